Background: an optimization exercise with open tools, aiming at small area, a short achievable clock period and few clock cycles. Do not read the settings as production practice. The RTL was checked by simulation tests, not by an equivalence proof against the original design. Order is by start time. A run may have started before the one above it ended, and the first run may already hold edits. The series may have gaps, and a smaller design here may also do less where the tests do not look.

==> flow/config.mk <==
export PLATFORM = sky130hd
export DESIGN_NAME = SP
export DESIGN_NICKNAME = SP
export VERILOG_FILES = /design/flow/design.v
export SDC_FILE = /design/flow/constraint.sdc
export NUM_CORES = 8
export LEC_CHECK = 0
export ABC_AREA = 1
export CAP_MARGIN = 20
export CORE_MARGIN = 2
export CORE_UTILIZATION = 40
export SLEW_MARGIN = 20
==> flow/constraint.sdc <==
create_clock -name core_clock -period 115.0 [get_ports {clk}]
set_input_delay 23.0000 -clock core_clock [delete_from_list [all_inputs] [get_ports {clk}]]
set_output_delay 23.0000 -clock core_clock [all_outputs]
set_load 0.01 [all_outputs]
==> flow/design.v <==
`timescale 1ns / 1ps
module SP(
input clk,
input rstn,
input in_valid,
input [15:0] in_data,
input [2:0] in_mode,
output reg out_valid,
output reg [15:0] out_data
    );
    parameter IDLE       = 3'b000 ;
    parameter READ_IN    = 3'b001 ;
    parameter MMI        = 3'b010 ;
    parameter MM         = 3'b011 ; 
    parameter SORTING    = 3'b100 ;
    parameter SUM        = 3'b101 ;
    parameter READ_OUT   = 3'b110 ;
    reg [2:0] cs, ns ;
    reg [2:0] mode[0:2] ;
    reg [15:0] A[0:5] ;
    reg [15:0] B[0:5] ;
    reg [15:0] C[0:5] ;
    reg [15:0] D[0:5] ;
    reg [15:0] E[0:5] ;
    reg [3:0] cnt_read_in ;
    reg [6:0] cnt_mmi ;
    reg [3:0] cnt_sorting ;
    reg [3:0] cnt_read_out ;
    always@(posedge clk)begin
        if(!rstn) cs <= IDLE ;
        else cs <= ns ;
    end
    always@(*)begin
        case(cs)
            IDLE:begin
                if(in_valid) ns = READ_IN ;  
                else ns = IDLE ;
            end
            READ_IN:begin
                if(in_valid == 1 && cnt_read_in == (9-1)) ns = MMI ;  
                else ns = READ_IN ;
            end
            MMI:begin
                if(cnt_mmi == 95) ns = MM ; 
                else ns = MMI ;
            end
            MM:begin
                ns = SORTING ;
            end
            SORTING:begin
                if(cnt_sorting == 5) ns = SUM ;
                else ns = SORTING ;
            end
            SUM:begin
                ns = READ_OUT ;
            end
            READ_OUT:begin
                if(cnt_read_out == 5) ns = IDLE ;
                else ns = READ_OUT ;
            end
            default: ns = IDLE ;
        endcase
    end
    always@(posedge clk)begin
        if(!rstn) cnt_read_in <= 0 ;
        else begin
            if((cs == IDLE || cs == READ_IN) && in_valid == 1) cnt_read_in <= cnt_read_in + 1 ;
            else cnt_read_in <= 0 ;
        end
    end
    always@(posedge clk)begin
        if(!rstn) cnt_mmi <= 0 ;
        else begin
            if(cs == MMI) cnt_mmi <= cnt_mmi + 1 ;
            else cnt_mmi <= 0 ;
        end
    end
    always@(posedge clk)begin
        if(!rstn) cnt_sorting <= 0 ;
        else begin
            if(cs == SORTING) cnt_sorting <= cnt_sorting + 1 ;
            else cnt_sorting <= 0 ;
        end
    end
    always@(posedge clk)begin
        if(!rstn) cnt_read_out <= 0 ;
        else begin
            if(cs == READ_OUT) cnt_read_out <= cnt_read_out + 1 ;
            else cnt_read_out <= 0 ;
        end
    end
    integer i ;
    always@(posedge clk)begin
        if(!rstn) begin
            for(i=0; i<3; i=i+1)begin
                mode[i] <= 0 ;
            end
        end
        else begin
            if(in_valid == 1 && cnt_read_in<3) mode[cnt_read_in] <= in_mode ;
        end
    end
    always@(posedge clk)begin
        if(!rstn)begin
            for(i=0; i<6; i=i+1)begin
                A[i] <= 0 ;
            end
        end
        else begin
            case(cs)
                IDLE, READ_IN:begin
                    if(in_valid == 1 && cnt_read_in>2) A[cnt_read_in-3] <= in_data ;
                end
                default:begin
                    A[0] <= A[0] ;
                    A[1] <= A[1] ;
                    A[2] <= A[2] ;
                    A[3] <= A[3] ;
                    A[4] <= A[4] ;
                    A[5] <= A[5] ;
                end   
            endcase
        end
    end
    reg signed[15:0] T1[0:15] ;
    reg signed[15:0] T2[0:15] ;
    reg signed[15:0] A0[0:15] ;
    reg signed[15:0] B0[0:15] ;
    reg signed[15:0] R [0:15] ;
    reg signed[15:0] Q [0:15] ;
    always@(posedge clk)begin
        if(!rstn)begin
            for(i=0; i<6; i=i+1)begin
                B[i] <= 0 ;
            end
        end
        else begin
            case(cs)
                MMI:begin
                    if(mode[0] == 0)begin
                        B[0] <= A[0] ;
                        B[1] <= A[1] ;
                        B[2] <= A[2] ;
                        B[3] <= A[3] ;
                        B[4] <= A[4] ;
                        B[5] <= A[5] ;
                    end
                    else begin
                        if(cnt_mmi[3:0] == 0)begin
                            T1[cnt_mmi[3:0]] = 0 ;
                            T2[cnt_mmi[3:0]] = 1 ;
                            A0[cnt_mmi[3:0]] = 509 ;
                            B0[cnt_mmi[3:0]] = A[cnt_mmi[6:4]] ;
                            R [cnt_mmi[3:0]] = A0[cnt_mmi[3:0]]%B0[cnt_mmi[3:0]] ;
                            Q [cnt_mmi[3:0]] = A0[cnt_mmi[3:0]]/B0[cnt_mmi[3:0]] ;
                        end
                        else begin
                            if(R[cnt_mmi[3:0] - 1] != 0)begin
                                T1[cnt_mmi[3:0]] = T2[cnt_mmi[3:0] - 1] ;
                                T2[cnt_mmi[3:0]] = T1[cnt_mmi[3:0] - 1] - Q[cnt_mmi[3:0] - 1]*T2[cnt_mmi[3:0] - 1] ;
                                A0[cnt_mmi[3:0]] = B0[cnt_mmi[3:0] - 1] ;
                                B0[cnt_mmi[3:0]] = R [cnt_mmi[3:0] - 1] ;
                                R [cnt_mmi[3:0]] = A0[cnt_mmi[3:0]]%B0[cnt_mmi[3:0]] ;
                                Q [cnt_mmi[3:0]] = A0[cnt_mmi[3:0]]/B0[cnt_mmi[3:0]] ;
                            end
                            else begin
                                T1[cnt_mmi[3:0]] = T1[cnt_mmi[3:0] - 1] ;
                                T2[cnt_mmi[3:0]] = T2[cnt_mmi[3:0] - 1] ;
                                A0[cnt_mmi[3:0]] = A0[cnt_mmi[3:0] - 1] ;
                                B0[cnt_mmi[3:0]] = B0[cnt_mmi[3:0] - 1] ;
                                R [cnt_mmi[3:0]] = R [cnt_mmi[3:0] - 1] ;
                                Q [cnt_mmi[3:0]] = Q [cnt_mmi[3:0] - 1] ;
                                if(T2[cnt_mmi[3:0] - 1] <  0) B[cnt_mmi[6:4]] <= T2[cnt_mmi[3:0] - 1] + 509 ;
                                else B[cnt_mmi[6:4]] <= T2[cnt_mmi[3:0] - 1] ;
                            end
                        end
                    end
                end
                default:begin
                    B[0] <= B[0] ;
                    B[1] <= B[1] ;
                    B[2] <= B[2] ;
                    B[3] <= B[3] ;
                    B[4] <= B[4] ;
                    B[5] <= B[5] ;
                end
            endcase
        end
    end
    reg [31:0]mm[0:5] ;
    always@(posedge clk)begin
        if(!rstn)begin
            for(i=0; i<6; i=i+1)begin
                C[i] <= 0 ;
            end
        end
        else begin
            case(cs)
                MM:begin
                    if(mode[1] == 0)begin
                        C[0] <= B[0] ;
                        C[1] <= B[1] ;
                        C[2] <= B[2] ;
                        C[3] <= B[3] ;
                        C[4] <= B[4] ;
                        C[5] <= B[5] ;
                    end
                    else begin
                        mm[0] = (((((((B[1]*B[2])%509)*B[3])%509)*B[4])%509)*B[5])%509 ;
                        mm[1] = (((((((B[0]*B[2])%509)*B[3])%509)*B[4])%509)*B[5])%509 ;
                        mm[2] = (((((((B[0]*B[1])%509)*B[3])%509)*B[4])%509)*B[5])%509 ;
                        mm[3] = (((((((B[0]*B[1])%509)*B[2])%509)*B[4])%509)*B[5])%509 ;
                        mm[4] = (((((((B[0]*B[1])%509)*B[2])%509)*B[3])%509)*B[5])%509 ;
                        mm[5] = (((((((B[0]*B[1])%509)*B[2])%509)*B[3])%509)*B[4])%509 ;
                        C[0] <= mm[0][15:0] ;
                        C[1] <= mm[1][15:0] ;
                        C[2] <= mm[2][15:0] ;
                        C[3] <= mm[3][15:0] ;
                        C[4] <= mm[4][15:0] ;
                        C[5] <= mm[5][15:0] ;                        
                    end
                end
                default:begin
                    C[0] <= C[0] ;
                    C[1] <= C[1] ;
                    C[2] <= C[2] ;
                    C[3] <= C[3] ;
                    C[4] <= C[4] ;
                    C[5] <= C[5] ;
                end
            endcase
        end
    end
    wire [15:0] S [0:5] ;
    sort6 sort15(.in0(C[0]), .in1(C[1]), .in2(C[2]), .in3(C[3]), .in4(C[4]), .in5(C[5]),
                .out0(S[0]), .out1(S[1]), .out2(S[2]), .out3(S[3]), .out4(S[4]), .out5(S[5])) ;
    always@(posedge clk)begin
        if(!rstn)begin
            for(i=0; i<6; i=i+1)begin
                D[i] <= 0 ;
            end
        end
        else begin
            case(cs)
                SORTING:begin
                    if(mode[2] == 0)begin
                        D[0] <= C[0] ;
                        D[1] <= C[1] ;
                        D[2] <= C[2] ;
                        D[3] <= C[3] ;
                        D[4] <= C[4] ;
                        D[5] <= C[5] ;
                    end
                    else begin
                        if(cnt_sorting == 5)begin
                            D[0] <= S[0] ;
                            D[1] <= S[1] ;
                            D[2] <= S[2] ;
                            D[3] <= S[3] ;
                            D[4] <= S[4] ;
                            D[5] <= S[5] ;
                        end
                        else begin
                            D[0] <= D[0] ;
                            D[1] <= D[1] ;
                            D[2] <= D[2] ;
                            D[3] <= D[3] ;
                            D[4] <= D[4] ;
                            D[5] <= D[5] ;
                        end
                    end
                end
                default:begin
                    D[0] <= D[0] ;
                    D[1] <= D[1] ;
                    D[2] <= D[2] ;
                    D[3] <= D[3] ;
                    D[4] <= D[4] ;
                    D[5] <= D[5] ;
                end
            endcase
        end
    end
    reg [20:0] sum [0:5] ;
    always@(posedge clk)begin
        if(!rstn)begin
            for(i=0; i<6; i=i+1)begin
                E[i] <= 0 ;
            end
        end
        else begin
            case(cs)
                SUM:begin
                    sum[0] = (A[0]+B[0]+C[0]+D[0])%509 ;
                    sum[1] = (A[1]+B[1]+C[1]+D[1])%509 ;
                    sum[2] = (A[2]+B[2]+C[2]+D[2])%509 ;
                    sum[3] = (A[3]+B[3]+C[3]+D[3])%509 ;
                    sum[4] = (A[4]+B[4]+C[4]+D[4])%509 ;
                    sum[5] = (A[5]+B[5]+C[5]+D[5])%509 ;
                    E[0] <= sum[0] ;
                    E[1] <= sum[1] ;
                    E[2] <= sum[2] ;
                    E[3] <= sum[3] ;
                    E[4] <= sum[4] ;
                    E[5] <= sum[5] ;
                end
                default:begin
                    E[0] <= E[0] ;
                    E[1] <= E[1] ;
                    E[2] <= E[2] ;
                    E[3] <= E[3] ;
                    E[4] <= E[4] ;
                    E[5] <= E[5] ;
                end
            endcase
        end
    end
    always@(posedge clk)begin
        if(!rstn) out_valid <= 0 ;
        else begin
            if(cs == READ_OUT) out_valid <= 1 ;
            else out_valid <= 0 ;
        end
    end
    always@(posedge clk)begin
        if(!rstn) out_data <= 0 ;
        else begin
            case(cs)
                READ_OUT:begin
                    out_data <= E[cnt_read_out] ;
                end
                default:out_data <= 0 ;
            endcase
        end
    end
endmodule
module sort6
(
    input [15:0] in0, in1, in2, in3, in4, in5,
    output [15:0] out0, out1, out2, out3, out4, out5
) ;
    wire [15:0] s10, s11, s12, s13, s14, s15 ;
    wire [15:0] s20, s21, s22, s23, s24, s25 ;
    wire [15:0] s30, s31, s32, s33, s34, s35 ;
    wire [15:0] s40, s41, s42, s43, s44, s45 ;
    wire [15:0] s50, s51, s52, s53, s54, s55 ;
    assign s20 = s10 ;
    assign s25 = s15 ;
    assign s40 = s30 ;
    assign s45 = s35 ;
    assign out0 = s50 ;
    assign out5 = s55 ;
    sort2 sort0(.in0(in0), .in1(in1), .out0(s10), .out1(s11)) ;
    sort2 sort1(.in0(in2), .in1(in3), .out0(s12), .out1(s13)) ;
    sort2 sort2(.in0(in4), .in1(in5), .out0(s14), .out1(s15)) ;
    sort2 sort3(.in0(s11), .in1(s12), .out0(s21), .out1(s22)) ;
    sort2 sort4(.in0(s13), .in1(s14), .out0(s23), .out1(s24)) ;
    sort2 sort5(.in0(s20), .in1(s21), .out0(s30), .out1(s31)) ;
    sort2 sort6(.in0(s22), .in1(s23), .out0(s32), .out1(s33)) ;
    sort2 sort7(.in0(s24), .in1(s25), .out0(s34), .out1(s35)) ;
    sort2 sort8(.in0(s31), .in1(s32), .out0(s41), .out1(s42)) ;
    sort2 sort9(.in0(s33), .in1(s34), .out0(s43), .out1(s44)) ;
    sort2 sort10(.in0(s40), .in1(s41), .out0(s50), .out1(s51)) ;
    sort2 sort11(.in0(s42), .in1(s43), .out0(s52), .out1(s53)) ;
    sort2 sort12(.in0(s44), .in1(s45), .out0(s54), .out1(s55)) ;
    sort2 sort13(.in0(s51), .in1(s52), .out0(out1), .out1(out2)) ;
    sort2 sort14(.in0(s53), .in1(s54), .out0(out3), .out1(out4)) ;
endmodule
module sort2
(
    input [15:0] in0, in1,
    output reg [15:0] out0, out1
) ;
    always@(*)begin
        if(in0 > in1)begin
            out0 <= in1 ;
            out1 <= in0 ;
        end
        else begin
            out0 <= in0 ;
            out1 <= in1 ;
        end
    end
endmodule
==> flow/run.sh <==
#!/bin/bash
# synth_recipe.tcl (not shown) runs the flow's synth.tcl, then flattens the netlist and writes it again
# the make line also repeats each setting of config.mk as NAME=value (left out here)
make -C /OpenROAD-flow-scripts/flow DESIGN_CONFIG=/design/flow/config.mk WORK_HOME=/design/flow/orfs CLKGATE_MAP_FILE= SYNTH_SCRIPT=/design/flow/synth_recipe.tcl finish
==> impl_metrics.xml, run 1 <==
<?xml version="1.0" encoding="UTF-8"?>
<metrics>
  <group name="logic_synthesis">
    <metric name="synth_enable_flop_cells" unit="">1721</metric>
    <metric name="ys_types" unit="">127</metric>
    <metric name="postSynth.asyncResetShare" unit="">0</metric>
    <metric name="postSynthAreaPerCell" unit="um2">7.18</metric>
    <metric name="ys_seq_elements" unit="">2048</metric>
    <metric name="synth_largest_type_area_fraction" unit="">0.226</metric>
    <metric name="synth.area.top_cells" unit="">sky130_fd_sc_hd__fa_1 (23%), sky130_fd_sc_hd__nand2_1 (12%), sky130_fd_sc_hd__edfxtp_1 (11%), sky130_fd_sc_hd__inv_1 (9.7%), sky130_fd_sc_hd__ha_1 (5.4%)</metric>
    <metric name="synth.yosys.warnings" unit="">24</metric>
    <metric name="post_synth_inst_count" unit="">67100</metric>
    <metric name="post_synth_instance_area" unit="um2">482000</metric>
    <metric name="synth_largest_area_cell" unit="">sky130_fd_sc_hd__fa_1</metric>
    <metric name="synth_ff_type" unit="">sky130_fd_sc_hd__edfxtp_1</metric>
    <metric name="ys_seq_area_frac" unit="">0.121</metric>
  </group>
  <group name="clocking">
    <metric name="clk_path_buf_depth" unit="">4</metric>
    <metric name="cts-resized-gates" unit="">0</metric>
    <metric name="clkSlewWorstSetupHoldPaths" unit="ns">0.07</metric>
    <metric name="cts.sinks" unit="">2048</metric>
    <metric name="insertion_delay" unit="ns">1.01</metric>
    <metric name="clock_tree_from_tritoncts" unit="">yes</metric>
    <metric name="cts_inserted_buffers" unit="">210</metric>
    <metric name="cts-root-buf" unit="">sky130_fd_sc_hd__clkbuf_16</metric>
    <metric name="postCtsSetupBuffers" unit="">0</metric>
    <metric name="cts_hold_buffers" unit="">0</metric>
    <metric name="h_tree_lvl_count" unit="">4</metric>
  </group>
  <group name="setup_path">
    <metric name="rrSetupSlack" unit="ns">12.19</metric>
    <metric name="critical-path-top-delay-family" unit="">simple AND/OR/NAND/NOR gates</metric>
    <metric name="reg2regPathDepth" unit="">651</metric>
    <metric name="reg2reg_to" unit="">C[5][14]</metric>
    <metric name="worstPathRequired" unit="ns">115.78</metric>
    <metric name="critical_path.slowest_cell" unit="">sky130_fd_sc_hd__edfxtp_1</metric>
    <metric name="critical-path-max-stage-delay" unit="ns">1.06</metric>
    <metric name="critical_path.endpoint_type" unit="">flop</metric>
    <metric name="worstPathArrival" unit="ns">103.60</metric>
    <metric name="cp_num_buf_inv" unit="">75</metric>
    <metric name="cpMostUsedCell" unit="">sky130_fd_sc_hd__nand2_2</metric>
    <metric name="worst-path-stages" unit="">651</metric>
    <metric name="crit_path_start_kind" unit="">flop</metric>
    <metric name="worst_setup_endpoint" unit="">C[5][14]</metric>
    <metric name="critPathMaxFanout" unit="">24</metric>
    <metric name="worstReg2RegStart" unit="">B[0][5]</metric>
    <metric name="path_type_of_the_worst_setup_path" unit="">flop to flop</metric>
    <metric name="timing.critical_path.from" unit="">B[0][5]</metric>
  </group>
  <group name="sta">
    <metric name="slew_of_the_pin_with_the_lowest_slew_margin" unit="ns">1.30</metric>
    <metric name="fmax" unit="GHz">0.00973</metric>
    <metric name="post-route-worst-setup-slack" unit="ns">12.19</metric>
    <metric name="timing.clock.skew" unit="ns">0.143</metric>
    <metric name="hold-worst-slack" unit="ns">0.468</metric>
    <metric name="sum_of_negative_setup_slack" unit="ns">0</metric>
    <metric name="max_slew_margin" unit="">0.127</metric>
    <metric name="grt_setup_unrepaired" unit="">no</metric>
    <metric name="finalCritPeriodShare" unit="">0.894</metric>
    <metric name="hold_violations" unit="">0</metric>
    <metric name="setup_violations" unit="">0</metric>
    <metric name="timing_max_transition_violations_final" unit="">0</metric>
    <metric name="finalWorstPathRequiredPeriod" unit="ns">102.81</metric>
  </group>
  <group name="routing">
    <metric name="detail_route.drc_violations" unit="">0</metric>
    <metric name="antenna_violating_nets_post_route" unit="">0</metric>
    <metric name="vias_per_std_cell" unit="">5.26</metric>
    <metric name="routedWlPerCell" unit="um">20.4</metric>
    <metric name="total_vias_in_the_final_route" unit="">433000</metric>
    <metric name="initialDrtViolationCount" unit="">37000</metric>
    <metric name="totalWireLength" unit="mm">1680</metric>
    <metric name="drt_first_pass_iters" unit="">7</metric>
  </group>
  <group name="floorplanning">
    <metric name="initial_util" unit="">0.401</metric>
    <metric name="rows" unit="">403</metric>
    <metric name="die-area" unit="um2">1210000</metric>
    <metric name="floorplan.io_pins" unit="">39</metric>
    <metric name="die_height" unit="mm">1.10</metric>
    <metric name="dieWidth" unit="mm">1.10</metric>
    <metric name="core" unit="um2">1200000</metric>
  </group>
  <group name="placed_design">
    <metric name="placedInstanceArea" unit="um2">498000</metric>
    <metric name="weighted_congestion_reported_at_the_end_of_routability_driven_placement" unit="">0.997</metric>
    <metric name="preCtsSetupSlack" unit="ns">12.00</metric>
    <metric name="hpwl" unit="mm">1320</metric>
    <metric name="portBuffers" unit="">38</metric>
  </group>
  <group name="min_path">
    <metric name="min_delay_worst_endpoint" unit="">E[1][1]</metric>
    <metric name="timing.hold.worst_path_depth" unit="">2</metric>
    <metric name="worstHoldStart" unit="">E[1][1]</metric>
    <metric name="worst_hold_path_type" unit="">flop to flop</metric>
  </group>
  <group name="grt">
    <metric name="globalRouteTotalUtil" unit="">0.271</metric>
    <metric name="globalRoute.totalOverflow" unit="">0</metric>
    <metric name="grt_max_degree" unit="">182</metric>
    <metric name="antenna_found_initial" unit="">77</metric>
    <metric name="grt_pass1_vias" unit="">422000</metric>
    <metric name="grt_pass1_wl" unit="mm">2560</metric>
  </group>
  <group name="cells_and_area">
    <metric name="drive_above_1_share" unit="">0.149</metric>
    <metric name="final_cell_area" unit="um2">506000</metric>
    <metric name="synthToLayoutAreaGrowth" unit="%">4.97</metric>
    <metric name="num-fill-cells" unit="">126000</metric>
    <metric name="num-nets-final" unit="">73600</metric>
  </group>
  <group name="run">
    <metric name="max_cap_viols" unit="">0</metric>
  </group>
  <group name="run_status">
    <metric name="outcome" unit="">complete, no violations</metric>
  </group>
</metrics>
==> flip-flops by register name, summed over array words and instances (netlist names), 7 cells and up <==
signal,flops
A,128
A0,240
B,96
B0,256
C,96
D,96
E,96
Q,256
R,256
T1,240
T2,240
cnt_mmi,7
mode,9
out_data,16
==> synth_stat cells, drive strengths merged, types with 177 or more instances <==
cell,n
nor2,6182
edfxtp,1721
xnor2,438
clkbuf,1790
nand3b,285
clkinv,282
inv,13300
ha,2065
nand4,741
o21bai,390
o22ai,234
o21ai,3791
nand3,4696
a21oi,2206
o211ai,304
nand2,19100
xor2,1374
buf,294
fa,5429
a22o,177
dfxtp,327
nor3,457
==> placed cells by master (no fill, tap or decap), types with 419 or more instances in the layout <==
master	synthesis	layout
sky130_fd_sc_hd__nand2_1	14900	14900
sky130_fd_sc_hd__inv_1	12400	12300
sky130_fd_sc_hd__fa_1	5429	5429
sky130_fd_sc_hd__nor2_1	5080	5035
sky130_fd_sc_hd__nand3_1	3674	3673
sky130_fd_sc_hd__nand2_2	2978	2980
sky130_fd_sc_hd__o21ai_0	2937	2900
sky130_fd_sc_hd__ha_1	2065	2065
sky130_fd_sc_hd__a21oi_1	1999	1965
sky130_fd_sc_hd__edfxtp_1	1721	1721
sky130_fd_sc_hd__xor2_1	1336	1335
sky130_fd_sc_hd__nand2_4	1196	1198
sky130_fd_sc_hd__nand3_2	889	889
sky130_fd_sc_hd__buf_4	13	801
sky130_fd_sc_hd__nor2_2	767	775
sky130_fd_sc_hd__inv_2	721	749
sky130_fd_sc_hd__nand4_1	699	699
sky130_fd_sc_hd__o21ai_1	567	581
sky130_fd_sc_hd__xnor2_1	423	419
==> through the flow <==
| step | cells | util |
|---|---|---|
| 6_report | 82300 | 0.421 |
| 5_1_grt | 82200 | 0.420 |
| 4_1_cts | 82200 | 0.420 |
| 3_5_place_dp | 81900 | 0.414 |
| 3_3_place_gp | 81800 | 0.414 |
| 2_1_floorplan | 67100 | - |
==> logic make-up (layout without fill, tap and decap cells) <==
group | Yosys count | in the layout | synth area share
flip-flops | 2048 | 2048 | 0.121
XOR/XNOR | 1814 | 1814 | 0.0340
adder cells (fa/ha/maj) | 7494 | 7494 | 0.279
multiplexers | 4 | 4 | 0.0000909
AND/OR/NAND/NOR | 31900 | 31900 | 0.331
buffers and inverters | 15700 | 14900 | 0.133
AO/OA/AOI/OAI | 8066 | 8066 | 0.102
other | 0 | 51 | 0
==> layout make-up <==
type	instances	area [um2]	area share
inverter	13600	52900	0.105
multi-input combinational	49300	360000	0.713
clock buffer	258	5550	0.0110
tap	16000	20000	0.0396
antenna	51	128	0.000252
clock inverter	126	1510	0.00298
timing repair buffer	860	6820	0.0135
sequential	2048	58200	0.115
==> per-layer routing <==
layer,global-route usage,vias up,part of all wire
met3,0.0451,3223,0.084
met4,0.113,30,0.051
li1,-,206000,-
met1,0.358,208000,0.41
met5,0,-,0.00012
met2,0.442,16100,0.45
Testbench counts, summed over its fixed seeds: cycles 152,328.
Power of run 1 is not shown: the default activity estimate is doubtful for this run.
==> inputs of run 2 (changes only) <==
==> flow/design.v (replaced) <==
`timescale 1ns / 1ps
module SP(
input clk,
input rstn,
input in_valid,
input [15:0] in_data,
input [2:0] in_mode,
output reg out_valid,
output reg [15:0] out_data
    );
    function [8:0] inv509(input [8:0] a);
        case (a)
            9'd0: inv509 = 9'd0;
            9'd1: inv509 = 9'd1;
            9'd2: inv509 = 9'd255;
            9'd3: inv509 = 9'd170;
            9'd4: inv509 = 9'd382;
            9'd5: inv509 = 9'd102;
            9'd6: inv509 = 9'd85;
            9'd7: inv509 = 9'd291;
            9'd8: inv509 = 9'd191;
            9'd9: inv509 = 9'd396;
            9'd10: inv509 = 9'd51;
            9'd11: inv509 = 9'd324;
            9'd12: inv509 = 9'd297;
            9'd13: inv509 = 9'd235;
            9'd14: inv509 = 9'd400;
            9'd15: inv509 = 9'd34;
            9'd16: inv509 = 9'd350;
            9'd17: inv509 = 9'd30;
            9'd18: inv509 = 9'd198;
            9'd19: inv509 = 9'd134;
            9'd20: inv509 = 9'd280;
            9'd21: inv509 = 9'd97;
            9'd22: inv509 = 9'd162;
            9'd23: inv509 = 9'd332;
            9'd24: inv509 = 9'd403;
            9'd25: inv509 = 9'd224;
            9'd26: inv509 = 9'd372;
            9'd27: inv509 = 9'd132;
            9'd28: inv509 = 9'd200;
            9'd29: inv509 = 9'd158;
            9'd30: inv509 = 9'd17;
            9'd31: inv509 = 9'd312;
            9'd32: inv509 = 9'd175;
            9'd33: inv509 = 9'd108;
            9'd34: inv509 = 9'd15;
            9'd35: inv509 = 9'd160;
            9'd36: inv509 = 9'd99;
            9'd37: inv509 = 9'd454;
            9'd38: inv509 = 9'd67;
            9'd39: inv509 = 9'd248;
            9'd40: inv509 = 9'd140;
            9'd41: inv509 = 9'd149;
            9'd42: inv509 = 9'd303;
            9'd43: inv509 = 9'd438;
            9'd44: inv509 = 9'd81;
            9'd45: inv509 = 9'd181;
            9'd46: inv509 = 9'd166;
            9'd47: inv509 = 9'd65;
            9'd48: inv509 = 9'd456;
            9'd49: inv509 = 9'd187;
            9'd50: inv509 = 9'd112;
            9'd51: inv509 = 9'd10;
            9'd52: inv509 = 9'd186;
            9'd53: inv509 = 9'd461;
            9'd54: inv509 = 9'd66;
            9'd55: inv509 = 9'd472;
            9'd56: inv509 = 9'd100;
            9'd57: inv509 = 9'd384;
            9'd58: inv509 = 9'd79;
            9'd59: inv509 = 9'd440;
            9'd60: inv509 = 9'd263;
            9'd61: inv509 = 9'd242;
            9'd62: inv509 = 9'd156;
            9'd63: inv509 = 9'd202;
            9'd64: inv509 = 9'd342;
            9'd65: inv509 = 9'd47;
            9'd66: inv509 = 9'd54;
            9'd67: inv509 = 9'd38;
            9'd68: inv509 = 9'd262;
            9'd69: inv509 = 9'd450;
            9'd70: inv509 = 9'd80;
            9'd71: inv509 = 9'd466;
            9'd72: inv509 = 9'd304;
            9'd73: inv509 = 9'd258;
            9'd74: inv509 = 9'd227;
            9'd75: inv509 = 9'd414;
            9'd76: inv509 = 9'd288;
            9'd77: inv509 = 9'd119;
            9'd78: inv509 = 9'd124;
            9'd79: inv509 = 9'd58;
            9'd80: inv509 = 9'd70;
            9'd81: inv509 = 9'd44;
            9'd82: inv509 = 9'd329;
            9'd83: inv509 = 9'd92;
            9'd84: inv509 = 9'd406;
            9'd85: inv509 = 9'd6;
            9'd86: inv509 = 9'd219;
            9'd87: inv509 = 9'd392;
            9'd88: inv509 = 9'd295;
            9'd89: inv509 = 9'd326;
            9'd90: inv509 = 9'd345;
            9'd91: inv509 = 9'd179;
            9'd92: inv509 = 9'd83;
            9'd93: inv509 = 9'd104;
            9'd94: inv509 = 9'd287;
            9'd95: inv509 = 9'd434;
            9'd96: inv509 = 9'd228;
            9'd97: inv509 = 9'd21;
            9'd98: inv509 = 9'd348;
            9'd99: inv509 = 9'd36;
            9'd100: inv509 = 9'd56;
            9'd101: inv509 = 9'd126;
            9'd102: inv509 = 9'd5;
            9'd103: inv509 = 9'd425;
            9'd104: inv509 = 9'd93;
            9'd105: inv509 = 9'd223;
            9'd106: inv509 = 9'd485;
            9'd107: inv509 = 9'd333;
            9'd108: inv509 = 9'd33;
            9'd109: inv509 = 9'd495;
            9'd110: inv509 = 9'd236;
            9'd111: inv509 = 9'd321;
            9'd112: inv509 = 9'd50;
            9'd113: inv509 = 9'd500;
            9'd114: inv509 = 9'd192;
            9'd115: inv509 = 9'd270;
            9'd116: inv509 = 9'd294;
            9'd117: inv509 = 9'd422;
            9'd118: inv509 = 9'd220;
            9'd119: inv509 = 9'd77;
            9'd120: inv509 = 9'd386;
            9'd121: inv509 = 9'd122;
            9'd122: inv509 = 9'd121;
            9'd123: inv509 = 9'd389;
            9'd124: inv509 = 9'd78;
            9'd125: inv509 = 9'd452;
            9'd126: inv509 = 9'd101;
            9'd127: inv509 = 9'd505;
            9'd128: inv509 = 9'd171;
            9'd129: inv509 = 9'd146;
            9'd130: inv509 = 9'd278;
            9'd131: inv509 = 9'd136;
            9'd132: inv509 = 9'd27;
            9'd133: inv509 = 9'd310;
            9'd134: inv509 = 9'd19;
            9'd135: inv509 = 9'd230;
            9'd136: inv509 = 9'd131;
            9'd137: inv509 = 9'd483;
            9'd138: inv509 = 9'd225;
            9'd139: inv509 = 9'd260;
            9'd140: inv509 = 9'd40;
            9'd141: inv509 = 9'd361;
            9'd142: inv509 = 9'd233;
            9'd143: inv509 = 9'd299;
            9'd144: inv509 = 9'd152;
            9'd145: inv509 = 9'd337;
            9'd146: inv509 = 9'd129;
            9'd147: inv509 = 9'd232;
            9'd148: inv509 = 9'd368;
            9'd149: inv509 = 9'd41;
            9'd150: inv509 = 9'd207;
            9'd151: inv509 = 9'd209;
            9'd152: inv509 = 9'd144;
            9'd153: inv509 = 9'd173;
            9'd154: inv509 = 9'd314;
            9'd155: inv509 = 9'd266;
            9'd156: inv509 = 9'd62;
            9'd157: inv509 = 9'd308;
            9'd158: inv509 = 9'd29;
            9'd159: inv509 = 9'd493;
            9'd160: inv509 = 9'd35;
            9'd161: inv509 = 9'd411;
            9'd162: inv509 = 9'd22;
            9'd163: inv509 = 9'd178;
            9'd164: inv509 = 9'd419;
            9'd165: inv509 = 9'd327;
            9'd166: inv509 = 9'd46;
            9'd167: inv509 = 9'd445;
            9'd168: inv509 = 9'd203;
            9'd169: inv509 = 9'd253;
            9'd170: inv509 = 9'd3;
            9'd171: inv509 = 9'd128;
            9'd172: inv509 = 9'd364;
            9'd173: inv509 = 9'd153;
            9'd174: inv509 = 9'd196;
            9'd175: inv509 = 9'd32;
            9'd176: inv509 = 9'd402;
            9'd177: inv509 = 9'd486;
            9'd178: inv509 = 9'd163;
            9'd179: inv509 = 9'd91;
            9'd180: inv509 = 9'd427;
            9'd181: inv509 = 9'd45;
            9'd182: inv509 = 9'd344;
            9'd183: inv509 = 9'd420;
            9'd184: inv509 = 9'd296;
            9'd185: inv509 = 9'd498;
            9'd186: inv509 = 9'd52;
            9'd187: inv509 = 9'd49;
            9'd188: inv509 = 9'd398;
            9'd189: inv509 = 9'd237;
            9'd190: inv509 = 9'd217;
            9'd191: inv509 = 9'd8;
            9'd192: inv509 = 9'd114;
            9'd193: inv509 = 9'd240;
            9'd194: inv509 = 9'd265;
            9'd195: inv509 = 9'd355;
            9'd196: inv509 = 9'd174;
            9'd197: inv509 = 9'd478;
            9'd198: inv509 = 9'd18;
            9'd199: inv509 = 9'd376;
            9'd200: inv509 = 9'd28;
            9'd201: inv509 = 9'd352;
            9'd202: inv509 = 9'd63;
            9'd203: inv509 = 9'd168;
            9'd204: inv509 = 9'd257;
            9'd205: inv509 = 9'd437;
            9'd206: inv509 = 9'd467;
            9'd207: inv509 = 9'd150;
            9'd208: inv509 = 9'd301;
            9'd209: inv509 = 9'd151;
            9'd210: inv509 = 9'd366;
            9'd211: inv509 = 9'd234;
            9'd212: inv509 = 9'd497;
            9'd213: inv509 = 9'd325;
            9'd214: inv509 = 9'd421;
            9'd215: inv509 = 9'd393;
            9'd216: inv509 = 9'd271;
            9'd217: inv509 = 9'd190;
            9'd218: inv509 = 9'd502;
            9'd219: inv509 = 9'd86;
            9'd220: inv509 = 9'd118;
            9'd221: inv509 = 9'd433;
            9'd222: inv509 = 9'd415;
            9'd223: inv509 = 9'd105;
            9'd224: inv509 = 9'd25;
            9'd225: inv509 = 9'd138;
            9'd226: inv509 = 9'd250;
            9'd227: inv509 = 9'd74;
            9'd228: inv509 = 9'd96;
            9'd229: inv509 = 9'd489;
            9'd230: inv509 = 9'd135;
            9'd231: inv509 = 9'd379;
            9'd232: inv509 = 9'd147;
            9'd233: inv509 = 9'd142;
            9'd234: inv509 = 9'd211;
            9'd235: inv509 = 9'd13;
            9'd236: inv509 = 9'd110;
            9'd237: inv509 = 9'd189;
            9'd238: inv509 = 9'd293;
            9'd239: inv509 = 9'd394;
            9'd240: inv509 = 9'd193;
            9'd241: inv509 = 9'd245;
            9'd242: inv509 = 9'd61;
            9'd243: inv509 = 9'd354;
            9'd244: inv509 = 9'd315;
            9'd245: inv509 = 9'd241;
            9'd246: inv509 = 9'd449;
            9'd247: inv509 = 9'd441;
            9'd248: inv509 = 9'd39;
            9'd249: inv509 = 9'd370;
            9'd250: inv509 = 9'd226;
            9'd251: inv509 = 9'd436;
            9'd252: inv509 = 9'd305;
            9'd253: inv509 = 9'd169;
            9'd254: inv509 = 9'd507;
            9'd255: inv509 = 9'd2;
            9'd256: inv509 = 9'd340;
            9'd257: inv509 = 9'd204;
            9'd258: inv509 = 9'd73;
            9'd259: inv509 = 9'd283;
            9'd260: inv509 = 9'd139;
            9'd261: inv509 = 9'd470;
            9'd262: inv509 = 9'd68;
            9'd263: inv509 = 9'd60;
            9'd264: inv509 = 9'd268;
            9'd265: inv509 = 9'd194;
            9'd266: inv509 = 9'd155;
            9'd267: inv509 = 9'd448;
            9'd268: inv509 = 9'd264;
            9'd269: inv509 = 9'd316;
            9'd270: inv509 = 9'd115;
            9'd271: inv509 = 9'd216;
            9'd272: inv509 = 9'd320;
            9'd273: inv509 = 9'd399;
            9'd274: inv509 = 9'd496;
            9'd275: inv509 = 9'd298;
            9'd276: inv509 = 9'd367;
            9'd277: inv509 = 9'd362;
            9'd278: inv509 = 9'd130;
            9'd279: inv509 = 9'd374;
            9'd280: inv509 = 9'd20;
            9'd281: inv509 = 9'd413;
            9'd282: inv509 = 9'd435;
            9'd283: inv509 = 9'd259;
            9'd284: inv509 = 9'd371;
            9'd285: inv509 = 9'd484;
            9'd286: inv509 = 9'd404;
            9'd287: inv509 = 9'd94;
            9'd288: inv509 = 9'd76;
            9'd289: inv509 = 9'd391;
            9'd290: inv509 = 9'd423;
            9'd291: inv509 = 9'd7;
            9'd292: inv509 = 9'd319;
            9'd293: inv509 = 9'd238;
            9'd294: inv509 = 9'd116;
            9'd295: inv509 = 9'd88;
            9'd296: inv509 = 9'd184;
            9'd297: inv509 = 9'd12;
            9'd298: inv509 = 9'd275;
            9'd299: inv509 = 9'd143;
            9'd300: inv509 = 9'd358;
            9'd301: inv509 = 9'd208;
            9'd302: inv509 = 9'd359;
            9'd303: inv509 = 9'd42;
            9'd304: inv509 = 9'd72;
            9'd305: inv509 = 9'd252;
            9'd306: inv509 = 9'd341;
            9'd307: inv509 = 9'd446;
            9'd308: inv509 = 9'd157;
            9'd309: inv509 = 9'd481;
            9'd310: inv509 = 9'd133;
            9'd311: inv509 = 9'd491;
            9'd312: inv509 = 9'd31;
            9'd313: inv509 = 9'd335;
            9'd314: inv509 = 9'd154;
            9'd315: inv509 = 9'd244;
            9'd316: inv509 = 9'd269;
            9'd317: inv509 = 9'd395;
            9'd318: inv509 = 9'd501;
            9'd319: inv509 = 9'd292;
            9'd320: inv509 = 9'd272;
            9'd321: inv509 = 9'd111;
            9'd322: inv509 = 9'd460;
            9'd323: inv509 = 9'd457;
            9'd324: inv509 = 9'd11;
            9'd325: inv509 = 9'd213;
            9'd326: inv509 = 9'd89;
            9'd327: inv509 = 9'd165;
            9'd328: inv509 = 9'd464;
            9'd329: inv509 = 9'd82;
            9'd330: inv509 = 9'd418;
            9'd331: inv509 = 9'd346;
            9'd332: inv509 = 9'd23;
            9'd333: inv509 = 9'd107;
            9'd334: inv509 = 9'd477;
            9'd335: inv509 = 9'd313;
            9'd336: inv509 = 9'd356;
            9'd337: inv509 = 9'd145;
            9'd338: inv509 = 9'd381;
            9'd339: inv509 = 9'd506;
            9'd340: inv509 = 9'd256;
            9'd341: inv509 = 9'd306;
            9'd342: inv509 = 9'd64;
            9'd343: inv509 = 9'd463;
            9'd344: inv509 = 9'd182;
            9'd345: inv509 = 9'd90;
            9'd346: inv509 = 9'd331;
            9'd347: inv509 = 9'd487;
            9'd348: inv509 = 9'd98;
            9'd349: inv509 = 9'd474;
            9'd350: inv509 = 9'd16;
            9'd351: inv509 = 9'd480;
            9'd352: inv509 = 9'd201;
            9'd353: inv509 = 9'd447;
            9'd354: inv509 = 9'd243;
            9'd355: inv509 = 9'd195;
            9'd356: inv509 = 9'd336;
            9'd357: inv509 = 9'd365;
            9'd358: inv509 = 9'd300;
            9'd359: inv509 = 9'd302;
            9'd360: inv509 = 9'd468;
            9'd361: inv509 = 9'd141;
            9'd362: inv509 = 9'd277;
            9'd363: inv509 = 9'd380;
            9'd364: inv509 = 9'd172;
            9'd365: inv509 = 9'd357;
            9'd366: inv509 = 9'd210;
            9'd367: inv509 = 9'd276;
            9'd368: inv509 = 9'd148;
            9'd369: inv509 = 9'd469;
            9'd370: inv509 = 9'd249;
            9'd371: inv509 = 9'd284;
            9'd372: inv509 = 9'd26;
            9'd373: inv509 = 9'd378;
            9'd374: inv509 = 9'd279;
            9'd375: inv509 = 9'd490;
            9'd376: inv509 = 9'd199;
            9'd377: inv509 = 9'd482;
            9'd378: inv509 = 9'd373;
            9'd379: inv509 = 9'd231;
            9'd380: inv509 = 9'd363;
            9'd381: inv509 = 9'd338;
            9'd382: inv509 = 9'd4;
            9'd383: inv509 = 9'd408;
            9'd384: inv509 = 9'd57;
            9'd385: inv509 = 9'd431;
            9'd386: inv509 = 9'd120;
            9'd387: inv509 = 9'd388;
            9'd388: inv509 = 9'd387;
            9'd389: inv509 = 9'd123;
            9'd390: inv509 = 9'd432;
            9'd391: inv509 = 9'd289;
            9'd392: inv509 = 9'd87;
            9'd393: inv509 = 9'd215;
            9'd394: inv509 = 9'd239;
            9'd395: inv509 = 9'd317;
            9'd396: inv509 = 9'd9;
            9'd397: inv509 = 9'd459;
            9'd398: inv509 = 9'd188;
            9'd399: inv509 = 9'd273;
            9'd400: inv509 = 9'd14;
            9'd401: inv509 = 9'd476;
            9'd402: inv509 = 9'd176;
            9'd403: inv509 = 9'd24;
            9'd404: inv509 = 9'd286;
            9'd405: inv509 = 9'd416;
            9'd406: inv509 = 9'd84;
            9'd407: inv509 = 9'd504;
            9'd408: inv509 = 9'd383;
            9'd409: inv509 = 9'd453;
            9'd410: inv509 = 9'd473;
            9'd411: inv509 = 9'd161;
            9'd412: inv509 = 9'd488;
            9'd413: inv509 = 9'd281;
            9'd414: inv509 = 9'd75;
            9'd415: inv509 = 9'd222;
            9'd416: inv509 = 9'd405;
            9'd417: inv509 = 9'd426;
            9'd418: inv509 = 9'd330;
            9'd419: inv509 = 9'd164;
            9'd420: inv509 = 9'd183;
            9'd421: inv509 = 9'd214;
            9'd422: inv509 = 9'd117;
            9'd423: inv509 = 9'd290;
            9'd424: inv509 = 9'd503;
            9'd425: inv509 = 9'd103;
            9'd426: inv509 = 9'd417;
            9'd427: inv509 = 9'd180;
            9'd428: inv509 = 9'd465;
            9'd429: inv509 = 9'd439;
            9'd430: inv509 = 9'd451;
            9'd431: inv509 = 9'd385;
            9'd432: inv509 = 9'd390;
            9'd433: inv509 = 9'd221;
            9'd434: inv509 = 9'd95;
            9'd435: inv509 = 9'd282;
            9'd436: inv509 = 9'd251;
            9'd437: inv509 = 9'd205;
            9'd438: inv509 = 9'd43;
            9'd439: inv509 = 9'd429;
            9'd440: inv509 = 9'd59;
            9'd441: inv509 = 9'd247;
            9'd442: inv509 = 9'd471;
            9'd443: inv509 = 9'd455;
            9'd444: inv509 = 9'd462;
            9'd445: inv509 = 9'd167;
            9'd446: inv509 = 9'd307;
            9'd447: inv509 = 9'd353;
            9'd448: inv509 = 9'd267;
            9'd449: inv509 = 9'd246;
            9'd450: inv509 = 9'd69;
            9'd451: inv509 = 9'd430;
            9'd452: inv509 = 9'd125;
            9'd453: inv509 = 9'd409;
            9'd454: inv509 = 9'd37;
            9'd455: inv509 = 9'd443;
            9'd456: inv509 = 9'd48;
            9'd457: inv509 = 9'd323;
            9'd458: inv509 = 9'd499;
            9'd459: inv509 = 9'd397;
            9'd460: inv509 = 9'd322;
            9'd461: inv509 = 9'd53;
            9'd462: inv509 = 9'd444;
            9'd463: inv509 = 9'd343;
            9'd464: inv509 = 9'd328;
            9'd465: inv509 = 9'd428;
            9'd466: inv509 = 9'd71;
            9'd467: inv509 = 9'd206;
            9'd468: inv509 = 9'd360;
            9'd469: inv509 = 9'd369;
            9'd470: inv509 = 9'd261;
            9'd471: inv509 = 9'd442;
            9'd472: inv509 = 9'd55;
            9'd473: inv509 = 9'd410;
            9'd474: inv509 = 9'd349;
            9'd475: inv509 = 9'd494;
            9'd476: inv509 = 9'd401;
            9'd477: inv509 = 9'd334;
            9'd478: inv509 = 9'd197;
            9'd479: inv509 = 9'd492;
            9'd480: inv509 = 9'd351;
            9'd481: inv509 = 9'd309;
            9'd482: inv509 = 9'd377;
            9'd483: inv509 = 9'd137;
            9'd484: inv509 = 9'd285;
            9'd485: inv509 = 9'd106;
            9'd486: inv509 = 9'd177;
            9'd487: inv509 = 9'd347;
            9'd488: inv509 = 9'd412;
            9'd489: inv509 = 9'd229;
            9'd490: inv509 = 9'd375;
            9'd491: inv509 = 9'd311;
            9'd492: inv509 = 9'd479;
            9'd493: inv509 = 9'd159;
            9'd494: inv509 = 9'd475;
            9'd495: inv509 = 9'd109;
            9'd496: inv509 = 9'd274;
            9'd497: inv509 = 9'd212;
            9'd498: inv509 = 9'd185;
            9'd499: inv509 = 9'd458;
            9'd500: inv509 = 9'd113;
            9'd501: inv509 = 9'd318;
            9'd502: inv509 = 9'd218;
            9'd503: inv509 = 9'd424;
            9'd504: inv509 = 9'd407;
            9'd505: inv509 = 9'd127;
            9'd506: inv509 = 9'd339;
            9'd507: inv509 = 9'd254;
            9'd508: inv509 = 9'd508;
            9'd509: inv509 = 9'd0;
            9'd510: inv509 = 9'd0;
            9'd511: inv509 = 9'd0;
            default: inv509 = 9'd0;
        endcase
    endfunction
    function [8:0] red16(input [15:0] x);
        reg [9:0] t;
        begin
            t = x[8:0] + {x[15:9], 1'b0} + x[15:9];
            red16 = (t >= 10'd509) ? t - 10'd509 : t[8:0];
        end
    endfunction
    function [8:0] red11(input [10:0] x);
        reg [9:0] t;
        begin
            t = x[8:0] + {x[10:9], 1'b0} + x[10:9];
            red11 = (t >= 10'd509) ? t - 10'd509 : t[8:0];
        end
    endfunction
    function [8:0] mulmod(input [8:0] x, input [8:0] y);
        reg [17:0] p;
        reg [10:0] t;
        begin
            p = x * y;
            t = p[8:0] + {p[17:9], 1'b0} + p[17:9];
            mulmod = red11(t);
        end
    endfunction
    reg [4:0] ph;
    reg m0, m1, m2;
    reg [8:0] P;
    reg [1:0] z;
    reg [15:0] k0, k1, k2, k3, k4, k5;
    reg [8:0]  s0, s1, s2, s3, s4, s5;
    reg [2:0]  r0, r1, r2, r3, r4, r5;
    wire arr     = (ph >= 5'd3) && (ph <= 5'd8);
    wire proc_a  = (ph >= 5'd4) && (ph <= 5'd9);
    wire first   = (ph == 5'd4);
    wire is_t5   = (ph == 5'd9);
    wire proc_c  = m1 && (ph >= 5'd10) && (ph <= 5'd14);
    wire proc    = proc_a || proc_c;
    wire [8:0] a  = red16(k0);
    wire [8:0] h  = inv509(a);
    wire [8:0] b  = m0 ? h : a;
    wire [8:0] g  = m0 ? a : h;
    wire       bz = (b == 9'd0);
    wire       gz = (k0[8:0] == 9'd0);
    wire [8:0] yc = (z == 2'd0) ? k0[8:0] : ((z == 2'd1) && gz) ? 9'd1 : 9'd0;
    wire [8:0] mx = first ? 9'd1 : P;
    wire [8:0] my = proc_c ? yc : (bz ? 9'd1 : b);
    wire [8:0] mp = mulmod(mx, my);
    wire [8:0] c5 = (z == 2'd0) ? P : 9'd0;
    wire [9:0] ab   = m0 ? (a + h) : {a, 1'b0};
    wire [8:0] cadd = m1 ? (is_t5 ? c5 : 9'd0) : b;
    wire [10:0] sa_sum = ab + cadd;
    wire [10:0] sc_sum = s0 + mp;
    wire [8:0] s_a  = red11(sa_sum);
    wire [8:0] s_c  = red11(sc_sum);
    wire [8:0] ns   = proc_c ? s_c : s_a;
    wire [15:0] nk  = proc_c ? {7'd0, mp} :
                      m1 ? {7'd0, (is_t5 ? c5 : g)} :
                      m0 ? {7'd0, h} : k0;
    wire ins = m2 && (m1 ? ((ph >= 5'd9) && (ph <= 5'd14)) : proc_a);
    wire [2:0] n = m1 ? (ph[2:0] - 3'd1) : (ph[2:0] - 3'd4);    
    wire v1 = (n >= 3'd1), v2 = (n >= 3'd2), v3 = (n >= 3'd3), v4 = (n >= 3'd4), v5 = (n >= 3'd5);
    wire l1 = nk < k1, l2 = nk < k2, l3 = nk < k3, l4 = nk < k4, l5 = nk < k5;
    wire i1 = ins & v1 & l1, i2 = ins & v2 & l2, i3 = ins & v3 & l3, i4 = ins & v4 & l4, i5 = ins & v5 & l5;
    wire [2:0] nr = (v1 & ~l1) + (v2 & ~l2) + (v3 & ~l3) + (v4 & ~l4) + (v5 & ~l5);
    wire [2:0] q0 = ins ? nr : r0;
    wire [15:0] kq0 = ins ? nk : k0;
    wire [2:0] q1 = r1 + i1, q2 = r2 + i2, q3 = r3 + i3, q4 = r4 + i4, q5 = r5 + i5;
    wire win_a = !m1 && (ph >= 5'd9) && (ph <= 5'd14);
    wire win_b = m1 && !m2 && (ph >= 5'd10) && (ph <= 5'd15);
    wire win_c = m1 && m2 && (ph >= 5'd14) && (ph <= 5'd19);
    wire win   = win_a || win_b || win_c;
    wire [2:0] idx = ph[2:0] - (win_a ? 3'd1 : win_b ? 3'd2 : 3'd6);   
    wire [15:0] ksel = ({16{q0 == idx}} & kq0) | ({16{q1 == idx}} & k1) | ({16{q2 == idx}} & k2) |
                       ({16{q3 == idx}} & k3) | ({16{q4 == idx}} & k4) | ({16{q5 == idx}} & k5);
    wire [8:0] dsel = red16(m2 ? ksel : k5);
    wire [8:0] dv   = (m1 && !m2) ? (proc_c ? mp : k0[8:0]) : dsel;
    wire [8:0] sv   = m1 ? (m2 ? s4 : (proc_c ? s_c : s0)) : s5;
    wire [10:0] e_sum = sv + dv;
    wire [8:0] e    = red11(e_sum);
    wire [4:0] last = !m1 ? 5'd14 : !m2 ? 5'd15 : 5'd19;
    always @(posedge clk) begin
        if (!rstn) begin
            ph <= 5'd0;
            out_valid <= 1'b0;
            out_data <= 16'd0;
        end else begin
            if (ph == 5'd0) ph <= in_valid ? 5'd1 : 5'd0;
            else if (ph == last) ph <= 5'd0;
            else ph <= ph + 5'd1;
            out_valid <= win;
            out_data <= win ? {7'd0, e} : 16'd0;
        end
    end
    always @(posedge clk) begin
        if (ph == 5'd0) m0 <= |in_mode;
        if (ph == 5'd1) m1 <= |in_mode;
        if (ph == 5'd2) m2 <= |in_mode;
        if (proc_a) begin
            P <= mp;
            z <= (first ? 2'd0 : z) + ((bz && !(z[1] && !first)) ? 2'd1 : 2'd0);
        end
        k0 <= arr ? in_data : k5;
        k1 <= proc ? nk : k0;
        k2 <= k1; k3 <= k2; k4 <= k3; k5 <= k4;
        s0 <= s5;
        s1 <= proc ? ns : s0;
        s2 <= s1; s3 <= s2; s4 <= s3; s5 <= s4;
        r0 <= q5;
        r1 <= proc ? nr : r0;
        r2 <= q1; r3 <= q2; r4 <= q3; r5 <= q4;
    end
endmodule
==> run 2 against run 1 <==
Against the previous run: the run now fails in synthesis (1_2_yosys).
==> impl_metrics.xml, run 2 <==
<?xml version="1.0" encoding="UTF-8"?>
<metrics>
  <group name="logic_synthesis">
    <metric name="synth.yosys.warnings" unit="">1</metric>
  </group>
  <group name="run_status">
    <metric name="outcome" unit="">aborted with a tool error</metric>
    <metric name="error" unit="">ERROR: TCL interpreter returned an error: Source files actually used in the design:</metric>
    <metric name="last_flow_stage_reached" unit="">synthesis (1_2_yosys)</metric>
  </group>
</metrics>
Testbench counts for the RTL of run 2, summed over its fixed seeds: cycles 21,177.
==> inputs of run 3 (changes only) <==
==> flow/design.v (replaced) <==
`timescale 1ns / 1ps
module SP(
input clk,
input rstn,
input in_valid,
input [15:0] in_data,
input [2:0] in_mode,
output reg out_valid,
output reg [15:0] out_data
    );
    function [8:0] inv_odd(input [7:0] k);
        case (k)
            8'd0: inv_odd = 9'd1;
            8'd1: inv_odd = 9'd170;
            8'd2: inv_odd = 9'd102;
            8'd3: inv_odd = 9'd291;
            8'd4: inv_odd = 9'd396;
            8'd5: inv_odd = 9'd324;
            8'd6: inv_odd = 9'd235;
            8'd7: inv_odd = 9'd34;
            8'd8: inv_odd = 9'd30;
            8'd9: inv_odd = 9'd134;
            8'd10: inv_odd = 9'd97;
            8'd11: inv_odd = 9'd332;
            8'd12: inv_odd = 9'd224;
            8'd13: inv_odd = 9'd132;
            8'd14: inv_odd = 9'd158;
            8'd15: inv_odd = 9'd312;
            8'd16: inv_odd = 9'd108;
            8'd17: inv_odd = 9'd160;
            8'd18: inv_odd = 9'd454;
            8'd19: inv_odd = 9'd248;
            8'd20: inv_odd = 9'd149;
            8'd21: inv_odd = 9'd438;
            8'd22: inv_odd = 9'd181;
            8'd23: inv_odd = 9'd65;
            8'd24: inv_odd = 9'd187;
            8'd25: inv_odd = 9'd10;
            8'd26: inv_odd = 9'd461;
            8'd27: inv_odd = 9'd472;
            8'd28: inv_odd = 9'd384;
            8'd29: inv_odd = 9'd440;
            8'd30: inv_odd = 9'd242;
            8'd31: inv_odd = 9'd202;
            8'd32: inv_odd = 9'd47;
            8'd33: inv_odd = 9'd38;
            8'd34: inv_odd = 9'd450;
            8'd35: inv_odd = 9'd466;
            8'd36: inv_odd = 9'd258;
            8'd37: inv_odd = 9'd414;
            8'd38: inv_odd = 9'd119;
            8'd39: inv_odd = 9'd58;
            8'd40: inv_odd = 9'd44;
            8'd41: inv_odd = 9'd92;
            8'd42: inv_odd = 9'd6;
            8'd43: inv_odd = 9'd392;
            8'd44: inv_odd = 9'd326;
            8'd45: inv_odd = 9'd179;
            8'd46: inv_odd = 9'd104;
            8'd47: inv_odd = 9'd434;
            8'd48: inv_odd = 9'd21;
            8'd49: inv_odd = 9'd36;
            8'd50: inv_odd = 9'd126;
            8'd51: inv_odd = 9'd425;
            8'd52: inv_odd = 9'd223;
            8'd53: inv_odd = 9'd333;
            8'd54: inv_odd = 9'd495;
            8'd55: inv_odd = 9'd321;
            8'd56: inv_odd = 9'd500;
            8'd57: inv_odd = 9'd270;
            8'd58: inv_odd = 9'd422;
            8'd59: inv_odd = 9'd77;
            8'd60: inv_odd = 9'd122;
            8'd61: inv_odd = 9'd389;
            8'd62: inv_odd = 9'd452;
            8'd63: inv_odd = 9'd505;
            8'd64: inv_odd = 9'd146;
            8'd65: inv_odd = 9'd136;
            8'd66: inv_odd = 9'd310;
            8'd67: inv_odd = 9'd230;
            8'd68: inv_odd = 9'd483;
            8'd69: inv_odd = 9'd260;
            8'd70: inv_odd = 9'd361;
            8'd71: inv_odd = 9'd299;
            8'd72: inv_odd = 9'd337;
            8'd73: inv_odd = 9'd232;
            8'd74: inv_odd = 9'd41;
            8'd75: inv_odd = 9'd209;
            8'd76: inv_odd = 9'd173;
            8'd77: inv_odd = 9'd266;
            8'd78: inv_odd = 9'd308;
            8'd79: inv_odd = 9'd493;
            8'd80: inv_odd = 9'd411;
            8'd81: inv_odd = 9'd178;
            8'd82: inv_odd = 9'd327;
            8'd83: inv_odd = 9'd445;
            8'd84: inv_odd = 9'd253;
            8'd85: inv_odd = 9'd128;
            8'd86: inv_odd = 9'd153;
            8'd87: inv_odd = 9'd32;
            8'd88: inv_odd = 9'd486;
            8'd89: inv_odd = 9'd91;
            8'd90: inv_odd = 9'd45;
            8'd91: inv_odd = 9'd420;
            8'd92: inv_odd = 9'd498;
            8'd93: inv_odd = 9'd49;
            8'd94: inv_odd = 9'd237;
            8'd95: inv_odd = 9'd8;
            8'd96: inv_odd = 9'd240;
            8'd97: inv_odd = 9'd355;
            8'd98: inv_odd = 9'd478;
            8'd99: inv_odd = 9'd376;
            8'd100: inv_odd = 9'd352;
            8'd101: inv_odd = 9'd168;
            8'd102: inv_odd = 9'd437;
            8'd103: inv_odd = 9'd150;
            8'd104: inv_odd = 9'd151;
            8'd105: inv_odd = 9'd234;
            8'd106: inv_odd = 9'd325;
            8'd107: inv_odd = 9'd393;
            8'd108: inv_odd = 9'd190;
            8'd109: inv_odd = 9'd86;
            8'd110: inv_odd = 9'd433;
            8'd111: inv_odd = 9'd105;
            8'd112: inv_odd = 9'd138;
            8'd113: inv_odd = 9'd74;
            8'd114: inv_odd = 9'd489;
            8'd115: inv_odd = 9'd379;
            8'd116: inv_odd = 9'd142;
            8'd117: inv_odd = 9'd13;
            8'd118: inv_odd = 9'd189;
            8'd119: inv_odd = 9'd394;
            8'd120: inv_odd = 9'd245;
            8'd121: inv_odd = 9'd354;
            8'd122: inv_odd = 9'd241;
            8'd123: inv_odd = 9'd441;
            8'd124: inv_odd = 9'd370;
            8'd125: inv_odd = 9'd436;
            8'd126: inv_odd = 9'd169;
            8'd127: inv_odd = 9'd2;
            8'd128: inv_odd = 9'd204;
            8'd129: inv_odd = 9'd283;
            8'd130: inv_odd = 9'd470;
            8'd131: inv_odd = 9'd60;
            8'd132: inv_odd = 9'd194;
            8'd133: inv_odd = 9'd448;
            8'd134: inv_odd = 9'd316;
            8'd135: inv_odd = 9'd216;
            8'd136: inv_odd = 9'd399;
            8'd137: inv_odd = 9'd298;
            8'd138: inv_odd = 9'd362;
            8'd139: inv_odd = 9'd374;
            8'd140: inv_odd = 9'd413;
            8'd141: inv_odd = 9'd259;
            8'd142: inv_odd = 9'd484;
            8'd143: inv_odd = 9'd94;
            8'd144: inv_odd = 9'd391;
            8'd145: inv_odd = 9'd7;
            8'd146: inv_odd = 9'd238;
            8'd147: inv_odd = 9'd88;
            8'd148: inv_odd = 9'd12;
            8'd149: inv_odd = 9'd143;
            8'd150: inv_odd = 9'd208;
            8'd151: inv_odd = 9'd42;
            8'd152: inv_odd = 9'd252;
            8'd153: inv_odd = 9'd446;
            8'd154: inv_odd = 9'd481;
            8'd155: inv_odd = 9'd491;
            8'd156: inv_odd = 9'd335;
            8'd157: inv_odd = 9'd244;
            8'd158: inv_odd = 9'd395;
            8'd159: inv_odd = 9'd292;
            8'd160: inv_odd = 9'd111;
            8'd161: inv_odd = 9'd457;
            8'd162: inv_odd = 9'd213;
            8'd163: inv_odd = 9'd165;
            8'd164: inv_odd = 9'd82;
            8'd165: inv_odd = 9'd346;
            8'd166: inv_odd = 9'd107;
            8'd167: inv_odd = 9'd313;
            8'd168: inv_odd = 9'd145;
            8'd169: inv_odd = 9'd506;
            8'd170: inv_odd = 9'd306;
            8'd171: inv_odd = 9'd463;
            8'd172: inv_odd = 9'd90;
            8'd173: inv_odd = 9'd487;
            8'd174: inv_odd = 9'd474;
            8'd175: inv_odd = 9'd480;
            8'd176: inv_odd = 9'd447;
            8'd177: inv_odd = 9'd195;
            8'd178: inv_odd = 9'd365;
            8'd179: inv_odd = 9'd302;
            8'd180: inv_odd = 9'd141;
            8'd181: inv_odd = 9'd380;
            8'd182: inv_odd = 9'd357;
            8'd183: inv_odd = 9'd276;
            8'd184: inv_odd = 9'd469;
            8'd185: inv_odd = 9'd284;
            8'd186: inv_odd = 9'd378;
            8'd187: inv_odd = 9'd490;
            8'd188: inv_odd = 9'd482;
            8'd189: inv_odd = 9'd231;
            8'd190: inv_odd = 9'd338;
            8'd191: inv_odd = 9'd408;
            8'd192: inv_odd = 9'd431;
            8'd193: inv_odd = 9'd388;
            8'd194: inv_odd = 9'd123;
            8'd195: inv_odd = 9'd289;
            8'd196: inv_odd = 9'd215;
            8'd197: inv_odd = 9'd317;
            8'd198: inv_odd = 9'd459;
            8'd199: inv_odd = 9'd273;
            8'd200: inv_odd = 9'd476;
            8'd201: inv_odd = 9'd24;
            8'd202: inv_odd = 9'd416;
            8'd203: inv_odd = 9'd504;
            8'd204: inv_odd = 9'd453;
            8'd205: inv_odd = 9'd161;
            8'd206: inv_odd = 9'd281;
            8'd207: inv_odd = 9'd222;
            8'd208: inv_odd = 9'd426;
            8'd209: inv_odd = 9'd164;
            8'd210: inv_odd = 9'd214;
            8'd211: inv_odd = 9'd290;
            8'd212: inv_odd = 9'd103;
            8'd213: inv_odd = 9'd180;
            8'd214: inv_odd = 9'd439;
            8'd215: inv_odd = 9'd385;
            8'd216: inv_odd = 9'd221;
            8'd217: inv_odd = 9'd282;
            8'd218: inv_odd = 9'd205;
            8'd219: inv_odd = 9'd429;
            8'd220: inv_odd = 9'd247;
            8'd221: inv_odd = 9'd455;
            8'd222: inv_odd = 9'd167;
            8'd223: inv_odd = 9'd353;
            8'd224: inv_odd = 9'd246;
            8'd225: inv_odd = 9'd430;
            8'd226: inv_odd = 9'd409;
            8'd227: inv_odd = 9'd443;
            8'd228: inv_odd = 9'd323;
            8'd229: inv_odd = 9'd397;
            8'd230: inv_odd = 9'd53;
            8'd231: inv_odd = 9'd343;
            8'd232: inv_odd = 9'd428;
            8'd233: inv_odd = 9'd206;
            8'd234: inv_odd = 9'd369;
            8'd235: inv_odd = 9'd442;
            8'd236: inv_odd = 9'd410;
            8'd237: inv_odd = 9'd494;
            8'd238: inv_odd = 9'd334;
            8'd239: inv_odd = 9'd492;
            8'd240: inv_odd = 9'd309;
            8'd241: inv_odd = 9'd137;
            8'd242: inv_odd = 9'd106;
            8'd243: inv_odd = 9'd347;
            8'd244: inv_odd = 9'd229;
            8'd245: inv_odd = 9'd311;
            8'd246: inv_odd = 9'd159;
            8'd247: inv_odd = 9'd109;
            8'd248: inv_odd = 9'd212;
            8'd249: inv_odd = 9'd458;
            8'd250: inv_odd = 9'd318;
            8'd251: inv_odd = 9'd424;
            8'd252: inv_odd = 9'd127;
            8'd253: inv_odd = 9'd254;
            default: inv_odd = 9'd0;
        endcase
    endfunction
    function [8:0] inv509(input [8:0] a);
        reg [8:0] x, v;
        begin
            x = a[0] ? a : 9'd509 - a;
            v = inv_odd(x[8:1]);
            inv509 = (!a[0] && a != 9'd0) ? 9'd509 - v : v;
        end
    endfunction
    function [8:0] red16(input [15:0] x);
        reg [9:0] t;
        begin
            t = x[8:0] + {x[15:9], 1'b0} + x[15:9];
            red16 = (t >= 10'd509) ? t - 10'd509 : t[8:0];
        end
    endfunction
    function [8:0] red11(input [10:0] x);
        reg [9:0] t;
        begin
            t = x[8:0] + {x[10:9], 1'b0} + x[10:9];
            red11 = (t >= 10'd509) ? t - 10'd509 : t[8:0];
        end
    endfunction
    function [8:0] mulmod(input [8:0] x, input [8:0] y);
        reg [17:0] p;
        reg [10:0] t;
        begin
            p = x * y;
            t = p[8:0] + {p[17:9], 1'b0} + p[17:9];
            mulmod = red11(t);
        end
    endfunction
    reg [4:0] ph;
    reg m0, m1, m2;
    reg [8:0] P;
    reg [1:0] z;
    reg [15:0] k0, k1, k2, k3, k4, k5;
    reg [8:0]  s0, s1, s2, s3, s4, s5;
    reg [2:0]  r0, r1, r2, r3, r4, r5;
    wire arr     = (ph >= 5'd3) && (ph <= 5'd8);
    wire proc_a  = (ph >= 5'd4) && (ph <= 5'd9);
    wire first   = (ph == 5'd4);
    wire is_t5   = (ph == 5'd9);
    wire proc_c  = m1 && (ph >= 5'd10) && (ph <= 5'd14);
    wire proc    = proc_a || proc_c;
    wire [8:0] a  = red16(k0);
    wire [8:0] h  = inv509(a);
    wire [8:0] b  = m0 ? h : a;
    wire [8:0] g  = m0 ? a : h;
    wire       bz = (b == 9'd0);
    wire       gz = (k0[8:0] == 9'd0);
    wire [8:0] yc = (z == 2'd0) ? k0[8:0] : ((z == 2'd1) && gz) ? 9'd1 : 9'd0;
    wire [8:0] mx = first ? 9'd1 : P;
    wire [8:0] my = proc_c ? yc : (bz ? 9'd1 : b);
    wire [8:0] mp = mulmod(mx, my);
    wire [8:0] c5 = (z == 2'd0) ? P : 9'd0;
    wire [9:0] ab   = m0 ? (a + h) : {a, 1'b0};
    wire [8:0] cadd = m1 ? (is_t5 ? c5 : 9'd0) : b;
    wire [10:0] sa_sum = ab + cadd;
    wire [10:0] sc_sum = s0 + mp;
    wire [8:0] s_a  = red11(sa_sum);
    wire [8:0] s_c  = red11(sc_sum);
    wire [8:0] ns   = proc_c ? s_c : s_a;
    wire [15:0] nk  = proc_c ? {7'd0, mp} :
                      m1 ? {7'd0, (is_t5 ? c5 : g)} :
                      m0 ? {7'd0, h} : k0;
    wire ins = m2 && (m1 ? ((ph >= 5'd9) && (ph <= 5'd14)) : proc_a);
    wire [2:0] n = m1 ? (ph[2:0] - 3'd1) : (ph[2:0] - 3'd4);    
    wire v1 = (n >= 3'd1), v2 = (n >= 3'd2), v3 = (n >= 3'd3), v4 = (n >= 3'd4), v5 = (n >= 3'd5);
    wire l1 = nk < k1, l2 = nk < k2, l3 = nk < k3, l4 = nk < k4, l5 = nk < k5;
    wire i1 = ins & v1 & l1, i2 = ins & v2 & l2, i3 = ins & v3 & l3, i4 = ins & v4 & l4, i5 = ins & v5 & l5;
    wire [2:0] nr = (v1 & ~l1) + (v2 & ~l2) + (v3 & ~l3) + (v4 & ~l4) + (v5 & ~l5);
    wire [2:0] q0 = ins ? nr : r0;
    wire [15:0] kq0 = ins ? nk : k0;
    wire [2:0] q1 = r1 + i1, q2 = r2 + i2, q3 = r3 + i3, q4 = r4 + i4, q5 = r5 + i5;
    wire win_a = !m1 && (ph >= 5'd9) && (ph <= 5'd14);
    wire win_b = m1 && !m2 && (ph >= 5'd10) && (ph <= 5'd15);
    wire win_c = m1 && m2 && (ph >= 5'd14) && (ph <= 5'd19);
    wire win   = win_a || win_b || win_c;
    wire [2:0] idx = ph[2:0] - (win_a ? 3'd1 : win_b ? 3'd2 : 3'd6);   
    wire [15:0] ksel = ({16{q0 == idx}} & kq0) | ({16{q1 == idx}} & k1) | ({16{q2 == idx}} & k2) |
                       ({16{q3 == idx}} & k3) | ({16{q4 == idx}} & k4) | ({16{q5 == idx}} & k5);
    wire [8:0] dsel = red16(m2 ? ksel : k5);
    wire [8:0] dv   = (m1 && !m2) ? (proc_c ? mp : k0[8:0]) : dsel;
    wire [8:0] sv   = m1 ? (m2 ? s4 : (proc_c ? s_c : s0)) : s5;
    wire [10:0] e_sum = sv + dv;
    wire [8:0] e    = red11(e_sum);
    wire [4:0] last = !m1 ? 5'd14 : !m2 ? 5'd15 : 5'd19;
    always @(posedge clk) begin
        if (!rstn) begin
            ph <= 5'd0;
            out_valid <= 1'b0;
            out_data <= 16'd0;
        end else begin
            if (ph == 5'd0) ph <= in_valid ? 5'd1 : 5'd0;
            else if (ph == last) ph <= 5'd0;
            else ph <= ph + 5'd1;
            out_valid <= win;
            out_data <= win ? {7'd0, e} : 16'd0;
        end
    end
    always @(posedge clk) begin
        if (ph == 5'd0) m0 <= |in_mode;
        if (ph == 5'd1) m1 <= |in_mode;
        if (ph == 5'd2) m2 <= |in_mode;
        if (proc_a) begin
            P <= mp;
            z <= (first ? 2'd0 : z) + ((bz && !(z[1] && !first)) ? 2'd1 : 2'd0);
        end
        k0 <= arr ? in_data : k5;
        k1 <= proc ? nk : k0;
        k2 <= k1; k3 <= k2; k4 <= k3; k5 <= k4;
        s0 <= s5;
        s1 <= proc ? ns : s0;
        s2 <= s1; s3 <= s2; s4 <= s3; s5 <= s4;
        r0 <= q5;
        r1 <= proc ? nr : r0;
        r2 <= q1; r3 <= q2; r4 <= q3; r5 <= q4;
    end
endmodule
==> run 3 against run 2 <==
Against the previous run: now clean on timing, DRC and antenna.
==> impl_metrics.xml, run 3 <==
<?xml version="1.0" encoding="UTF-8"?>
<metrics>
  <group name="setup_path">
    <metric name="critical_path.slowest_cell" unit="">sky130_fd_sc_hd__buf_4</metric>
    <metric name="critical_path.endpoint_type" unit="">flop</metric>
    <metric name="critical-path-max-stage-delay" unit="ns">0.60</metric>
    <metric name="crit_path_start_kind" unit="">flop</metric>
    <metric name="worst-path-stages" unit="">156</metric>
    <metric name="reg2regPathDepth" unit="">156</metric>
    <metric name="worstPathArrival" unit="ns">27.91</metric>
    <metric name="critPathMaxFanout" unit="">57</metric>
    <metric name="path_type_of_the_worst_setup_path" unit="">flop to flop</metric>
    <metric name="cpMostUsedCell" unit="">sky130_fd_sc_hd__nand2_1</metric>
    <metric name="cp_num_buf_inv" unit="">25</metric>
    <metric name="worstPathRequired" unit="ns">115.36</metric>
    <metric name="critical-path-top-delay-family" unit="">adder cells</metric>
  </group>
  <group name="routing">
    <metric name="vias_per_std_cell" unit="">5.41</metric>
    <metric name="drt_first_pass_iters" unit="">8</metric>
    <metric name="antenna_violating_nets_post_route" unit="">0</metric>
    <metric name="initialDrtViolationCount" unit="">2529</metric>
    <metric name="detail_route.drc_violations" unit="">0</metric>
    <metric name="total_vias_in_the_final_route" unit="">21100</metric>
    <metric name="totalWireLength" unit="mm">70.0</metric>
    <metric name="routedWlPerCell" unit="um">17.9</metric>
  </group>
  <group name="logic_synthesis">
    <metric name="synth_largest_type_area_fraction" unit="">0.170</metric>
    <metric name="synth_largest_area_cell" unit="">sky130_fd_sc_hd__dfxtp_1</metric>
    <metric name="synth.area.top_cells" unit="">sky130_fd_sc_hd__dfxtp_1 (17%), sky130_fd_sc_hd__ha_1 (14%), sky130_fd_sc_hd__nand2_1 (14%), sky130_fd_sc_hd__nand3_1 (8.9%), sky130_fd_sc_hd__inv_1 (8.6%)</metric>
    <metric name="synth.yosys.warnings" unit="">1</metric>
    <metric name="most_frequent_cells_after_synthesis" unit="">sky130_fd_sc_hd__nand2_1 (786), sky130_fd_sc_hd__inv_1 (495), sky130_fd_sc_hd__nand3_1 (382), sky130_fd_sc_hd__ha_1 (240), sky130_fd_sc_hd__nor2_1 (231)</metric>
    <metric name="ys_types" unit="">65</metric>
    <metric name="post_synth_inst_count" unit="">3235</metric>
    <metric name="synth_most_common_cell" unit="">sky130_fd_sc_hd__nand2_1</metric>
    <metric name="ys_seq_elements" unit="">197</metric>
    <metric name="postSynthAreaPerCell" unit="um2">6.65</metric>
    <metric name="post_synth_instance_area" unit="um2">21500</metric>
    <metric name="postSynth.asyncResetShare" unit="">0</metric>
    <metric name="synth_enable_flop_cells" unit="">14</metric>
    <metric name="synth_ff_type" unit="">sky130_fd_sc_hd__dfxtp_1</metric>
    <metric name="ys_seq_area_frac" unit="">0.190</metric>
  </group>
  <group name="sta">
    <metric name="hold_violations" unit="">0</metric>
    <metric name="slew_of_the_pin_with_the_lowest_slew_margin" unit="ns">0.889</metric>
    <metric name="timing.clock.skew" unit="ns">0.0160</metric>
    <metric name="finalCritPeriodShare" unit="">0.239</metric>
    <metric name="fmax" unit="GHz">0.0363</metric>
    <metric name="setup_violations" unit="">0</metric>
    <metric name="timing_max_transition_violations_final" unit="">0</metric>
    <metric name="max_slew_margin" unit="">0.403</metric>
    <metric name="finalWorstPathRequiredPeriod" unit="ns">27.54</metric>
    <metric name="sum_of_negative_setup_slack" unit="ns">0</metric>
    <metric name="grt_setup_unrepaired" unit="">no</metric>
  </group>
  <group name="cells_and_area">
    <metric name="synthToLayoutAreaGrowth" unit="%">6.39</metric>
    <metric name="antenna_cells" unit="">0</metric>
    <metric name="num-nets-final" unit="">3547</metric>
    <metric name="layout.cells.most_common_list" unit="">sky130_fd_sc_hd__nand2_1 (786), sky130_fd_sc_hd__inv_1 (495), sky130_fd_sc_hd__nand3_1 (382)</metric>
    <metric name="drive_above_1_share" unit="">0.0461</metric>
    <metric name="final_common_cell" unit="">sky130_fd_sc_hd__nand2_1</metric>
  </group>
  <group name="floorplanning">
    <metric name="floorplan.io_pins" unit="">39</metric>
    <metric name="dieWidth" unit="um">236</metric>
    <metric name="die_height" unit="um">236</metric>
    <metric name="die-area" unit="um2">55700</metric>
    <metric name="initial_util" unit="">0.402</metric>
    <metric name="rows" unit="">85</metric>
    <metric name="core" unit="um2">53500</metric>
  </group>
  <group name="clocking">
    <metric name="cts_hold_buffers" unit="">0</metric>
    <metric name="h_tree_lvl_count" unit="">4</metric>
    <metric name="cts_inserted_buffers" unit="">17</metric>
    <metric name="clkSlewWorstSetupHoldPaths" unit="ns">0.08</metric>
    <metric name="insertion_delay" unit="ns">0.48</metric>
    <metric name="clk_path_buf_depth" unit="">2</metric>
    <metric name="cts-root-buf" unit="">sky130_fd_sc_hd__clkbuf_16</metric>
    <metric name="clock_tree_from_tritoncts" unit="">yes</metric>
    <metric name="cts-resized-gates" unit="">0</metric>
    <metric name="cts.sinks" unit="">197</metric>
    <metric name="postCtsSetupBuffers" unit="">0</metric>
  </group>
  <group name="placed_design">
    <metric name="weighted_congestion_reported_at_the_end_of_routability_driven_placement" unit="">1.02</metric>
    <metric name="hpwl" unit="mm">53.9</metric>
    <metric name="portBuffers" unit="">31</metric>
  </group>
  <group name="grt">
    <metric name="globalRouteTotalUtil" unit="">0.252</metric>
    <metric name="grt_pass1_wl" unit="mm">111</metric>
    <metric name="antenna_found_initial" unit="">0</metric>
    <metric name="grt_max_degree" unit="">109</metric>
    <metric name="grt_pass1_vias" unit="">20100</metric>
    <metric name="globalRoute.totalOverflow" unit="">0</metric>
  </group>
  <group name="min_path">
    <metric name="timing.hold.worst_path_depth" unit="">0</metric>
    <metric name="worst_hold_path_type" unit="">flop to flop</metric>
  </group>
  <group name="run_status">
    <metric name="outcome" unit="">complete, no violations</metric>
  </group>
  <group name="run">
    <metric name="max_cap_viols" unit="">0</metric>
  </group>
</metrics>
==> run 3: per-stage QoR <==
step | instance area [um2] | hold WS (ns) | cells | setup slack, ns | utilization
detailed placement | 22300 | 0.312 | 3876 | 87.86 | 0.417
global route | 22900 | 0.331 | 3908 | 84.73 | 0.428
finish | 22900 | 0.323 | 3908 | 87.46 | 0.428
global placement | 22300 | 0.310 | 3876 | 88.18 | 0.416
floorplan | 21500 | 0.310 | 3241 | 91.35 | -
CTS | 22900 | 0.326 | 3908 | 87.68 | 0.428
==> run 3: final cells by class <==
| cell class | count | area, um2 |
|---|---|---|
| Clock buffer | 17 | 425 |
| Timing Repair Buffer | 51 | 460 |
| Multi-Input combinational cell | 2412 | 14900 |
| Sequential cell | 197 | 4080 |
| Tap cell | 696 | 871 |
| Fill cell | 5662 | 30600 |
| Inverter | 520 | 1950 |
| Clock inverter | 15 | 188 |
==> run 3: worst paths after layout <==
| kind | start | end | slack, ns |
|---|---|---|---|
| worst max-delay path | k0[1] | out_data[1] | 87.46 |
| worst min-delay path | s1[3] | s2[3] | 0.32 |
| worst max register to register | k0[1] | out_data[1] | 87.46 |
| worst min register to register | s1[3] | s2[3] | 0.32 |
==> run 3: per-layer routing <==
metal	up-vias	part of all wire	track usage
met5	-	0	0
met4	0	0.050	0.123
met3	204	0.076	0.0341
met2	935	0.45	0.407
met1	9592	0.43	0.331
li1	10400	-	-
==> run 3: cells by family (layout without fill, tap and decap cells) <==
kind of cell,after synthesis,in the layout,synth area share
adders and majority gates,326,326,0.220
muxes,1,1,0.000523
DFF,197,197,0.190
other,1,7,0.000174
AOI/OAI and AO/OA,440,440,0.118
xor gates and xnor gates,98,98,0.0406
and+or+nand+nor,1540,1540,0.312
buffers and inverters,632,603,0.120
Testbench counts for the RTL of run 3, summed over its fixed seeds: cycles 21,177.
Power of run 3 is not shown: default switching activity piles up to over one toggle a cycle in this logic, so the estimate is an artifact.
==> inputs of run 4 (changes only) <==
--- a/flow/design.v
+++ b/flow/design.v
@@ -290,11 +290,13 @@
         end
     endfunction
-    function [8:0] mulmod(input [8:0] x, input [8:0] y);
-        reg [17:0] p;
+    function [8:0] red17(input [8:0] x, input [15:0] d);
+        reg [16:0] v;
         reg [10:0] t;
+        reg [9:0] u;
         begin
-            p = x * y;
-            t = p[8:0] + {p[17:9], 1'b0} + p[17:9];
-            mulmod = red11(t);
+            v = x + d;
+            t = v[8:0] + {v[16:9], 1'b0} + v[16:9];
+            u = t[8:0] + {t[10:9], 1'b0} + t[10:9];
+            red17 = (u >= 10'd509) ? u - 10'd509 : u[8:0];
         end
     endfunction
@@ -320,6 +322,7 @@
     wire [8:0] yc = (z == 2'd0) ? k0[8:0] : ((z == 2'd1) && gz) ? 9'd1 : 9'd0;
     wire [8:0] mx = first ? 9'd1 : P;
-    wire [8:0] my = proc_c ? yc : (bz ? 9'd1 : b);
-    wire [8:0] mp = mulmod(mx, my);
+    wire [8:0] my = proc_c ? yc : {b[8:1], b[0] | bz};
+    wire [8:0] mp;
+    mulmod509 mul(.x(mx), .y(my), .z(mp));
     wire [8:0] c5 = (z == 2'd0) ? P : 9'd0;
     wire [9:0] ab   = m0 ? (a + h) : {a, 1'b0};
@@ -339,6 +342,4 @@
     wire i1 = ins & v1 & l1, i2 = ins & v2 & l2, i3 = ins & v3 & l3, i4 = ins & v4 & l4, i5 = ins & v5 & l5;
     wire [2:0] nr = (v1 & ~l1) + (v2 & ~l2) + (v3 & ~l3) + (v4 & ~l4) + (v5 & ~l5);
-    wire [2:0] q0 = ins ? nr : r0;
-    wire [15:0] kq0 = ins ? nk : k0;
     wire [2:0] q1 = r1 + i1, q2 = r2 + i2, q3 = r3 + i3, q4 = r4 + i4, q5 = r5 + i5;
     wire win_a = !m1 && (ph >= 5'd9) && (ph <= 5'd14);
@@ -347,11 +348,16 @@
     wire win   = win_a || win_b || win_c;
     wire [2:0] idx = ph[2:0] - (win_a ? 3'd1 : win_b ? 3'd2 : 3'd6);   
-    wire [15:0] ksel = ({16{q0 == idx}} & kq0) | ({16{q1 == idx}} & k1) | ({16{q2 == idx}} & k2) |
-                       ({16{q3 == idx}} & k3) | ({16{q4 == idx}} & k4) | ({16{q5 == idx}} & k5);
-    wire [8:0] dsel = red16(m2 ? ksel : k5);
-    wire [8:0] dv   = (m1 && !m2) ? (proc_c ? mp : k0[8:0]) : dsel;
-    wire [8:0] sv   = m1 ? (m2 ? s4 : (proc_c ? s_c : s0)) : s5;
-    wire [10:0] e_sum = sv + dv;
-    wire [8:0] e    = red11(e_sum);
+    wire e0 = !ins && (r0 == idx), e1 = (r1 == idx), e2 = (r2 == idx), e3 = (r3 == idx), e4 = (r4 == idx), e5 = (r5 == idx);
+    wire [15:0] ksel = ({16{e0}} & k0) | ({16{e1}} & k1) | ({16{e2}} & k2) |
+                       ({16{e3}} & k3) | ({16{e4}} & k4) | ({16{e5}} & k5);
+    wire newmin = ins && ((e1 & l1) | (e2 & l2) | (e3 & l3) | (e4 & l4) | (e5 & l5));
+    wire [8:0] nres = proc_c ? mp : m1 ? c5 : b;
+    wire [8:0] dred = red16(m2 ? ksel : k5);
+    wire [8:0] dsrt = newmin ? nres : dred;
+    wire [9:0] dd = (m1 && !m2) ? (proc_c ? {mp, 1'b0} : {1'b0, k0[8:0]}) :
+                    {1'b0, dsrt};
+    wire [8:0] sv  = m1 ? (m2 ? s4 : s0) : s5;
+    wire [10:0] e_sum = sv + dd;
+    wire [8:0] e   = red11(e_sum);
     wire [4:0] last = !m1 ? 5'd14 : !m2 ? 5'd15 : 5'd19;
     always @(posedge clk) begin
@@ -387,2 +393,567 @@
     end
 endmodule
+module mulmod509(input [8:0] x, input [8:0] y, output [8:0] z);
+    wire w1;
+    assign w1 = ~(x[0]&y[0]);
+    wire w2;
+    assign w2 = ~(x[0]&y[1]);
+    wire w3;
+    assign w3 = ~(x[0]&y[2]);
+    wire w4;
+    assign w4 = ~(x[0]&y[3]);
+    wire w5;
+    assign w5 = ~(x[0]&y[4]);
+    wire w6;
+    assign w6 = ~(x[0]&y[5]);
+    wire w7;
+    assign w7 = ~(x[0]&y[6]);
+    wire w8;
+    assign w8 = ~(x[0]&y[7]);
+    wire w9;
+    assign w9 = ~(x[0]&y[8]);
+    wire w10;
+    assign w10 = ~(x[1]&y[0]);
+    wire w11;
+    assign w11 = ~(x[1]&y[1]);
+    wire w12;
+    assign w12 = ~(x[1]&y[2]);
+    wire w13;
+    assign w13 = ~(x[1]&y[3]);
+    wire w14;
+    assign w14 = ~(x[1]&y[4]);
+    wire w15;
+    assign w15 = ~(x[1]&y[5]);
+    wire w16;
+    assign w16 = ~(x[1]&y[6]);
+    wire w17;
+    assign w17 = ~(x[1]&y[7]);
+    wire w18;
+    assign w18 = ~(x[1]&y[8]);
+    wire w19;
+    assign w19 = ~(x[2]&y[0]);
+    wire w20;
+    assign w20 = ~(x[2]&y[1]);
+    wire w21;
+    assign w21 = ~(x[2]&y[2]);
+    wire w22;
+    assign w22 = ~(x[2]&y[3]);
+    wire w23;
+    assign w23 = ~(x[2]&y[4]);
+    wire w24;
+    assign w24 = ~(x[2]&y[5]);
+    wire w25;
+    assign w25 = ~(x[2]&y[6]);
+    wire w26;
+    assign w26 = ~(x[2]&y[7]);
+    wire w27;
+    assign w27 = ~(x[2]&y[8]);
+    wire w28;
+    assign w28 = ~(x[3]&y[0]);
+    wire w29;
+    assign w29 = ~(x[3]&y[1]);
+    wire w30;
+    assign w30 = ~(x[3]&y[2]);
+    wire w31;
+    assign w31 = ~(x[3]&y[3]);
+    wire w32;
+    assign w32 = ~(x[3]&y[4]);
+    wire w33;
+    assign w33 = ~(x[3]&y[5]);
+    wire w34;
+    assign w34 = ~(x[3]&y[6]);
+    wire w35;
+    assign w35 = ~(x[3]&y[7]);
+    wire w36;
+    assign w36 = ~(x[3]&y[8]);
+    wire w37;
+    assign w37 = ~(x[4]&y[0]);
+    wire w38;
+    assign w38 = ~(x[4]&y[1]);
+    wire w39;
+    assign w39 = ~(x[4]&y[2]);
+    wire w40;
+    assign w40 = ~(x[4]&y[3]);
+    wire w41;
+    assign w41 = ~(x[4]&y[4]);
+    wire w42;
+    assign w42 = ~(x[4]&y[5]);
+    wire w43;
+    assign w43 = ~(x[4]&y[6]);
+    wire w44;
+    assign w44 = ~(x[4]&y[7]);
+    wire w45;
+    assign w45 = ~(x[4]&y[8]);
+    wire w46;
+    assign w46 = ~(x[5]&y[0]);
+    wire w47;
+    assign w47 = ~(x[5]&y[1]);
+    wire w48;
+    assign w48 = ~(x[5]&y[2]);
+    wire w49;
+    assign w49 = ~(x[5]&y[3]);
+    wire w50;
+    assign w50 = ~(x[5]&y[4]);
+    wire w51;
+    assign w51 = ~(x[5]&y[5]);
+    wire w52;
+    assign w52 = ~(x[5]&y[6]);
+    wire w53;
+    assign w53 = ~(x[5]&y[7]);
+    wire w54;
+    assign w54 = ~(x[5]&y[8]);
+    wire w55;
+    assign w55 = ~(x[6]&y[0]);
+    wire w56;
+    assign w56 = ~(x[6]&y[1]);
+    wire w57;
+    assign w57 = ~(x[6]&y[2]);
+    wire w58;
+    assign w58 = ~(x[6]&y[3]);
+    wire w59;
+    assign w59 = ~(x[6]&y[4]);
+    wire w60;
+    assign w60 = ~(x[6]&y[5]);
+    wire w61;
+    assign w61 = ~(x[6]&y[6]);
+    wire w62;
+    assign w62 = ~(x[6]&y[7]);
+    wire w63;
+    assign w63 = ~(x[6]&y[8]);
+    wire w64;
+    assign w64 = ~(x[7]&y[0]);
+    wire w65;
+    assign w65 = ~(x[7]&y[1]);
+    wire w66;
+    assign w66 = ~(x[7]&y[2]);
+    wire w67;
+    assign w67 = ~(x[7]&y[3]);
+    wire w68;
+    assign w68 = ~(x[7]&y[4]);
+    wire w69;
+    assign w69 = ~(x[7]&y[5]);
+    wire w70;
+    assign w70 = ~(x[7]&y[6]);
+    wire w71;
+    assign w71 = ~(x[7]&y[7]);
+    wire w72;
+    assign w72 = ~(x[7]&y[8]);
+    wire w73;
+    assign w73 = ~(x[8]&y[0]);
+    wire w74;
+    assign w74 = ~(x[8]&y[1]);
+    wire w75;
+    assign w75 = ~(x[8]&y[2]);
+    wire w76;
+    assign w76 = ~(x[8]&y[3]);
+    wire w77;
+    assign w77 = ~(x[8]&y[4]);
+    wire w78;
+    assign w78 = ~(x[8]&y[5]);
+    wire w79;
+    assign w79 = ~(x[8]&y[6]);
+    wire w80;
+    assign w80 = ~(x[8]&y[7]);
+    wire w81;
+    assign w81 = ~(x[8]&y[8]);
+    wire w82;
+    wire w83;
+    assign w82 = w74^w66^w58;
+    assign w83 = (w74&w66)|(w74&w58)|(w66&w58);
+    wire w84;
+    wire w85;
+    assign w84 = w50^w42^w34;
+    assign w85 = (w50&w42)|(w50&w34)|(w42&w34);
+    wire w86;
+    wire w87;
+    assign w86 = w26^w18^w1;
+    assign w87 = (w26&w18)|(w26&w1)|(w18&w1);
+    wire w88;
+    wire w89;
+    assign w88 = w75^w74^w67;
+    assign w89 = (w75&w74)|(w75&w67)|(w74&w67);
+    wire w90;
+    wire w91;
+    assign w90 = w66^w59^w58;
+    assign w91 = (w66&w59)|(w66&w58)|(w59&w58);
+    wire w92;
+    wire w93;
+    assign w92 = w51^w50^w43;
+    assign w93 = (w51&w50)|(w51&w43)|(w50&w43);
+    wire w94;
+    wire w95;
+    assign w94 = w42^w35^w34;
+    assign w95 = (w42&w35)|(w42&w34)|(w35&w34);
+    wire w96;
+    wire w97;
+    assign w96 = w27^w26^w18;
+    assign w97 = (w27&w26)|(w27&w18)|(w26&w18);
+    wire w98;
+    wire w99;
+    assign w98 = w76^w75^w68;
+    assign w99 = (w76&w75)|(w76&w68)|(w75&w68);
+    wire w100;
+    wire w101;
+    assign w100 = w67^w60^w59;
+    assign w101 = (w67&w60)|(w67&w59)|(w60&w59);
+    wire w102;
+    wire w103;
+    assign w102 = w52^w51^w44;
+    assign w103 = (w52&w51)|(w52&w44)|(w51&w44);
+    wire w104;
+    wire w105;
+    assign w104 = w43^w36^w35;
+    assign w105 = (w43&w36)|(w43&w35)|(w36&w35);
+    wire w106;
+    wire w107;
+    assign w106 = w27^w19^w11;
+    assign w107 = (w27&w19)|(w27&w11)|(w19&w11);
+    wire w108;
+    wire w109;
+    assign w108 = w77^w76^w69;
+    assign w109 = (w77&w76)|(w77&w69)|(w76&w69);
+    wire w110;
+    wire w111;
+    assign w110 = w68^w61^w60;
+    assign w111 = (w68&w61)|(w68&w60)|(w61&w60);
+    wire w112;
+    wire w113;
+    assign w112 = w53^w52^w45;
+    assign w113 = (w53&w52)|(w53&w45)|(w52&w45);
+    wire w114;
+    wire w115;
+    assign w114 = w44^w36^w28;
+    assign w115 = (w44&w36)|(w44&w28)|(w36&w28);
+    wire w116;
+    wire w117;
+    assign w116 = w20^w12^w4;
+    assign w117 = (w20&w12)|(w20&w4)|(w12&w4);
+    wire w118;
+    wire w119;
+    assign w118 = w78^w77^w70;
+    assign w119 = (w78&w77)|(w78&w70)|(w77&w70);
+    wire w120;
+    wire w121;
+    assign w120 = w69^w62^w61;
+    assign w121 = (w69&w62)|(w69&w61)|(w62&w61);
+    wire w122;
+    wire w123;
+    assign w122 = w54^w53^w45;
+    assign w123 = (w54&w53)|(w54&w45)|(w53&w45);
+    wire w124;
+    wire w125;
+    assign w124 = w37^w29^w21;
+    assign w125 = (w37&w29)|(w37&w21)|(w29&w21);
+    wire w126;
+    wire w127;
+    assign w126 = w79^w78^w71;
+    assign w127 = (w79&w78)|(w79&w71)|(w78&w71);
+    wire w128;
+    wire w129;
+    assign w128 = w70^w63^w62;
+    assign w129 = (w70&w63)|(w70&w62)|(w63&w62);
+    wire w130;
+    wire w131;
+    assign w130 = w54^w46^w38;
+    assign w131 = (w54&w46)|(w54&w38)|(w46&w38);
+    wire w132;
+    wire w133;
+    assign w132 = w30^w22^w14;
+    assign w133 = (w30&w22)|(w30&w14)|(w22&w14);
+    wire w134;
+    wire w135;
+    assign w134 = w80^w79^w72;
+    assign w135 = (w80&w79)|(w80&w72)|(w79&w72);
+    wire w136;
+    wire w137;
+    assign w136 = w71^w63^w55;
+    assign w137 = (w71&w63)|(w71&w55)|(w63&w55);
+    wire w138;
+    wire w139;
+    assign w138 = w47^w39^w31;
+    assign w139 = (w47&w39)|(w47&w31)|(w39&w31);
+    wire w140;
+    wire w141;
+    assign w140 = w23^w15^w7;
+    assign w141 = (w23&w15)|(w23&w7)|(w15&w7);
+    wire w142;
+    wire w143;
+    assign w142 = w81^w80^w72;
+    assign w143 = (w81&w80)|(w81&w72)|(w80&w72);
+    wire w144;
+    wire w145;
+    assign w144 = w64^w56^w48;
+    assign w145 = (w64&w56)|(w64&w48)|(w56&w48);
+    wire w146;
+    wire w147;
+    assign w146 = w40^w32^w24;
+    assign w147 = (w40&w32)|(w40&w24)|(w32&w24);
+    wire w148;
+    wire w149;
+    assign w148 = w81^w73^w65;
+    assign w149 = (w81&w73)|(w81&w65)|(w73&w65);
+    wire w150;
+    wire w151;
+    assign w150 = w57^w49^w41;
+    assign w151 = (w57&w49)|(w57&w41)|(w49&w41);
+    wire w152;
+    wire w153;
+    assign w152 = w33^w25^w17;
+    assign w153 = (w33&w25)|(w33&w17)|(w25&w17);
+    wire w154;
+    wire w155;
+    assign w154 = w86^w84^w82;
+    assign w155 = (w86&w84)|(w86&w82)|(w84&w82);
+    wire w156;
+    wire w157;
+    assign w156 = w10^w2^w96;
+    assign w157 = (w10&w2)|(w10&w96)|(w2&w96);
+    wire w158;
+    wire w159;
+    assign w158 = w94^w92^w90;
+    assign w159 = (w94&w92)|(w94&w90)|(w92&w90);
+    wire w160;
+    wire w161;
+    assign w160 = w88^w87^w85;
+    assign w161 = (w88&w87)|(w88&w85)|(w87&w85);
+    wire w162;
+    wire w163;
+    assign w162 = w3^w106^w104;
+    assign w163 = (w3&w106)|(w3&w104)|(w106&w104);
+    wire w164;
+    wire w165;
+    assign w164 = w102^w100^w98;
+    assign w165 = (w102&w100)|(w102&w98)|(w100&w98);
+    wire w166;
+    wire w167;
+    assign w166 = w97^w95^w93;
+    assign w167 = (w97&w95)|(w97&w93)|(w95&w93);
+    wire w168;
+    wire w169;
+    assign w168 = w116^w114^w112;
+    assign w169 = (w116&w114)|(w116&w112)|(w114&w112);
+    wire w170;
+    wire w171;
+    assign w170 = w110^w108^w107;
+    assign w171 = (w110&w108)|(w110&w107)|(w108&w107);
+    wire w172;
+    wire w173;
+    assign w172 = w105^w103^w101;
+    assign w173 = (w105&w103)|(w105&w101)|(w103&w101);
+    wire w174;
+    wire w175;
+    assign w174 = w13^w5^w124;
+    assign w175 = (w13&w5)|(w13&w124)|(w5&w124);
+    wire w176;
+    wire w177;
+    assign w176 = w122^w120^w118;
+    assign w177 = (w122&w120)|(w122&w118)|(w120&w118);
+    wire w178;
+    wire w179;
+    assign w178 = w117^w115^w113;
+    assign w179 = (w117&w115)|(w117&w113)|(w115&w113);
+    wire w180;
+    wire w181;
+    assign w180 = w6^w132^w130;
+    assign w181 = (w6&w132)|(w6&w130)|(w132&w130);
+    wire w182;
+    wire w183;
+    assign w182 = w128^w126^w125;
+    assign w183 = (w128&w126)|(w128&w125)|(w126&w125);
+    wire w184;
+    wire w185;
+    assign w184 = w123^w121^w119;
+    assign w185 = (w123&w121)|(w123&w119)|(w121&w119);
+    wire w186;
+    wire w187;
+    assign w186 = w140^w138^w136;
+    assign w187 = (w140&w138)|(w140&w136)|(w138&w136);
+    wire w188;
+    wire w189;
+    assign w188 = w134^w133^w131;
+    assign w189 = (w134&w133)|(w134&w131)|(w133&w131);
+    wire w190;
+    wire w191;
+    assign w190 = w16^w8^w146;
+    assign w191 = (w16&w8)|(w16&w146)|(w8&w146);
+    wire w192;
+    wire w193;
+    assign w192 = w144^w142^w141;
+    assign w193 = (w144&w142)|(w144&w141)|(w142&w141);
+    wire w194;
+    wire w195;
+    assign w194 = w139^w137^w135;
+    assign w195 = (w139&w137)|(w139&w135)|(w137&w135);
+    wire w196;
+    wire w197;
+    assign w196 = w9^w152^w150;
+    assign w197 = (w9&w152)|(w9&w150)|(w152&w150);
+    wire w198;
+    wire w199;
+    assign w198 = w148^w147^w145;
+    assign w199 = (w148&w147)|(w148&w145)|(w147&w145);
+    wire w200;
+    wire w201;
+    assign w200 = w153^w151^w149;
+    assign w201 = (w153&w151)|(w153&w149)|(w151&w149);
+    wire w202;
+    wire w203;
+    assign w202 = w83^w160^w158;
+    assign w203 = (w83&w160)|(w83&w158)|(w160&w158);
+    wire w204;
+    wire w205;
+    assign w204 = w91^w89^w166;
+    assign w205 = (w91&w89)|(w91&w166)|(w89&w166);
+    wire w206;
+    wire w207;
+    assign w206 = w164^w162^w161;
+    assign w207 = (w164&w162)|(w164&w161)|(w162&w161);
+    wire w208;
+    wire w209;
+    assign w208 = w99^w172^w170;
+    assign w209 = (w99&w172)|(w99&w170)|(w172&w170);
+    wire w210;
+    wire w211;
+    assign w210 = w168^w167^w165;
+    assign w211 = (w168&w167)|(w168&w165)|(w167&w165);
+    wire w212;
+    wire w213;
+    assign w212 = w111^w109^w178;
+    assign w213 = (w111&w109)|(w111&w178)|(w109&w178);
+    wire w214;
+    wire w215;
+    assign w214 = w176^w174^w173;
+    assign w215 = (w176&w174)|(w176&w173)|(w174&w173);
+    wire w216;
+    wire w217;
+    assign w216 = w184^w182^w180;
+    assign w217 = (w184&w182)|(w184&w180)|(w182&w180);
+    wire w218;
+    wire w219;
+    assign w218 = w179^w177^w175;
+    assign w219 = (w179&w177)|(w179&w175)|(w177&w175);
+    wire w220;
+    wire w221;
+    assign w220 = w129^w127^w188;
+    assign w221 = (w129&w127)|(w129&w188)|(w127&w188);
+    wire w222;
+    wire w223;
+    assign w222 = w186^w185^w183;
+    assign w223 = (w186&w185)|(w186&w183)|(w185&w183);
+    wire w224;
+    wire w225;
+    assign w224 = w194^w192^w190;
+    assign w225 = (w194&w192)|(w194&w190)|(w192&w190);
+    wire w226;
+    wire w227;
+    assign w226 = w143^w198^w196;
+    assign w227 = (w143&w198)|(w143&w196)|(w198&w196);
+    wire w228;
+    wire w229;
+    assign w228 = w195^w193^w191;
+    assign w229 = (w195&w193)|(w195&w191)|(w193&w191);
+    wire w230;
+    wire w231;
+    assign w230 = w200^w199^w197;
+    assign w231 = (w200&w199)|(w200&w197)|(w199&w197);
+    wire w232;
+    wire w233;
+    assign w232 = w156^w155^w202;
+    assign w233 = (w156&w155)|(w156&w202)|(w155&w202);
+    wire w234;
+    wire w235;
+    assign w234 = w159^w157^w206;
+    assign w235 = (w159&w157)|(w159&w206)|(w157&w206);
+    wire w236;
+    wire w237;
+    assign w236 = w163^w210^w208;
+    assign w237 = (w163&w210)|(w163&w208)|(w210&w208);
+    wire w238;
+    wire w239;
+    assign w238 = w171^w169^w214;
+    assign w239 = (w171&w169)|(w171&w214)|(w169&w214);
+    wire w240;
+    wire w241;
+    assign w240 = w212^w211^w209;
+    assign w241 = (w212&w211)|(w212&w209)|(w211&w209);
+    wire w242;
+    wire w243;
+    assign w242 = w218^w216^w215;
+    assign w243 = (w218&w216)|(w218&w215)|(w216&w215);
+    wire w244;
+    wire w245;
+    assign w244 = w181^w222^w220;
+    assign w245 = (w181&w222)|(w181&w220)|(w222&w220);
+    wire w246;
+    wire w247;
+    assign w246 = w189^w187^w224;
+    assign w247 = (w189&w187)|(w189&w224)|(w187&w224);
+    wire w248;
+    wire w249;
+    assign w248 = w228^w226^w225;
+    assign w249 = (w228&w226)|(w228&w225)|(w226&w225);
+    wire w250;
+    wire w251;
+    assign w250 = w230^w229^w227;
+    assign w251 = (w230&w229)|(w230&w227)|(w229&w227);
+    wire w252;
+    wire w253;
+    assign w252 = w204^w203^w234;
+    assign w253 = (w204&w203)|(w204&w234)|(w203&w234);
+    wire w254;
+    wire w255;
+    assign w254 = w207^w205^w236;
+    assign w255 = (w207&w205)|(w207&w236)|(w205&w236);
+    wire w256;
+    wire w257;
+    assign w256 = w240^w238^w237;
+    assign w257 = (w240&w238)|(w240&w237)|(w238&w237);
+    wire w258;
+    wire w259;
+    assign w258 = w213^w242^w241;
+    assign w259 = (w213&w242)|(w213&w241)|(w242&w241);
+    wire w260;
+    wire w261;
+    assign w260 = w219^w217^w244;
+    assign w261 = (w219&w217)|(w219&w244)|(w217&w244);
+    wire w262;
+    wire w263;
+    assign w262 = w223^w221^w246;
+    assign w263 = (w223&w221)|(w223&w246)|(w221&w246);
+    wire w264;
+    wire w265;
+    assign w264 = w201^w231^w251;
+    assign w265 = (w201&w231)|(w201&w251)|(w231&w251);
+    wire w266;
+    wire w267;
+    assign w266 = w235^w254^w253;
+    assign w267 = (w235&w254)|(w235&w253)|(w254&w253);
+    wire w268;
+    wire w269;
+    assign w268 = w239^w258^w257;
+    assign w269 = (w239&w258)|(w239&w257)|(w258&w257);
+    wire w270;
+    wire w271;
+    assign w270 = w243^w260^w259;
+    assign w271 = (w243&w260)|(w243&w259)|(w260&w259);
+    wire w272;
+    wire w273;
+    assign w272 = w245^w262^w261;
+    assign w273 = (w245&w262)|(w245&w261)|(w262&w261);
+    wire w274;
+    wire w275;
+    assign w274 = w248^w247^w263;
+    assign w275 = (w248&w247)|(w248&w263)|(w247&w263);
+    wire w276;
+    wire w277;
+    assign w276 = w256^w255^w267;
+    assign w277 = (w256&w255)|(w256&w267)|(w255&w267);
+    wire w278;
+    wire w279;
+    assign w278 = w250^w249^w275;
+    assign w279 = (w250&w249)|(w250&w275)|(w249&w275);
+    wire [13:0] ra = {1'b1,1'b1,w265,w279,w278,w273,w271,w269,w277,w276,w266,w252,w232,w154};
+    wire [13:0] rb = {1'b1,1'b1,1'b1,w264,1'b1,w274,w272,w270,w268,1'b1,1'b1,w233,1'b1,1'b1};
+    wire [13:0] t = (~ra) + (~rb);
+    wire [9:0] u = t[8:0] + {t[13:9],1'b0} + t[13:9];
+    assign z = (u >= 10'd509) ? u - 10'd509 : u[8:0];
+endmodule
==> run 4 against run 3 <==
Against the previous run: register-to-register slack improved by 3.5 ns; worst setup slack improved by 3.2 ns; still clean on timing, DRC and antenna; sequential cell count unchanged; area after synthesis down 1.3%; clock skew shrank 0.0019 ns; sequential share of layout area rose by 0.20 points; clock-buffer cell count up 3.
==> impl_metrics.xml, run 4 <==
<?xml version="1.0" encoding="UTF-8"?>
<metrics>
  <group name="clocking">
    <metric name="clkSlewWorstSetupHoldPaths" unit="ns">0.07</metric>
    <metric name="cts-root-buf" unit="">sky130_fd_sc_hd__clkbuf_16</metric>
    <metric name="insertion_delay" unit="ns">0.46</metric>
    <metric name="postCtsSetupBuffers" unit="">0</metric>
    <metric name="cts_inserted_buffers" unit="">17</metric>
    <metric name="clock_tree_from_tritoncts" unit="">yes</metric>
    <metric name="h_tree_lvl_count" unit="">4</metric>
    <metric name="cts.sinks" unit="">197</metric>
    <metric name="cts_hold_buffers" unit="">0</metric>
    <metric name="clk_path_buf_depth" unit="">2</metric>
    <metric name="cts-resized-gates" unit="">0</metric>
  </group>
  <group name="setup_path">
    <metric name="cp_cell_sequence" unit="">clkdlybuf4s50_1</metric>
    <metric name="critical-path-top-delay-family" unit="">buffers and inverters</metric>
    <metric name="crit_path_start_kind" unit="">flop</metric>
    <metric name="path_type_of_the_worst_setup_path" unit="">flop to primary output</metric>
    <metric name="cp_num_buf_inv" unit="">1</metric>
    <metric name="worstPathRequired" unit="ns">92.00</metric>
    <metric name="critical_path.slowest_cell" unit="">sky130_fd_sc_hd__clkdlybuf4s50_1</metric>
    <metric name="worstPathArrival" unit="ns">1.32</metric>
    <metric name="critical_path.endpoint_type" unit="">primary output</metric>
    <metric name="critical-path-max-stage-delay" unit="ns">0.53</metric>
    <metric name="critPathMaxFanout" unit="">1</metric>
  </group>
  <group name="grt">
    <metric name="grt_pass1_wl" unit="mm">113</metric>
    <metric name="globalRouteTotalUtil" unit="">0.267</metric>
    <metric name="grt_pass1_vias" unit="">20500</metric>
    <metric name="grt_max_degree" unit="">71</metric>
    <metric name="globalRoute.totalOverflow" unit="">0</metric>
    <metric name="antenna_found_initial" unit="">2</metric>
  </group>
  <group name="sta">
    <metric name="slew_of_the_pin_with_the_lowest_slew_margin" unit="ns">1.05</metric>
    <metric name="grt_setup_unrepaired" unit="">no</metric>
    <metric name="hold-worst-slack" unit="ns">0.327</metric>
    <metric name="hold_violations" unit="">0</metric>
    <metric name="post-route-worst-setup-slack" unit="ns">90.68</metric>
    <metric name="max_slew_margin" unit="">0.299</metric>
    <metric name="setup_violations" unit="">0</metric>
    <metric name="fmax" unit="GHz">0.0411</metric>
    <metric name="timing.clock.skew" unit="ns">0.0141</metric>
    <metric name="finalCritPeriodShare" unit="">0.211</metric>
    <metric name="sum_of_negative_setup_slack" unit="ns">0</metric>
    <metric name="timing_max_transition_violations_final" unit="">0</metric>
    <metric name="finalWorstPathRequiredPeriod" unit="ns">24.32</metric>
  </group>
  <group name="logic_synthesis">
    <metric name="ys_types" unit="">67</metric>
    <metric name="ys_seq_area_frac" unit="">0.192</metric>
    <metric name="synth_largest_type_area_fraction" unit="">0.173</metric>
    <metric name="synth_largest_area_cell" unit="">sky130_fd_sc_hd__dfxtp_1</metric>
    <metric name="synth_most_common_cell" unit="">sky130_fd_sc_hd__nand2_1</metric>
    <metric name="synth_ff_type" unit="">sky130_fd_sc_hd__dfxtp_1</metric>
    <metric name="post_synth_inst_count" unit="">3039</metric>
    <metric name="postSynthAreaPerCell" unit="um2">6.99</metric>
    <metric name="most_frequent_cells_after_synthesis" unit="">sky130_fd_sc_hd__nand2_1 (582), sky130_fd_sc_hd__inv_1 (512), sky130_fd_sc_hd__nor2_1 (262), sky130_fd_sc_hd__nand3_1 (230), sky130_fd_sc_hd__ha_1 (204)</metric>
    <metric name="synth_enable_flop_cells" unit="">14</metric>
    <metric name="post_synth_instance_area" unit="um2">21200</metric>
    <metric name="ys_seq_elements" unit="">197</metric>
    <metric name="synth.area.top_cells" unit="">sky130_fd_sc_hd__dfxtp_1 (17%), sky130_fd_sc_hd__fa_1 (12%), sky130_fd_sc_hd__ha_1 (12%), sky130_fd_sc_hd__nand2_1 (10%), sky130_fd_sc_hd__inv_1 (9.1%)</metric>
    <metric name="postSynth.asyncResetShare" unit="">0</metric>
    <metric name="synth.yosys.warnings" unit="">1</metric>
  </group>
  <group name="cells_and_area">
    <metric name="final_common_cell" unit="">sky130_fd_sc_hd__nand2_1</metric>
    <metric name="synthToLayoutAreaGrowth" unit="%">6.63</metric>
    <metric name="drive_above_1_share" unit="">0.0557</metric>
    <metric name="num-nets-final" unit="">3378</metric>
    <metric name="layout.cells.most_common_list" unit="">sky130_fd_sc_hd__nand2_1 (581), sky130_fd_sc_hd__inv_1 (512), sky130_fd_sc_hd__nor2_1 (261)</metric>
    <metric name="num-fill-cells" unit="">5486</metric>
    <metric name="layoutNonFillerInstCount" unit="">3725</metric>
    <metric name="multi_input_area" unit="um2">14600</metric>
    <metric name="seqCellArea" unit="um2">4080</metric>
  </group>
  <group name="placed_design">
    <metric name="weighted_congestion_reported_at_the_end_of_routability_driven_placement" unit="">0.974</metric>
    <metric name="preCtsSetupSlack" unit="ns">90.90</metric>
    <metric name="portBuffers" unit="">31</metric>
    <metric name="hpwl" unit="mm">57.2</metric>
    <metric name="place_inst" unit="">3692</metric>
  </group>
  <group name="routing">
    <metric name="total_vias_in_the_final_route" unit="">20600</metric>
    <metric name="antenna_violating_nets_post_route" unit="">0</metric>
    <metric name="initialDrtViolationCount" unit="">1875</metric>
    <metric name="detail_route.drc_violations" unit="">0</metric>
    <metric name="totalWireLength" unit="mm">72.6</metric>
    <metric name="routedWlPerCell" unit="um">19.5</metric>
    <metric name="drt_first_pass_iters" unit="">7</metric>
    <metric name="vias_per_std_cell" unit="">5.53</metric>
  </group>
  <group name="floorplanning">
    <metric name="die-area" unit="um2">54900</metric>
    <metric name="floorplan.io_pins" unit="">39</metric>
    <metric name="dieWidth" unit="um">234</metric>
    <metric name="die_height" unit="um">234</metric>
    <metric name="rows" unit="">84</metric>
    <metric name="initial_util" unit="">0.404</metric>
    <metric name="core" unit="um2">52600</metric>
  </group>
  <group name="run_status">
    <metric name="outcome" unit="">complete, no violations</metric>
  </group>
  <group name="run">
    <metric name="max_cap_viols" unit="">0</metric>
  </group>
  <group name="min_path">
    <metric name="worst_hold_path_type" unit="">flop to flop</metric>
  </group>
</metrics>
## run 4: cell types whose count changed in the layout (fill, tap and decap cells not counted), sizes merged, moves of 28 or more
cell	change
nand2	-207
nand3	-153
o21ai	+48
fa	+43
ha	-36
nor2	+32
o22ai	+29
inv	+28
## run 4: final cells by class
class,count,area share
Antenna cell,1,0.000111
Clock buffer,20,0.0211
Clock inverter,12,0.00470
Inverter,546,0.0905
Multi-Input combinational cell,2209,0.645
Sequential cell,197,0.180
Tap cell,688,0.0380
Timing Repair Buffer,52,0.0207
## run 4: logic make-up after synthesis
logic type,Yosys count,synth area share
buffers and inverters,639,0.122
DFF,197,0.192
muxes,1,0.000530
other,1,0.000177
adders and majority gates,333,0.242
xor gates and xnor gates,97,0.0404
and+or+nand+nor,1222,0.249
AOI/OAI and AO/OA,549,0.154
## run 4: worst paths after layout
path,start,end,slack [ns],cells after the start
worst max-delay path,out_data[5],out_data[5],90.68,1
worst min-delay path,s3[3],s4[3],0.33,0
worst max register to register,k0[1],out_data[5],90.97,123
worst min register to register,s3[3],s4[3],0.33,0
## run 4: per-layer routing
layer | global-route usage | vias up | part of all wire
met4 | 0.132 | 2 | 0.051
met3 | 0.0371 | 189 | 0.072
met1 | 0.336 | 9695 | 0.41
met2 | 0.448 | 882 | 0.46
met5 | 0 | - | 0.00018
li1 | - | 9849 | -
## run 4: through the flow
stage / utilization / instance area, um2
after floorplan: - / 21300
after global placement: 0.420 / 22100
after detailed placement: 0.420 / 22100
after CTS: 0.431 / 22600
after global routing: 0.431 / 22600
final: 0.431 / 22600
Testbench counts for the RTL of run 4, summed over its fixed seeds: cycles 21,177.
Power of run 4 is left out for the same reason.
==> inputs of run 5 (changes only) <==
--- a/flow/design.v
+++ b/flow/design.v
@@ -265,4 +265,6 @@
             8'd252: inv_odd = 9'd127;
             8'd253: inv_odd = 9'd254;
+            8'd254: inv_odd = 9'd0;
+            8'd255: inv_odd = 9'd255;
             default: inv_odd = 9'd0;
         endcase
@@ -273,31 +275,19 @@
             x = a[0] ? a : 9'd509 - a;
             v = inv_odd(x[8:1]);
-            inv509 = (!a[0] && a != 9'd0) ? 9'd509 - v : v;
+            inv509 = (a == 9'd510) ? 9'd1 : (!a[0] && a != 9'd0) ? 9'd509 - v : v;
         end
     endfunction
-    function [8:0] red16(input [15:0] x);
+    function [8:0] fold16(input [15:0] x);
         reg [9:0] t;
         begin
-            t = x[8:0] + {x[15:9], 1'b0} + x[15:9];
-            red16 = (t >= 10'd509) ? t - 10'd509 : t[8:0];
+            t = x[8:0] + {x[15:9], 1'b0} + x[15:9];    
+            fold16 = t[8:0] + {t[9], t[9]};            
         end
     endfunction
-    function [8:0] red11(input [10:0] x);
-        reg [9:0] t;
-        begin
-            t = x[8:0] + {x[10:9], 1'b0} + x[10:9];
-            red11 = (t >= 10'd509) ? t - 10'd509 : t[8:0];
-        end
+    function [8:0] canon(input [8:0] x);
+        canon = (x[8:2] == 7'h7f && x[1:0] != 2'd0) ? {7'd0, x[1:0] - 2'd1} : x;
     endfunction
-    function [8:0] red17(input [8:0] x, input [15:0] d);
-        reg [16:0] v;
-        reg [10:0] t;
-        reg [9:0] u;
-        begin
-            v = x + d;
-            t = v[8:0] + {v[16:9], 1'b0} + v[16:9];
-            u = t[8:0] + {t[10:9], 1'b0} + t[10:9];
-            red17 = (u >= 10'd509) ? u - 10'd509 : u[8:0];
-        end
+    function [9:0] fold11(input [10:0] x);
+        fold11 = x[8:0] + {x[10:9], 1'b0} + x[10:9];
     endfunction
     reg [4:0] ph;
@@ -306,5 +296,5 @@
     reg [1:0] z;
     reg [15:0] k0, k1, k2, k3, k4, k5;
-    reg [8:0]  s0, s1, s2, s3, s4, s5;
+    reg [9:0]  s0, s1, s2, s3, s4, s5;
     reg [2:0]  r0, r1, r2, r3, r4, r5;
     wire arr     = (ph >= 5'd3) && (ph <= 5'd8);
@@ -314,23 +304,18 @@
     wire proc_c  = m1 && (ph >= 5'd10) && (ph <= 5'd14);
     wire proc    = proc_a || proc_c;
-    wire [8:0] a  = red16(k0);
+    wire [8:0] a  = fold16(k0);    
     wire [8:0] h  = inv509(a);
     wire [8:0] b  = m0 ? h : a;
     wire [8:0] g  = m0 ? a : h;
-    wire       bz = (b == 9'd0);
+    wire       bz = (b == 9'd0) || (b == 9'd509);
     wire       gz = (k0[8:0] == 9'd0);
     wire [8:0] yc = (z == 2'd0) ? k0[8:0] : ((z == 2'd1) && gz) ? 9'd1 : 9'd0;
     wire [8:0] mx = first ? 9'd1 : P;
-    wire [8:0] my = proc_c ? yc : {b[8:1], b[0] | bz};
+    wire [8:0] my = proc_c ? yc : bz ? 9'd1 : b;
     wire [8:0] mp;
     mulmod509 mul(.x(mx), .y(my), .z(mp));
     wire [8:0] c5 = (z == 2'd0) ? P : 9'd0;
-    wire [9:0] ab   = m0 ? (a + h) : {a, 1'b0};
-    wire [8:0] cadd = m1 ? (is_t5 ? c5 : 9'd0) : b;
-    wire [10:0] sa_sum = ab + cadd;
-    wire [10:0] sc_sum = s0 + mp;
-    wire [8:0] s_a  = red11(sa_sum);
-    wire [8:0] s_c  = red11(sc_sum);
-    wire [8:0] ns   = proc_c ? s_c : s_a;
+    wire [10:0] sa_sum = a + b + (m1 ? 9'd0 : b);
+    wire [9:0] ns   = fold11(sa_sum);
     wire [15:0] nk  = proc_c ? {7'd0, mp} :
                       m1 ? {7'd0, (is_t5 ? c5 : g)} :
@@ -353,11 +338,14 @@
     wire newmin = ins && ((e1 & l1) | (e2 & l2) | (e3 & l3) | (e4 & l4) | (e5 & l5));
     wire [8:0] nres = proc_c ? mp : m1 ? c5 : b;
-    wire [8:0] dred = red16(m2 ? ksel : k5);
+    wire [8:0] dred = fold16(m2 ? ksel : k5);
     wire [8:0] dsrt = newmin ? nres : dred;
-    wire [9:0] dd = (m1 && !m2) ? (proc_c ? {mp, 1'b0} : {1'b0, k0[8:0]}) :
-                    {1'b0, dsrt};
-    wire [8:0] sv  = m1 ? (m2 ? s4 : s0) : s5;
-    wire [10:0] e_sum = sv + dd;
-    wire [8:0] e   = red11(e_sum);
+    wire [8:0] cself = proc_c ? mp : k0[8:0];
+    wire [9:0] dd = (m1 && !m2) ? {cself, 1'b0} : {1'b0, dsrt};
+    wire [9:0] sv = m1 ? (m2 ? s4 : s0) : s5;
+    wire [8:0] xc = (m1 && m2) ? k4[8:0] : 9'd0;
+    wire [10:0] e_base = sv + xc;
+    wire [10:0] e_sum = e_base + dd;
+    wire [9:0] ef = fold11(e_sum);
+    wire [8:0] e = (ef >= 10'd509) ? ef - 10'd509 : ef[8:0];
     wire [4:0] last = !m1 ? 5'd14 : !m2 ? 5'd15 : 5'd19;
     always @(posedge clk) begin
@@ -386,5 +374,5 @@
         k2 <= k1; k3 <= k2; k4 <= k3; k5 <= k4;
         s0 <= s5;
-        s1 <= proc ? ns : s0;
+        s1 <= proc_a ? ns : s0;
         s2 <= s1; s3 <= s2; s4 <= s3; s5 <= s4;
         r0 <= q5;
==> run 5 against run 4 <==
Against the previous run: die area shrank 3.4%; clock skew shrank 0.00068 ns; global-route usage is essentially flat; hold slack lost 0.0057 ns; clock-buffer cell count grew 15; cell count shrank 5.9%; register-to-register slack lost 0.35 ns; fmax shrank 0.25%; worst setup slack lost 0.061 ns; first-iteration DRC count grew 0.27%; via count shrank 5.8%.
==> impl_metrics.xml, run 5 <==
<?xml version="1.0" encoding="UTF-8"?>
<metrics>
  <group name="run_status">
    <metric name="outcome" unit="">complete, no violations</metric>
  </group>
  <group name="cells_and_area">
    <metric name="layout.cells.most_common_list" unit="">sky130_fd_sc_hd__nand2_1 (501), sky130_fd_sc_hd__inv_1 (464), sky130_fd_sc_hd__nor2_1 (256)</metric>
    <metric name="num-nets-final" unit="">3170</metric>
    <metric name="final_cell_area" unit="um2">22100</metric>
    <metric name="antenna_cells" unit="">0</metric>
    <metric name="final_common_cell" unit="">sky130_fd_sc_hd__nand2_1</metric>
    <metric name="drive_above_1_share" unit="">0.0790</metric>
    <metric name="synthToLayoutAreaGrowth" unit="%">7.98</metric>
  </group>
  <group name="logic_synthesis">
    <metric name="synth_most_common_cell" unit="">sky130_fd_sc_hd__nand2_1</metric>
    <metric name="ys_seq_area_frac" unit="">0.205</metric>
    <metric name="synth_largest_area_cell" unit="">sky130_fd_sc_hd__dfxtp_1</metric>
    <metric name="synth_enable_flop_cells" unit="">14</metric>
    <metric name="synth.area.top_cells" unit="">sky130_fd_sc_hd__dfxtp_1 (18%), sky130_fd_sc_hd__fa_1 (14%), sky130_fd_sc_hd__ha_1 (11%), sky130_fd_sc_hd__nand2_1 (9.2%), sky130_fd_sc_hd__inv_1 (8.5%)</metric>
    <metric name="post_synth_inst_count" unit="">2820</metric>
    <metric name="synth_largest_type_area_fraction" unit="">0.185</metric>
    <metric name="most_frequent_cells_after_synthesis" unit="">sky130_fd_sc_hd__nand2_1 (502), sky130_fd_sc_hd__inv_1 (464), sky130_fd_sc_hd__nor2_1 (256), sky130_fd_sc_hd__dfxtp_1 (189), sky130_fd_sc_hd__ha_1 (186)</metric>
    <metric name="ys_seq_elements" unit="">203</metric>
    <metric name="synth_ff_type" unit="">sky130_fd_sc_hd__dfxtp_1</metric>
    <metric name="postSynth.asyncResetShare" unit="">0</metric>
    <metric name="post_synth_instance_area" unit="um2">20500</metric>
    <metric name="ys_types" unit="">70</metric>
    <metric name="postSynthAreaPerCell" unit="um2">7.27</metric>
    <metric name="synth.yosys.warnings" unit="">1</metric>
  </group>
  <group name="floorplanning">
    <metric name="dieWidth" unit="um">230</metric>
    <metric name="die-area" unit="um2">53100</metric>
    <metric name="core" unit="um2">50400</metric>
    <metric name="floorplan.io_pins" unit="">39</metric>
    <metric name="initial_util" unit="">0.407</metric>
    <metric name="rows" unit="">82</metric>
    <metric name="die_height" unit="um">230</metric>
  </group>
  <group name="clocking">
    <metric name="clkSlewWorstSetupHoldPaths" unit="ns">0.06</metric>
    <metric name="insertion_delay" unit="ns">0.55</metric>
    <metric name="postCtsSetupBuffers" unit="">0</metric>
    <metric name="h_tree_lvl_count" unit="">1</metric>
    <metric name="clk_path_buf_depth" unit="">3</metric>
    <metric name="cts-resized-gates" unit="">0</metric>
    <metric name="cts-root-buf" unit="">sky130_fd_sc_hd__clkbuf_16</metric>
    <metric name="cts_inserted_buffers" unit="">25</metric>
    <metric name="cts_hold_buffers" unit="">0</metric>
    <metric name="cts.sinks" unit="">203</metric>
    <metric name="clock_tree_from_tritoncts" unit="">yes</metric>
  </group>
  <group name="setup_path">
    <metric name="critical-path-max-stage-delay" unit="ns">0.60</metric>
    <metric name="cp_num_buf_inv" unit="">23</metric>
    <metric name="worstPathRequired" unit="ns">115.42</metric>
    <metric name="rrSetupSlack" unit="ns">90.62</metric>
    <metric name="cpMostUsedCell" unit="">sky130_fd_sc_hd__nand2_1</metric>
    <metric name="critical_path.slowest_cell" unit="">sky130_fd_sc_hd__fa_1</metric>
    <metric name="worstPathArrival" unit="ns">24.80</metric>
    <metric name="path_type_of_the_worst_setup_path" unit="">flop to flop</metric>
    <metric name="critPathMaxFanout" unit="">16</metric>
    <metric name="timing.critical_path.from" unit="">k0[1]</metric>
    <metric name="worstReg2RegStart" unit="">k0[1]</metric>
    <metric name="critical_path.endpoint_type" unit="">flop</metric>
    <metric name="crit_path_start_kind" unit="">flop</metric>
    <metric name="worst-path-stages" unit="">131</metric>
    <metric name="critical-path-top-delay-family" unit="">adder cells</metric>
    <metric name="reg2regPathDepth" unit="">131</metric>
  </group>
  <group name="routing">
    <metric name="antenna_violating_nets_post_route" unit="">0</metric>
    <metric name="totalWireLength" unit="mm">71.4</metric>
    <metric name="detail_route.drc_violations" unit="">0</metric>
    <metric name="vias_per_std_cell" unit="">5.54</metric>
    <metric name="initialDrtViolationCount" unit="">1880</metric>
    <metric name="drt_first_pass_iters" unit="">6</metric>
    <metric name="routedWlPerCell" unit="um">20.3</metric>
    <metric name="total_vias_in_the_final_route" unit="">19400</metric>
  </group>
  <group name="grt">
    <metric name="grt_pass1_vias" unit="">19100</metric>
    <metric name="globalRouteTotalUtil" unit="">0.267</metric>
    <metric name="antenna_found_initial" unit="">0</metric>
    <metric name="globalRoute.totalOverflow" unit="">0</metric>
    <metric name="grt_pass1_wl" unit="mm">110</metric>
    <metric name="grt_max_degree" unit="">59</metric>
  </group>
  <group name="sta">
    <metric name="setup_violations" unit="">0</metric>
    <metric name="slew_of_the_pin_with_the_lowest_slew_margin" unit="ns">0.868</metric>
    <metric name="finalCritPeriodShare" unit="">0.212</metric>
    <metric name="timing_max_transition_violations_final" unit="">0</metric>
    <metric name="sum_of_negative_setup_slack" unit="ns">0</metric>
    <metric name="hold_violations" unit="">0</metric>
    <metric name="grt_setup_unrepaired" unit="">no</metric>
    <metric name="finalWorstPathRequiredPeriod" unit="ns">24.38</metric>
    <metric name="timing.clock.skew" unit="ns">0.0134</metric>
    <metric name="max_slew_margin" unit="">0.417</metric>
    <metric name="fmax" unit="GHz">0.0410</metric>
  </group>
  <group name="min_path">
    <metric name="worst_hold_path_type" unit="">flop to flop</metric>
    <metric name="timing.hold.worst_path_depth" unit="">0</metric>
    <metric name="worstHoldStart" unit="">s1[5]</metric>
  </group>
  <group name="run">
    <metric name="max_cap_viols" unit="">0</metric>
  </group>
  <group name="placed_design">
    <metric name="hpwl" unit="mm">56.5</metric>
    <metric name="weighted_congestion_reported_at_the_end_of_routability_driven_placement" unit="">1.04</metric>
    <metric name="placedInstanceArea" unit="um2">21400</metric>
    <metric name="portBuffers" unit="">31</metric>
  </group>
</metrics>
run 5: cell types whose count changed after synthesis, sizes merged, moves of 18 or more:
cell	change
nand2	-68
nand3	-56
inv	-38
xor2	-22
a21oi	-18
ha	-18
run 5: final timing paths:
kind,endpoint
worst max-delay path,out_data[7]
worst min-delay path,s2[5]
worst min register to register,s2[5]
worst max register to register,out_data[7]
run 5: per-stage QoR:
stage                     hold WS (ns)  worst slack (ns)  std cells   util
after global routing             0.333             88.58       3507  0.439
after global placement           0.311             90.63       3464  0.424
after detailed placement         0.312             90.61       3464  0.424
after CTS                        0.325             90.60       3507  0.439
final                            0.321             90.62       3507  0.439
after floorplan                  0.310             91.35       2826      -
run 5: kinds of logic after synthesis:
family                   Yosys count  synth area share
AND/OR/NAND/NOR                 1086             0.233
buffers and inverters            594             0.117
AO/OA/AOI/OAI                    526             0.155
adder cells (fa/ha/maj)          329             0.253
flip-flops                       203             0.205
XOR/XNOR                          78            0.0346
multiplexers                       3           0.00165
other                              1          0.000183
run 5: final cells by class:
| class | count | area [um2] |
|---|---|---|
| clock buffers | 35 | 724 |
| clock inverters | 8 | 50.0 |
| fillers | 5132 | 28200 |
| inverters | 504 | 1900 |
| multi-input cells | 2029 | 13900 |
| flip-flops and latches | 203 | 4200 |
| well taps | 672 | 841 |
| repair buffers | 56 | 498 |
run 5: layer usage:
| layer | wire (um) | track usage | vias up |
|---|---|---|---|
| met4 | 3010 | 0.0994 | 0 |
| met1 | 30800 | 0.356 | 9219 |
| met5 | 0 | 0 | - |
| li1 | - | - | 9135 |
| met3 | 5040 | 0.0371 | 179 |
| met2 | 32500 | 0.440 | 891 |
Testbench counts for the RTL of run 5, summed over its fixed seeds: cycles 21,177.
Power of run 5 is left out for the same reason.
==> inputs of run 6 (changes only) <==
==> flow/flow/run.sh (new file) <==
#!/bin/bash
# The standard layout (standard.sh), with two changes:
#  - synthesis skips the fine-grained "abc -fast" pass inside yosys's synth
#    (SYNTH_ARGS=-noabc); the final ABC mapping still runs, registers are untouched
#  - the input and output ports are buffered with buf_2 cells
# Each step's full output goes to a log file in this folder.
set -euo pipefail
ARGS=(SYNTH_ARGS=-noabc "BUFFER_PORTS_ARGS=-buffer_cell sky130_fd_sc_hd__buf_2")
bash standard.sh "${ARGS[@]}" synth > synth.log 2>&1
bash standard.sh "${ARGS[@]}" finish > layout.log 2>&1
==> flow/standard.sh (new file) <==
#!/bin/bash
# synth_recipe.tcl (not shown) runs the flow's synth.tcl, then flattens the netlist and writes it again
# the make line also repeats each setting of config.mk as NAME=value (left out here)
make -C /OpenROAD-flow-scripts/flow DESIGN_CONFIG=/design/flow/config.mk WORK_HOME=/design/flow/orfs CLKGATE_MAP_FILE= SYNTH_SCRIPT=/design/flow/synth_recipe.tcl "${@:-finish}"
--- a/flow/config.mk
+++ b/flow/config.mk
@@ -10,3 +10,5 @@
 export CORE_MARGIN = 2
 export CORE_UTILIZATION = 40
+export CTS_CLUSTER_DIAMETER = 150
+export CTS_CLUSTER_SIZE = 25
 export SLEW_MARGIN = 20
removed: flow/run.sh
==> run 6 against run 5 <==
Against the previous run: utilization down 1.4 points; via count down 1.9%; worst setup slack worse by 0.57 ns; clock skew up 0.055 ns; global-route usage decreased by 0.56 points; critical path type unchanged; design area fell by 5.7%.
==> impl_metrics.xml, run 6 <==
<?xml version="1.0" encoding="UTF-8"?>
<metrics>
  <group name="run_status">
    <metric name="outcome" unit="">complete, no violations</metric>
  </group>
  <group name="routing">
    <metric name="antenna_violating_nets_post_route" unit="">0</metric>
    <metric name="routedWlPerCell" unit="um">19.6</metric>
    <metric name="total_vias_in_the_final_route" unit="">19100</metric>
    <metric name="initialDrtViolationCount" unit="">2002</metric>
    <metric name="drt_first_pass_iters" unit="">6</metric>
    <metric name="vias_per_std_cell" unit="">5.54</metric>
    <metric name="detail_route.drc_violations" unit="">0</metric>
    <metric name="totalWireLength" unit="mm">67.4</metric>
  </group>
  <group name="placed_design">
    <metric name="portBuffers" unit="">31</metric>
    <metric name="weighted_congestion_reported_at_the_end_of_routability_driven_placement" unit="">0.997</metric>
    <metric name="placedInstanceArea" unit="um2">20500</metric>
    <metric name="hpwl" unit="mm">53.0</metric>
  </group>
  <group name="cells_and_area">
    <metric name="synthToLayoutAreaGrowth" unit="%">4.96</metric>
    <metric name="num-nets-final" unit="">3112</metric>
    <metric name="drive_above_1_share" unit="">0.0469</metric>
    <metric name="layout.cells.most_common_list" unit="">sky130_fd_sc_hd__nand2_1 (697), sky130_fd_sc_hd__inv_1 (365), sky130_fd_sc_hd__nand3_1 (308)</metric>
    <metric name="antenna_cells" unit="">0</metric>
    <metric name="final_common_cell" unit="">sky130_fd_sc_hd__nand2_1</metric>
    <metric name="final_cell_area" unit="um2">20900</metric>
  </group>
  <group name="setup_path">
    <metric name="worstReg2RegStart" unit="">k0[1]</metric>
    <metric name="reg2reg_to" unit="">out_data[4]</metric>
    <metric name="crit_path_start_kind" unit="">flop</metric>
    <metric name="critPathMaxFanout" unit="">74</metric>
    <metric name="reg2regPathDepth" unit="">115</metric>
    <metric name="critical_path.endpoint_type" unit="">flop</metric>
    <metric name="rrSetupSlack" unit="ns">90.05</metric>
    <metric name="critical_path.slowest_cell" unit="">sky130_fd_sc_hd__fa_1</metric>
    <metric name="path_type_of_the_worst_setup_path" unit="">flop to flop</metric>
    <metric name="worstPathRequired" unit="ns">115.36</metric>
    <metric name="worstPathArrival" unit="ns">25.31</metric>
    <metric name="cpMostUsedCell" unit="">sky130_fd_sc_hd__nand2_1</metric>
    <metric name="timing.critical_path.from" unit="">k0[1]</metric>
    <metric name="critical-path-max-stage-delay" unit="ns">0.91</metric>
    <metric name="worst_setup_endpoint" unit="">out_data[4]</metric>
  </group>
  <group name="sta">
    <metric name="timing.clock.skew" unit="ns">0.0680</metric>
    <metric name="finalCritPeriodShare" unit="">0.217</metric>
    <metric name="max_slew_margin" unit="">0.259</metric>
    <metric name="grt_setup_unrepaired" unit="">no</metric>
    <metric name="fmax" unit="GHz">0.0401</metric>
    <metric name="finalWorstPathRequiredPeriod" unit="ns">24.95</metric>
    <metric name="hold_violations" unit="">0</metric>
    <metric name="setup_violations" unit="">0</metric>
    <metric name="slew_of_the_pin_with_the_lowest_slew_margin" unit="ns">1.11</metric>
    <metric name="sum_of_negative_setup_slack" unit="ns">0</metric>
    <metric name="timing_max_transition_violations_final" unit="">0</metric>
  </group>
  <group name="grt">
    <metric name="grt_pass1_wl" unit="mm">104</metric>
    <metric name="globalRoute.totalOverflow" unit="">0</metric>
    <metric name="antenna_found_initial" unit="">0</metric>
    <metric name="globalRouteTotalUtil" unit="">0.261</metric>
    <metric name="grt_max_degree" unit="">76</metric>
    <metric name="grt_pass1_vias" unit="">18700</metric>
  </group>
  <group name="clocking">
    <metric name="clock_tree_from_tritoncts" unit="">yes</metric>
    <metric name="cts-resized-gates" unit="">0</metric>
    <metric name="h_tree_lvl_count" unit="">1</metric>
    <metric name="cts-root-buf" unit="">sky130_fd_sc_hd__clkbuf_16</metric>
    <metric name="clk_path_buf_depth" unit="">3</metric>
    <metric name="insertion_delay" unit="ns">0.53</metric>
    <metric name="cts_hold_buffers" unit="">0</metric>
    <metric name="cts.sinks" unit="">203</metric>
    <metric name="clkSlewWorstSetupHoldPaths" unit="ns">0.11</metric>
    <metric name="cts_inserted_buffers" unit="">12</metric>
    <metric name="postCtsSetupBuffers" unit="">0</metric>
  </group>
  <group name="floorplanning">
    <metric name="dieWidth" unit="um">227</metric>
    <metric name="rows" unit="">81</metric>
    <metric name="die_height" unit="um">227</metric>
    <metric name="floorplan.io_pins" unit="">39</metric>
    <metric name="die-area" unit="um2">51500</metric>
    <metric name="initial_util" unit="">0.405</metric>
    <metric name="core" unit="um2">49100</metric>
  </group>
  <group name="min_path">
    <metric name="worst_hold_path_type" unit="">flop to flop</metric>
  </group>
  <group name="logic_synthesis">
    <metric name="synth.area.top_cells" unit="">sky130_fd_sc_hd__dfxtp_1 (19%), sky130_fd_sc_hd__fa_1 (15%), sky130_fd_sc_hd__nand2_1 (13%), sky130_fd_sc_hd__ha_1 (11%), sky130_fd_sc_hd__nand3_1 (7.8%)</metric>
    <metric name="synth_most_common_cell" unit="">sky130_fd_sc_hd__nand2_1</metric>
    <metric name="synth_enable_flop_cells" unit="">14</metric>
    <metric name="synth_largest_type_area_fraction" unit="">0.190</metric>
    <metric name="ys_seq_elements" unit="">203</metric>
    <metric name="ys_seq_area_frac" unit="">0.211</metric>
    <metric name="synth.yosys.warnings" unit="">1</metric>
    <metric name="ys_types" unit="">50</metric>
    <metric name="postSynth.asyncResetShare" unit="">0</metric>
    <metric name="synth_ff_type" unit="">sky130_fd_sc_hd__dfxtp_1</metric>
    <metric name="postSynthAreaPerCell" unit="um2">7.10</metric>
    <metric name="post_synth_inst_count" unit="">2800</metric>
    <metric name="synth_largest_area_cell" unit="">sky130_fd_sc_hd__dfxtp_1</metric>
    <metric name="post_synth_instance_area" unit="um2">19900</metric>
    <metric name="most_frequent_cells_after_synthesis" unit="">sky130_fd_sc_hd__nand2_1 (698), sky130_fd_sc_hd__inv_1 (365), sky130_fd_sc_hd__nand3_1 (308), sky130_fd_sc_hd__a21oi_1 (210), sky130_fd_sc_hd__dfxtp_1 (189)</metric>
  </group>
  <group name="run">
    <metric name="max_cap_viols" unit="">0</metric>
  </group>
</metrics>
==> run 6: critical path, delay by kind of cell, from the launching register on <==
family | cells | cell delay (ns)
compound gates | 28 | 4.54
simple gates | 42 | 6.57
xor+xnor | 5 | 1.11
fa+ha+maj | 23 | 9.77
flops | 1 | 0.51
buf+inv | 17 | 2.27
==> run 6: metrics by stage <==
step | hold WS, ns | cells | worst slack (ns) | utilization
4_1_cts | 0.328 | 3437 | 90.41 | 0.425
3_3_place_gp | 0.310 | 3420 | 91.16 | 0.418
6_report | 0.329 | 3437 | 90.05 | 0.425
3_5_place_dp | 0.312 | 3420 | 90.55 | 0.418
2_1_floorplan | 0.310 | 2806 | 91.35 | -
5_1_grt | 0.333 | 3437 | 87.98 | 0.425
==> run 6: worst min path at each step <==
stage,from,endpoint,slack [ns],cells past startpoint
final,s1[3],s2[3],0.33,0
after global routing,s1[3],s2[3],0.33,0
after CTS,s1[3],s2[3],0.33,0
after detailed placement,s1[8],s2[8],0.31,0
after global placement,s1[6],s2[6],0.31,0
after floorplan,s1[0],s2[0],0.31,0
==> run 6: layout make-up <==
class	count	area [um2]
Tap cell	664	831
Multi-Input combinational cell	2119	13800
Fill cell	5152	28200
Clock inverter	4	45.0
Clock buffer	13	304
Timing Repair Buffer	47	275
Inverter	387	1450
Sequential cell	203	4200
==> run 6: cell families after synthesis <==
family,after synthesis,synth area share
other cells,1,0.000189
fa+ha+maj,320,0.256
compound gates,437,0.122
simple gates,1279,0.278
flops,203,0.211
mux,1,0.000566
buf+inv,484,0.0979
xor+xnor,75,0.0334
==> run 6: routing by layer <==
metal  vias up  share of wire  wire length (um)  global-route usage
met5         -              0                 0                   0
met4         0          0.036              2410              0.0867
met3       153          0.077              5170              0.0342
met2       804           0.47             31400               0.441
met1      9003           0.42             28400               0.347
li1       9091              -                 -                   -
Power of run 6 is left out for the same reason.

==> static timing again, ports no longer ideal <==
How much do the figures lean on ideal ports? The routed layouts below were timed once more, with nothing changed but the port constraints. Step 1: set_driving_cell puts a clkbuf_16 on clk and a buf_2 on each other input, an assumption about the parent block. Step 2 times the ports against the registers' clock, not the clock port: input delays grow and output delays shrink by t, the midpoint of the rising clock arrivals with the driver on. Three values: ideal, step 1, step 2; two values: the first two.
run	t, ns	setup WS [ns]	clock arrival spread, ns
run 1	1.059	12.188 / 12.188 / 12.188	0.143 / 0.143
run 3	0.528	87.458 / 87.458 / 87.458	0.018 / 0.019
run 4	0.500	90.679 / 90.628 / 90.913	0.015 / 0.014
run 5	0.599	90.618 / 90.569 / 90.567	0.014 / 0.013
run 6	0.551	90.053 / 90.053 / 90.053	0.068 / 0.068
After both steps setup and hold are still met in every run listed. The setup slack of run 5, which loses most, moves by -0.049 ns with the drivers and by -0.051 ns with both steps.
